This design comes from an exercise in tuning for small area on the open sky130 flow, not from production work. At most, simulation tests tie the RTL to the original design; equivalence was not proved. Order is by start time. A run may have started before the one above it ended, and the first run may already hold edits. The series may have gaps, and a smaller design here may also do less where the tests do not look. The RTL of runs 5 and 6 was laid out without a check of its function.

**flow/design.v**
```verilog
module led_7_segment(
    input [3:0] bcd,     
    output reg [6:0] led  
);
    always @(*) begin
        case (bcd)
            4'b0000: led= 7'b1000000; 
            4'b0001: led= 7'b1111001; 
            4'b0010: led= 7'b0100100; 
            4'b0011: led= 7'b0110000; 
            4'b0100: led= 7'b0011001; 
            4'b0101: led= 7'b0010010; 
            4'b0110: led= 7'b0000010; 
            4'b0111: led= 7'b1111000; 
            4'b1000: led= 7'b0000000; 
            4'b1001: led= 7'b0010000; 
            default: led= 7'b1111111; 
        endcase
    end
endmodule
module frequency_1hz (
    input wire clk_in,        
    input wire reset,         
    output wire tick          
);
    reg [4:0] counter;  
    reg clk_out;        
    localparam [4:0] TC = 5'd24;
    assign tick = (counter == TC) && !clk_out;
    always @(posedge clk_in or posedge reset) begin
        if (reset) begin
            counter <= 5'd0;   
            clk_out <= 1'b0;    
        end else begin
            if (counter == TC) begin
                counter <= 5'd0;          
                clk_out <= ~clk_out;       
            end else begin
                counter <= counter + 1'b1;    
            end
        end
    end
endmodule
module led_blinker (
    input wire clk,           
    input wire reset,         
    input wire tick,          
    input wire enable,        
    output reg led_out        
);
    always @(posedge clk or posedge reset) begin
        if (reset) begin
            led_out <= 1'b0;
        end else if (tick) begin
            if (enable) begin
                led_out <= ~led_out;   
            end else begin
                led_out <= 1'b0;   
            end
        end
    end
endmodule
module timer10
#(parameter N = 4'b1001)  
(
    input wire set_time,       
    input wire set_time_nxt,   
    input wire Clk,            
    input wire en,             
    input wire start,
    input wire stop,
    input wire reset,
    input wire pause,
    input wire UpOrDown,   
    input wire [3:0] Init_value,
    output wire [3:0] Count,
    output wire carry,
    output wire carry_nxt      
);
localparam [3:0] Count0 = 4'b0000, 
                 Count1 = 4'b0001,
                 Count2 = 4'b0010,
                 Count3 = 4'b0011,
		 Count4 = 4'b0100,
		 Count5 = 4'b0101,
		 Count6 = 4'b0110,
		 Count7 = 4'b0111,
		 Count8 = 4'b1000,
		 Count9 = 4'b1001,
		 IDE    = 4'b1010,
		 Pause_state= 4'b1011,
		 Stop_state = 4'b1100;
reg [3:0] state_reg, state_next, state_hold;
reg [3:0] state_d, hold_d;
wire [3:0] Count_nxt_unused;
always @* begin
    state_d = state_reg;
    hold_d = state_hold;
    if (set_time_nxt)
        state_d = IDE;
    else if (en) begin
        if (set_time)
            state_d = IDE;
        else begin
            if (state_reg != Pause_state) hold_d = state_reg;
            state_d = state_next;
        end
    end
end
always @(posedge Clk or posedge reset) begin
    if (reset) 
        state_reg <= IDE;
    else
        state_reg <= state_d;
end
always @(posedge Clk) begin
    state_hold <= hold_d;
end
always @* begin
    state_next = state_reg;
    case (state_reg)
        IDE: begin
            if (start) begin
		if(UpOrDown)  begin 
			if( Init_value == N)  state_next= Count0;
			else 			 state_next = Init_value +1'b1; 
	    	end else begin 	
			if( Init_value == 1'b0)  state_next= N;
			else 			 state_next = Init_value - 1'b1; 
		end 
	    end 
        end
        Count0: begin
            if (pause || !start )
                state_next = Pause_state;
            else if (stop)
                state_next = Stop_state ;
	    else begin 
		if(UpOrDown) begin 
		state_next = Count1;
		end else begin 
		state_next = N;
                end 
	    end 
        end
        Count1: begin
            if (pause || !start )
                state_next = Pause_state;
            else if (stop)
                state_next = Stop_state ;
	    else begin 
		if(UpOrDown) begin
		   if(Count==N)      state_next=Count0;
		   else 	     state_next=Count2;
		end else begin
		   state_next = Count0;
		end 	
	    end 
        end
        Count2: begin
            if (pause || !start )
                state_next = Pause_state;
            else if (stop)
                state_next = Stop_state ;
	    else begin 
		if(UpOrDown) begin
		   if(Count==N)      state_next=Count0;
		   else 	     state_next=Count3;
		end else begin
		   state_next = Count1;
		end 	
	     end 
        end
        Count3: begin
            if (pause || !start )
                state_next = Pause_state;
            else if (stop)
                state_next = Stop_state ;
	    else begin 
		if(UpOrDown) begin
		   if(Count==N)      state_next=Count0;
		   else 	     state_next=Count4;
		end else begin
		   state_next = Count2;
		end 	
	    end 
        end
        Count4: begin
            if (pause || !start )
                state_next = Pause_state;
            else if (stop)
                state_next = Stop_state ;
	    else begin 
		if(UpOrDown) begin
		   if(Count==N)      state_next=Count0;
		   else 	     state_next=Count5;
		end else begin
		   state_next = Count3;
		end 	
	    end 
        end
        Count5: begin
            if (pause || !start )
                state_next = Pause_state;
            else if (stop)
                state_next = Stop_state ;
	    else begin 
		if(UpOrDown) begin
		   if(Count==N)      state_next=Count0;
		   else 	     state_next=Count6;
		end else begin
		   state_next = Count4;
		end 	
	    end 
        end
        Count6: begin
            if (pause || !start )
                state_next = Pause_state;
            else if (stop)
                state_next = Stop_state ;
	    else begin 
		if(UpOrDown) begin
		   if(Count==N)      state_next=Count0;
		   else 	     state_next=Count7;
		end else begin
		   state_next = Count5;
		end 	
	    end 
        end
        Count7: begin
            if (pause || !start )
                state_next = Pause_state;
            else if (stop)
                state_next = Stop_state ;
	    else begin 
		if(UpOrDown) begin
		   if(Count==N)      state_next=Count0;
		   else 	     state_next=Count8;
		end else begin
		   state_next = Count6;
		end 	
	    end 
        end
        Count8: begin
            if (pause || !start )
                state_next = Pause_state;
            else if (stop)
                state_next = Stop_state;
	    else begin 
		if(UpOrDown) begin
		   if(Count==N)      state_next=Count0;
		   else 	     state_next=Count9;
		end else begin
		   state_next = Count7;
		end 	
	    end 
        end
        Count9: begin
            if (pause || !start )
                state_next = Pause_state;
            else if (stop)
                state_next = Stop_state ;
	    else begin 
		if(UpOrDown) begin 
		state_next = Count0;
		end else begin 
		state_next = Count8;
		end 
	    end 
        end
        Pause_state: begin  
            if (!pause && start) begin 
		if(UpOrDown)  begin 
			if( Count == N)  state_next= Count0;
			else 			 state_next = Count + 1'b1; 
	    	end else begin 	
			if( Count == 1'b0)  state_next= N;
			else 			 state_next = Count - 1'b1; 
		end 
	   end 
        end
        Stop_state: begin
        end
        default: state_next = IDE;
    endcase
end
timer10_out #(.N(N)) Out_now (
    .state_reg(state_reg),
    .state_hold(state_hold),
    .UpOrDown(UpOrDown),
    .Init_value(Init_value),
    .Count(Count),
    .carry(carry)
);
timer10_out #(.N(N)) Out_nxt (
    .state_reg(state_d),
    .state_hold(hold_d),
    .UpOrDown(UpOrDown),
    .Init_value(Init_value),
    .Count(Count_nxt_unused),
    .carry(carry_nxt)
);
endmodule
module timer10_out
#(parameter N = 4'b1001)
(
    input wire [3:0] state_reg,
    input wire [3:0] state_hold,
    input wire UpOrDown,
    input wire [3:0] Init_value,
    output reg [3:0] Count,
    output reg carry
);
localparam [3:0] Count0 = 4'b0000, 
                 Count1 = 4'b0001,
                 Count2 = 4'b0010,
                 Count3 = 4'b0011,
		 Count4 = 4'b0100,
		 Count5 = 4'b0101,
		 Count6 = 4'b0110,
		 Count7 = 4'b0111,
		 Count8 = 4'b1000,
		 Count9 = 4'b1001,
		 IDE    = 4'b1010,
		 Pause_state= 4'b1011,
		 Stop_state = 4'b1100;
always @* begin 
case (state_reg) 
	IDE: begin 
		Count=Init_value;
		carry=1'b0; 
	     end 
	Count0: begin 
		Count=4'b0000;
		if(UpOrDown) carry=1'b1 ;
		else         carry=1'b0;
	        end 
	Count1: begin 
		Count=4'b0001;
		if(UpOrDown) carry=1'b0 ;
		else  begin     
			if( Count==N)  carry=1'b1;
			else           carry=1'b0;
               end 
	     end 
	Count2: begin 
		Count=4'b0010;
		if(UpOrDown) carry=1'b0 ;
		else  begin     
			if( Count==N)  carry=1'b1;
			else           carry=1'b0;
               end 
	     end 
	Count3: begin 
		Count=4'b011;
		if(UpOrDown) carry=1'b0 ;
		else  begin     
			if( Count==N)  carry=1'b1;
			else           carry=1'b0;
               end 
	     end 
	Count4: begin 
		Count=4'b0100;
		if(UpOrDown) carry=1'b0 ;
		else  begin     
			if( Count==N)  carry=1'b1;
			else           carry=1'b0;
               end 
	     end 
	Count5: begin 
		Count=4'b0101;
		if(UpOrDown) carry=1'b0 ;
		else  begin     
			if( Count==N)  carry=1'b1;
			else           carry=1'b0;
               end 
	     end 
	Count6: begin 
		Count=4'b0110;
		if(UpOrDown) carry=1'b0 ;
		else  begin     
			if( Count==N)  carry=1'b1;
			else           carry=1'b0;
               end 
	     end 
	Count7: begin 
		Count=4'b0111;
		if(UpOrDown) carry=1'b0 ;
		else  begin     
			if( Count==N)  carry=1'b1;
			else           carry=1'b0;
               end 
	     end 
	Count8: begin 
		Count=4'b1000;
		if(UpOrDown) carry = 1'b0 ;
		else  begin     
			if( Count==N)  carry = 1'b1;
			else           carry = 1'b0;
               end 
	     end 
	Count9: begin 
		Count=4'b1001;
		if(UpOrDown)	   carry=1'b0 ;
		else              carry=1'b1;
	     end 
	Pause_state: begin 
			Count=state_hold;
			if(UpOrDown)begin
				if(state_hold==4'b0000) carry=1'b1;
				else                    carry=1'b0;
			end else begin  
				if(state_hold==N)       carry=1'b1;
				else                    carry=1'b0;
			end 
	     end 
	Stop_state: begin
		Count=4'b0000;
		carry=1'b0;
		end 
	default  : begin 
		Count=4'b0000;
		carry=1'b0;
	end 
	endcase
end 
endmodule
module timer60 (
    input wire Clk,
    input wire en,
    input wire set_time,
    input wire set_time_nxt,
    input wire UpOrDown, 
    input wire start, 
    input wire stop,
    input wire reset,
    input wire pause,
    input wire [3:0] Init_unitvalue,
    input wire [3:0] Init_dozenvalue,
    output wire [7:0] Init_value60,
    output wire [7:0] Count60,
    output wire [1:0] carry60,
    output wire [1:0] carry60_nxt
);
    wire [3:0] count_lower, count_upper;
    wire carry_lower, carry_upper;
    wire carry_lower_nxt, carry_upper_nxt;
    assign Init_value60 = {Init_dozenvalue, Init_unitvalue};
    assign Count60 = {count_upper, count_lower};
    assign carry60 = {carry_upper, carry_lower};
    assign carry60_nxt = {carry_upper_nxt, carry_lower_nxt};
    timer10 #(.N(4'b1001)) Unit (
        .Clk(Clk),
        .en(en),
        .set_time(set_time),
        .set_time_nxt(set_time_nxt),
        .start(start),
        .stop(stop),
        .reset(reset),
        .pause(pause),
        .UpOrDown(UpOrDown),
        .Init_value(Init_unitvalue),
        .Count(count_lower),
        .carry(carry_lower),
        .carry_nxt(carry_lower_nxt)
    );
    timer10 #(.N(4'b0101)) Dozen (  
        .Clk(Clk),
        .en(carry_lower_nxt & ~carry_lower),
        .set_time(set_time),
        .set_time_nxt(set_time_nxt),
        .start(start),
        .stop(stop),
        .reset(reset),
        .pause(pause),
        .UpOrDown(UpOrDown),
        .Init_value(Init_dozenvalue),
        .Count(count_upper),
        .carry(carry_upper),
        .carry_nxt(carry_upper_nxt)
    );
endmodule
module timer_group3ok (
    input wire Clk,           
    input wire tick,          
    input wire set_time_increase,
    input wire set_time_decrease,
    input wire start,
    input wire pause,
    input wire reset,
    output wire [7:0] Init_minvalue,
    output wire [7:0] Init_secvalue,
    output wire [7:0] Countmin,
    output wire [7:0] Countsec,
    output wire [1:0] carrymin,
    output wire [1:0] carrysec,
    output wire blink_led
);
    reg [3:0] Int_min1value, Int_min0value;
    wire [3:0] Int_sec1value = 4'b0000;
    wire [3:0] Int_sec0value = 4'b0000;
    reg blink_signal;
    reg Set_clk;
    reg Set_clk_nxt;
    reg stop;
    wire trigger_start;
    wire UpOrDown = 1'b0;  
    wire [1:0] carrysec_nxt, carrymin_nxt;
    assign blink_led = blink_signal;
assign trigger_start = (start && (|Int_min1value || |Int_min0value)) ? 1 : 0;
    always @* begin
        Set_clk_nxt = Set_clk;
        if (tick && !start && !stop) begin
            if (set_time_increase==1'b0 || set_time_decrease==1'b0)
                Set_clk_nxt = 1'b1;
            else
                Set_clk_nxt = 1'b0;
        end
    end
      always @(posedge Clk or posedge reset) begin
        if (reset) begin
            Int_min1value <= 4'b0000;
            Int_min0value <= 4'b0000;
            Set_clk <= 1'b1;
        end else if (tick) begin
		if (!start && !stop) begin 
        if (set_time_increase==1'b0 ) begin
            if (Int_min0value < 4'b1001) begin
                Int_min0value <= Int_min0value + 1'b1;
            end else if (Int_min1value < 4'b0101) begin
                Int_min0value <= 4'b0000;
                Int_min1value <= Int_min1value + 1'b1;
            end else begin
                Int_min0value <= 4'b0000;
                Int_min1value <= 4'b0000;
            end
        end else if (set_time_decrease==1'b0 ) begin
            if (Int_min0value > 4'b0000) begin
                Int_min0value <= Int_min0value - 1'b1;
            end else if (Int_min1value > 4'b0000) begin
                Int_min1value <= Int_min1value - 1'b1;
                Int_min0value <= 4'b1001;
            end else begin
                Int_min1value <= 4'b0000;
                Int_min0value <= 4'b0000;
            end
        end
		  end 
            Set_clk <= Set_clk_nxt;
        end
    end
always @(posedge Clk or posedge reset) begin
    if (reset) begin
        blink_signal <= 1'b0;
        stop <= 1'b0;
    end else if (tick && trigger_start) begin
        if (Countmin==8'b00000000 && Countsec==8'b00000001 ) begin
            blink_signal <= 1'b1;
            stop <= 1'b1; 
        end 
    end
end
    timer60 seccount (
        .Clk(Clk),
        .en(tick),
        .set_time(Set_clk),
        .set_time_nxt(Set_clk_nxt),
        .UpOrDown(UpOrDown),
        .start(trigger_start),
        .stop(stop),
        .reset(reset),
        .pause(pause),
        .Init_unitvalue(Int_sec0value),
        .Init_dozenvalue(Int_sec1value),
        .Init_value60(Init_secvalue),
        .Count60(Countsec),
        .carry60(carrysec),
        .carry60_nxt(carrysec_nxt)
    );
    timer60 mincount (
        .Clk(Clk),
        .en(carrysec_nxt[1] & ~carrysec[1]),
        .set_time(Set_clk),
        .set_time_nxt(Set_clk_nxt),
        .UpOrDown(UpOrDown),
        .start(trigger_start),
        .stop(stop),
        .reset(reset),
        .pause(pause),
        .Init_unitvalue(Int_min0value),
        .Init_dozenvalue(Int_min1value),
        .Init_value60(Init_minvalue),
        .Count60(Countmin),
        .carry60(carrymin),
        .carry60_nxt(carrymin_nxt)
    );
endmodule
module timer_group3_final
(
input wire sys_clk,
input wire set_time_increase,
input wire set_time_decrease,
input wire start,
input wire pause,
input wire reset,
output wire [6:0] min1_led,
output wire [6:0] min0_led,
output wire [6:0] sec1_led,
output wire [6:0] sec0_led,
output wire blink_led
);
wire tick_1hz;
wire [7:0] Init_minvalue ;
wire [7:0] Init_secvalue ;
wire [7:0] Countmin ;
wire [7:0] Countsec ;
wire [1:0] carrymin ;
wire [1:0] carrysec ; 
wire enable_led ;
frequency_1hz Clk_block (.clk_in(sys_clk),.reset(reset),.tick(tick_1hz));
timer_group3ok FPGA_timer (
.Clk(sys_clk),
.tick(tick_1hz),
.set_time_increase(set_time_increase),
.set_time_decrease(set_time_decrease),
.start(start),
.pause(pause),
.reset(reset),
.Init_minvalue(Init_minvalue),
.Init_secvalue(Init_secvalue),
.Countmin(Countmin),
.Countsec(Countsec),
.carrymin(carrymin),
.carrysec(carrysec),
.blink_led(enable_led)
);
led_7_segment leg1_min (
.bcd(Countmin[7:4]),
.led(min1_led)
);
led_7_segment leg0_min (
.bcd(Countmin[3:0]),
.led(min0_led)
);
led_7_segment leg1_sec (
.bcd(Countsec[7:4]),
.led(sec1_led)
);
led_7_segment leg0_sec (
.bcd(Countsec[3:0]),
.led(sec0_led)
);
led_blinker toggle_led (
.clk(sys_clk),
.reset(reset),
.tick(tick_1hz),
.enable(enable_led),
.led_out(blink_led)
);
endmodule 
```
**flow/run.sh**
```bash
#!/bin/bash
# synth_recipe.tcl (not shown) runs the flow's synth.tcl, then flattens the netlist and writes it again
# the make line also repeats each setting of config.mk as NAME=value (left out here)
make -C /OpenROAD-flow-scripts/flow DESIGN_CONFIG=/design/flow/config.mk WORK_HOME=/design/flow/orfs CLKGATE_MAP_FILE= SYNTH_SCRIPT=/design/flow/synth_recipe.tcl finish
```
**flow/constraint.sdc**
```tcl
create_clock -name core_clock -period 10.0 [get_ports {sys_clk}]
set_input_delay 2.0000 -clock core_clock [delete_from_list [all_inputs] [get_ports {sys_clk}]]
set_output_delay 2.0000 -clock core_clock [all_outputs]
set_load 0.01 [all_outputs]
```
**flow/config.mk**
```make
export PLATFORM = sky130hd
export DESIGN_NAME = timer_group3_final
export DESIGN_NICKNAME = timer_group3_final
export VERILOG_FILES = /design/flow/design.v
export SDC_FILE = /design/flow/constraint.sdc
export NUM_CORES = 4
export LEC_CHECK = 0
export CAP_MARGIN = 20
export CORE_MARGIN = 2
export CORE_UTILIZATION = 40
export SLEW_MARGIN = 20
```
==> impl_metrics.toml, run 1 <==
[status]
status = "no timing/DRC/antenna violations"

[sta]
min_period_over_period_pct = 61.0
achievable-frequency_mhz = 164
maxSlewHeadroom_pct = 39.0
setup_violations = 0
hold_viol_final = 0
skew_ps = 8.85
grt_setup_unrepaired = "no"
timing_worst_slew_pin_value_ps = 903
fin_crit_ps = 6100
hold_ws_ps = 484
fin_tns_setup_ps = 0
slew_viol_final = 0

[critical_path]
ordered_list_of_cells_on_the_worst_path = "clkdlybuf4s50_1 -> a211o_1 -> and4_1 -> nand2_1 -> a221o_1 -> o211a_1 -> a211o_1 -> mux2_4 -> clkinv_2 -> nor3_2 -> o41a_1 -> nor3_1"
cpMostUsedCell = "sky130_fd_sc_hd__a211o_1"
worst_path_slowest_cell = "sky130_fd_sc_hd__clkdlybuf4s50_1"
critical_path.startpoint_type = "primary input"
critical_path.n_buffers_inverters = 2
critPathTopFamily = "compound AO/OA/AOI/OAI gates"
critPathCaptureType = "flop"
critical_path.max_stage_delay_ps = 970
type_of_the_setup_path_with_the_least_slack = "in -> reg"
cp.arrival_ps = 6040
crit_path_max_fanout = 20
cp.required_ps = 9940

[placed_design]
globalplace.congestion = 0.893
post_dp_cell_area_um2 = 5600
dp_hpwl_um = 11100
placement.io_buffers = 34

[cts]
clock-root-buffer = "sky130_fd_sc_hd__clkbuf_16"
cts_hold_buf = 0
clk-insertion-delay-late_ps = 310
postCtsSetupRepairBufs = 0
htreeDepth = 2
postCtsResizedCells = 0
tritoncts_num_sinks = 49
path_clk_slew_ps = 70
tritoncts.num_buffers = 5
cts.path.max_buffers = 2
tritoncts = "done"

[floorplan]
placementRows = 41
die_height_um = 118
die_area_um2 = 13900
floorplan.die.width_um = 118
std_cell_core_area_um2 = 12600
floorplan.initialDensity_pct = 41.1
design.portCount = 35

[routing]
drt-pass1-iter-count = 5
via_per_inst = 5.96
ant_nets = 0
routed-via-count = 5209
routed_wirelength_um = 14800
drt_iter0_markers = 452
post_drt_wl_per_cell_um = 17.0
drc_violations_left = 0

[logic_synthesis]
synth_top_cell_area_share_pct = 11.6
synth-async-reset-ratio_pct = 67.3
syn_inst = 694
dominantRegCellSynth = "sky130_fd_sc_hd__dfrtp_1"
synth.area.top_cells = "sky130_fd_sc_hd__dfrtp_1, sky130_fd_sc_hd__ha_1, sky130_fd_sc_hd__a21oi_1, sky130_fd_sc_hd__nand2_1, sky130_fd_sc_hd__o21ai_0"
synth.ff_latch_count = 49
synthesized_netlist_net_count = 731
synth-edff-count = 4
mappedNetlistArea_um2 = 5190
yosys.cell_types.count = 95
yosysWarningCount = 8
avgSynthCellArea_um2 = 7.48
yosysTopAreaCell = "sky130_fd_sc_hd__dfrtp_1"
synth-seq-area-share_pct = 23.1

[run]
max_cap_viol_count = 0

[grt]
number_of_global_route_vias_before_repair = 4866
grt_overflow = 0
grt_start_max_net_pins = 34
gr-usage-all-layers_pct = 21.1
global_route_wire_length_before_repair_um = 24500
antenna_found_initial = 0

[finish]
post-route-cell-area_um2 = 5750
proportion_of_layout_cells_with_a_drive_suffix_above_1_pct = 7.55
antennaDiodeCount = 0
final_util_pct = 45.6
fill_cells = 1308
area_delta_synth_final_pct = 10.9
registers.top_by_ff_count = "Clk_block.counter"
largest_reg_flops = 5
num-nets-final = 738

[worst_hold_path]
timing.hold.worst.class = "reg -> reg"
[routing by layer]
metal	GRT usage [%]	share of wire (%)
met5	0	0
met4	7.61	2.0
met3	3.25	4.3
met2	35.7	49
met1	27.3	45
[placed cells by master, fill, tap and decap left out, types with 5 or more instances in the layout]
cell / synthesis / final
sky130_fd_sc_hd__dfrtp_1: 24 / 24
sky130_fd_sc_hd__a31oi_1: 11 / 11
sky130_fd_sc_hd__o22ai_1: 9 / 9
sky130_fd_sc_hd__xnor2_1: 7 / 7
sky130_fd_sc_hd__a21oi_1: 66 / 66
sky130_fd_sc_hd__nand2_1: 81 / 81
sky130_fd_sc_hd__clkbuf_16: 0 / 5
sky130_fd_sc_hd__mux2i_1: 18 / 18
sky130_fd_sc_hd__o21a_1: 13 / 13
sky130_fd_sc_hd__dfstp_2: 9 / 9
sky130_fd_sc_hd__o21ai_0: 57 / 57
sky130_fd_sc_hd__a32oi_1: 7 / 7
sky130_fd_sc_hd__inv_1: 38 / 38
sky130_fd_sc_hd__a22oi_1: 7 / 7
sky130_fd_sc_hd__o2111ai_1: 5 / 5
sky130_fd_sc_hd__o31a_1: 5 / 5
sky130_fd_sc_hd__a21o_1: 5 / 5
sky130_fd_sc_hd__clkdlybuf4s50_1: 0 / 34
sky130_fd_sc_hd__nand2b_1: 14 / 14
sky130_fd_sc_hd__dfxtp_1: 12 / 12
sky130_fd_sc_hd__nor2b_1: 7 / 7
sky130_fd_sc_hd__nor3_1: 19 / 19
sky130_fd_sc_hd__and3_1: 5 / 5
sky130_fd_sc_hd__ha_1: 31 / 31
sky130_fd_sc_hd__a211oi_1: 10 / 10
sky130_fd_sc_hd__nor2_1: 66 / 66
sky130_fd_sc_hd__nand3_1: 14 / 14
[metrics by stage]
step / std cells / worst slack, ps
after global placement: 866 / 3780
final: 874 / 3910
after CTS: 874 / 3960
after detailed placement: 866 / 3650
after floorplan: 694 / 4980
after global routing: 874 / 3640
[Yosys cell counts (5+ instances only)]
cell / instances
sky130_fd_sc_hd__o31a_1: 5
sky130_fd_sc_hd__a211oi_1: 10
sky130_fd_sc_hd__clkbuf_1: 28
sky130_fd_sc_hd__ha_1: 31
sky130_fd_sc_hd__and3_1: 5
sky130_fd_sc_hd__nand3_1: 14
sky130_fd_sc_hd__a32oi_1: 7
sky130_fd_sc_hd__nand2_1: 81
sky130_fd_sc_hd__nor2b_1: 7
sky130_fd_sc_hd__o21ai_0: 57
sky130_fd_sc_hd__dfstp_2: 9
sky130_fd_sc_hd__a21o_1: 5
sky130_fd_sc_hd__dfxtp_1: 12
sky130_fd_sc_hd__a31oi_1: 11
sky130_fd_sc_hd__buf_2: 5
sky130_fd_sc_hd__nand2b_1: 14
sky130_fd_sc_hd__nor2_1: 66
sky130_fd_sc_hd__xnor2_1: 7
sky130_fd_sc_hd__o22ai_1: 9
sky130_fd_sc_hd__o21a_1: 13
sky130_fd_sc_hd__inv_1: 38
sky130_fd_sc_hd__a22oi_1: 7
sky130_fd_sc_hd__nor3_1: 19
sky130_fd_sc_hd__a21oi_1: 66
sky130_fd_sc_hd__o2111ai_1: 5
sky130_fd_sc_hd__mux2i_1: 18
sky130_fd_sc_hd__dfrtp_1: 24
[layout make-up]
cell class | count | area [um^2] | area share, %
inverter | 43 | 168 | 2.91
sequential | 49 | 1200 | 20.8
clock inverter | 1 | 7.51 | 0.130
clock buffer | 7 | 143 | 2.48
timing repair buffer | 38 | 370 | 6.44
tap | 172 | 215 | 3.74
multi-input combinational | 564 | 3650 | 63.5
[final timing paths]
check	from	end	slack, ps	depth (start not counted)
setup / recovery	set_time_increase	FPGA_timer.mincount.Dozen.state_hold[3]$_DFFE_PP_	3910	12
setup reg to reg	FPGA_timer.seccount.Dozen.state_reg[0]$_DFF_PP0_	FPGA_timer.mincount.Dozen.state_hold[1]$_DFFE_PP_	4840	16
min in group asynchronous	reset	toggle_led.led_out$_DFFE_PP0P_	2100	3
hold / removal	Clk_block.counter[0]$_DFF_PP0_	Clk_block.counter[0]$_DFF_PP0_	480	1
max in group asynchronous	reset	FPGA_timer.mincount.Dozen.state_reg[1]$_DFFE_PP1P_	7550	3
hold reg to reg	Clk_block.counter[0]$_DFF_PP0_	Clk_block.counter[0]$_DFF_PP0_	480	1
[kinds of logic after synthesis]
family | count (synthesis) | synth area share [%]
muxes | 21 | 4.20
adders and majority gates | 31 | 7.48
buffers and inverters | 81 | 6.53
and+or+nand+nor | 246 | 23.6
AOI/OAI and AO/OA | 257 | 33.6
DFF | 49 | 23.1
xor gates and xnor gates | 9 | 1.52
Power of run 1 is not shown: the default activity estimate is doubtful for this run.
==> run 2, diff against run 1 <==
==> flow/design.v (replaced) <==
module led_7_segment(
    input [3:0] bcd,     
    output reg [6:0] led  
);
    always @(*) begin
        case (bcd)
            4'b0000: led= 7'b1000000; 
            4'b0001: led= 7'b1111001; 
            4'b0010: led= 7'b0100100; 
            4'b0011: led= 7'b0110000; 
            4'b0100: led= 7'b0011001; 
            4'b0101: led= 7'b0010010; 
            4'b0110: led= 7'b0000010; 
            4'b0111: led= 7'b1111000; 
            4'b1000: led= 7'b0000000; 
            4'b1001: led= 7'b0010000; 
            default: led= 7'b1111111; 
        endcase
    end
endmodule
module timer_group3_final
(
input wire sys_clk,
input wire set_time_increase,
input wire set_time_decrease,
input wire start,
input wire pause,
input wire reset,
output wire [6:0] min1_led,
output wire [6:0] min0_led,
output wire [6:0] sec1_led,
output wire [6:0] sec0_led,
output wire blink_led
);
reg [4:0] div;
reg       half;
wire      wrap = div[4] & div[3];           
wire      tick = wrap & ~half;
always @(posedge sys_clk or posedge reset)
    if (reset) begin
        div  <= 5'd0;
        half <= 1'b0;
    end else if (wrap) begin
        div  <= 5'd0;
        half <= ~half;
    end else
        div <= div + 1'b1;
reg [2:0] m1;
reg [3:0] m0;
reg T, a, b, led;
reg [2:0] d3, d1;
reg [3:0] d2, d0;
wire btn  = ~set_time_increase | ~set_time_decrease;
wire go   = start & ~pause;
wire idle = ~T & ~b;
wire [2:0] s3 = idle ? m1 : d3;
wire [3:0] s2 = idle ? m0 : d2;
wire [2:0] s1 = idle ? 3'd0 : d1;
wire [3:0] s0 = idle ? 4'd0 : d0;
wire z0 = (s0 == 4'd0);
wire z1 = (s1 == 3'd0);
wire z2 = (s2 == 4'd0);
wire z3 = (s3 == 3'd0);
wire [3:0] n0 = z0 ? 4'd9 : s0 - 1'b1;
wire [2:0] n1 = z1 ? 3'd5 : s1 - 1'b1;
wire [3:0] n2 = z2 ? 4'd9 : s2 - 1'b1;
wire [2:0] n3 = s3 - 1'b1;
wire at_one = z3 & z2 & z1 & (s0 == 4'd1);
wire preset_nz = (m1 != 3'd0) | (m0 != 4'd0);
always @(posedge sys_clk or posedge reset)
    if (reset) begin
        m1 <= 3'd0;
        m0 <= 4'd0;
        T <= 1'b0;
        a <= 1'b1;
        b <= 1'b0;
        led <= 1'b0;
    end else if (tick) begin
        led <= T & ~led;
        if (!T) begin
            if (!start) begin
                a <= btn;
                b <= b & ~btn;
                if (!set_time_increase) begin
                    if (m0 != 4'd9) m0 <= m0 + 1'b1;
                    else begin
                        m0 <= 4'd0;
                        m1 <= (m1 == 3'd5) ? 3'd0 : m1 + 1'b1;
                    end
                end else if (!set_time_decrease) begin
                    if (m0 != 4'd0) m0 <= m0 - 1'b1;
                    else if (m1 != 3'd0) begin
                        m0 <= 4'd9;
                        m1 <= m1 - 1'b1;
                    end
                end
            end else if (b) begin
                if (at_one) begin
                    T <= 1'b1;
                    a <= pause;
                    b <= 1'b0;
                end
            end else if (!a && preset_nz)
                b <= 1'b1;
        end else begin
            a <= ~go & ~b;
            b <= b | (go & ~a);
        end
    end
always @(posedge sys_clk)
    if (tick) begin
        if (!T) begin
            if (idle || go) begin
                d0 <= n0;
                d1 <= z0 ? n1 : s1;
                d2 <= (z0 & z1) ? n2 : s2;
                d3 <= (z0 & z1 & z2) ? n3 : s3;
            end
        end else if (go)
            d0 <= a ? n0 : 4'd0;
    end
led_7_segment leg1_min (.bcd({1'b0, s3}), .led(min1_led));
led_7_segment leg0_min (.bcd(s2), .led(min0_led));
led_7_segment leg1_sec (.bcd({1'b0, s1}), .led(sec1_led));
led_7_segment leg0_sec (.bcd(s0), .led(sec0_led));
assign blink_led = led;
endmodule
==> run 2 against run 1 <==
  * First-iteration DRC count decreased by 63%
  * Via count decreased by 57%
  * Final area decreased by 47%
  * Wire length decreased by 63%
  * Maximum frequency increased by 14%
  * Synthesized cell count decreased by 56%
  * Non-clock buffer count decreased by 4
  * Die area decreased by 48%
  * Highest routed layer unchanged
  * Critical path type is now reg -> out
  * Sequential share of layout area increased by 6.8 points
  * Still clean on timing, DRC and antenna
==> impl_metrics.toml, run 2 <==
[status]
status = "no timing/DRC/antenna violations"

[cts]
tritoncts = "done"
path_clk_slew_ps = 70
cts.path.max_buffers = 2
tritoncts.num_buffers = 5
tritoncts_num_sinks = 31
htreeDepth = 2
cts_hold_buf = 0
clk-insertion-delay-late_ps = 280
clock-root-buffer = "sky130_fd_sc_hd__clkbuf_8"
postCtsSetupRepairBufs = 0
postCtsResizedCells = 0

[sta]
min_period_over_period_pct = 53.4
fin_tns_setup_ps = 0
fin_crit_ps = 5340
slew_viol_final = 0
hold_viol_final = 0
timing_worst_slew_pin_value_ps = 1020
grt_setup_unrepaired = "no"
hold_ws_ps = 461
setup_violations = 0
maxSlewHeadroom_pct = 31.7
achievable-frequency_mhz = 187
skew_ps = 8.75

[critical_path]
regToRegStartpoint = "T$_DFFE_PP0P_"
reg2reg_depth = 8
critical_path.n_buffers_inverters = 2
r2r_setup_slk_ps = 6730
crit_path_max_fanout = 22
type_of_the_setup_path_with_the_least_slack = "reg -> out"
ordered_list_of_cells_on_the_worst_path = "or2_1 -> mux2i_1 -> inv_1 -> ha_1 -> a21boi_0 -> a21oi_1 -> clkdlybuf4s50_1"
r2r_end = "a$_DFFE_PP1P_"
critPathCaptureType = "output port"
crit_start = "T$_DFFE_PP0P_"
critical_path.max_stage_delay_ps = 830
cp.required_ps = 8000
cp.arrival_ps = 3340
worst_path_slowest_cell = "sky130_fd_sc_hd__or2_1"
critPathTopFamily = "simple AND/OR/NAND/NOR gates"
critical_path.startpoint_type = "flop"

[grt]
grt_start_max_net_pins = 23
number_of_global_route_vias_before_repair = 2023
grt_overflow = 0
global_route_wire_length_before_repair_um = 9250
antenna_found_initial = 0
gr-usage-all-layers_pct = 15.6

[floorplan]
floorplan.initialDensity_pct = 41.2
design.portCount = 35
placementRows = 29
die_area_um2 = 7160
std_cell_core_area_um2 = 6310
floorplan.die.width_um = 84.6
die_height_um = 84.6

[routing]
via_per_inst = 5.48
routed-via-count = 2220
drt-pass1-iter-count = 4
drt_iter0_markers = 168
ant_nets = 0
drc_violations_left = 0
routed_wirelength_um = 5430
post_drt_wl_per_cell_um = 13.4

[logic_synthesis]
synth.ff_latch_count = 31
yosysWarningCount = 2
synth-edff-count = 14
yosys.cell_types.count = 53
synthesized_netlist_net_count = 335
synth-async-reset-ratio_pct = 54.8
yosysTopAreaCell = "sky130_fd_sc_hd__edfxtp_1"
synth-seq-area-share_pct = 32.6
syn_inst = 302
dominantRegCellSynth = "sky130_fd_sc_hd__dfrtp_1"
synth_top_cell_area_share_pct = 16.2
mappedNetlistArea_um2 = 2600
synth_common_cells = "sky130_fd_sc_hd__nand2_1, sky130_fd_sc_hd__nor2_1, sky130_fd_sc_hd__ha_1"
synth.area.top_cells = "sky130_fd_sc_hd__edfxtp_1, sky130_fd_sc_hd__dfrtp_1, sky130_fd_sc_hd__ha_1, sky130_fd_sc_hd__nand2_1, sky130_fd_sc_hd__o21ai_0"
yosysMostFrequentCell = "sky130_fd_sc_hd__nand2_1"
avgSynthCellArea_um2 = 8.61

[run]
max_cap_viol_count = 0

[finish]
post-route-cell-area_um2 = 3070
layout.cells.most_common_list = "sky130_fd_sc_hd__clkdlybuf4s50_1, sky130_fd_sc_hd__nand2_1, sky130_fd_sc_hd__nor2_1, sky130_fd_sc_hd__ha_1, sky130_fd_sc_hd__o21ai_0"
antennaDiodeCount = 0
num-nets-final = 360
largest_reg_flops = 5
registers.top_by_ff_count = "div"
proportion_of_layout_cells_with_a_drive_suffix_above_1_pct = 6.40
final_common_cell = "sky130_fd_sc_hd__clkdlybuf4s50_1"
area_delta_synth_final_pct = 17.9

[placed_design]
globalplace.congestion = 0.822
post_dp_cell_area_um2 = 2960
dp_hpwl_um = 3970
placement.io_buffers = 34

[worst_hold_path]
holdCritStartpoint = "div[0]$_DFF_PP0_"
timing.hold.worst.class = "reg -> reg"
holdPathStages = 1
min_to = "div[0]$_DFF_PP0_"
==> run 2: cell count changes in the layout (fill, tap and decap cells not counted), sizes merged, moves of 12 or more <==
cell	change
nand2	-48
inv	-21
nor2	-35
nor3	-14
o21ai	-35
a21oi	-45
dfxtp	-12
==> run 2: final cells by class <==
class                           count  area [um^2]
Clock inverter                      1         7.51
Sequential cell                    31          847
Clock buffer                        7         96.3
Tap cell                           77         96.3
Fill cell                         645         3250
Multi-Input combinational cell    236         1600
Timing Repair Buffer               34          340
Inverter                           19         76.3
==> run 2: layer usage <==
metal / GRT usage [%] / vias up / part of all wire (%)
met5: 0 / - / 0
met4: 4.47 / 0 / 1.1
met3: 3.34 / 6 / 3.0
met2: 25.1 / 39 / 48
met1: 21.1 / 1058 / 48
li1: - / 1117 / -
==> run 2: cells by family (layout without fill, tap and decap cells) <==
group	Yosys count	after routing	synth area share (%)
AOI/OAI and AO/OA	75	75	17.3
xor gates and xnor gates	8	8	2.69
adders and majority gates	27	27	13.0
buffers and inverters	35	61	6.06
DFF	31	31	32.6
muxes	15	15	7.12
and+or+nand+nor	111	111	21.3
==> run 2: worst max path at each step <==
stage / end / slack [ps] / cells after the start
global placement: min0_led[0] / 5120 / 7
floorplan: sec0_led[5] / 5930 / 10
CTS: min0_led[3] / 4660 / 7
global route: min0_led[0] / 4430 / 7
finish: min0_led[3] / 4660 / 7
detailed placement: min0_led[3] / 4980 / 7
==> run 2: per-stage QoR <==
| stage | std cells | utilization, % | worst slack [ps] |
|---|---|---|---|
| final | 405 | 48.6 | 4660 |
| after global routing | 405 | 48.6 | 4430 |
| after CTS | 405 | 48.5 | 4660 |
| after detailed placement | 397 | 46.8 | 4980 |
| after global placement | 397 | 46.8 | 5120 |
| after floorplan | 302 | - | 5930 |
Power of run 2 is not shown: the default activity estimate is doubtful for this run.
==> run 3, diff against run 2 <==
==> flow/design.v (replaced) <==
module led_7_segment(
    input [3:0] b,       
    output [6:0] led
);
    assign led[0] = ~(b[1] | b[3] | ~(b[2] ^ b[0]));
    assign led[1] = ~(~(b[1] ^ b[0]) | ~b[2]);
    assign led[2] = ~b[2] & b[1] & ~b[0];
    assign led[3] = (~b[3] & ~b[2] & ~b[1] & b[0]) | (b[2] & ~b[1] & ~b[0]) | (b[2] & b[1] & b[0]);
    assign led[4] = b[0] | (b[2] & ~b[1]);
    assign led[5] = (~b[3] & ~b[2] & b[0]) | (~b[2] & b[1]) | (b[1] & b[0]);
    assign led[6] = (b[2] & b[1] & b[0]) | (~b[3] & ~b[2] & ~b[1]);
endmodule
module led_7_segment6(
    input [2:0] b,       
    output [6:0] led
);
    assign led[0] = (~b[2] & ~b[1] & b[0]) | (b[2] & ~b[0]);
    assign led[1] = b[2] & b[0];
    assign led[2] = b[1] & ~b[0];
    assign led[3] = (~b[2] & ~b[1] & b[0]) | (b[2] & ~b[0]);
    assign led[4] = b[0] | b[2];
    assign led[5] = (~b[2] & b[0]) | b[1];
    assign led[6] = ~b[2] & ~b[1];
endmodule
module timer_group3_final
(
input wire sys_clk,
input wire set_time_increase,
input wire set_time_decrease,
input wire start,
input wire pause,
input wire reset,
output wire [6:0] min1_led,
output wire [6:0] min0_led,
output wire [6:0] sec1_led,
output wire [6:0] sec0_led,
output wire blink_led
);
function [3:0] dec9(input [3:0] x);
    dec9 = {(x[3] & x[0]) | (x == 4'd0),
            (x[2] & (x[1] | x[0])) | (x[3] & ~x[0]),
            ~(x[1] ^ x[0]) & (x[1] | x[2] | x[3]),
            ~x[0]};
endfunction
function [3:0] inc9(input [3:0] x);
    inc9 = {(x[2] & x[1] & x[0]) | (x[3] & ~x[0]),
            x[2] ^ (x[1] & x[0]),
            (x[1] ^ x[0]) & ~x[3],
            ~x[0]};
endfunction
function [2:0] dec5(input [2:0] x);
    dec5 = {(x == 3'd0) | (x[2] & x[0]),
            (x[1] & x[0]) | (x[2] & ~x[0]),
            ~x[0]};
endfunction
function [2:0] inc5(input [2:0] x);
    inc5 = {(x[1] & x[0]) | (x[2] & ~x[0]),
            ~x[2] & (x[1] ^ x[0]),
            ~x[0]};
endfunction
reg [4:0] div;
reg       half;
wire      wrap = div[4] & div[3];           
wire      tick = wrap & ~half;
wire [4:0] div_inc = {div[4] ^ (&div[3:0]), div[3] ^ (&div[2:0]), div[2] ^ (&div[1:0]), div[1] ^ div[0], ~div[0]};
always @(posedge sys_clk or posedge reset)
    if (reset) begin
        div  <= 5'd0;
        half <= 1'b0;
    end else if (wrap) begin
        div  <= 5'd0;
        half <= ~half;
    end else
        div <= div_inc;
reg [2:0] m1;
reg [3:0] m0;
reg T, a, b, led;
reg [2:0] d3, d1;
reg [3:0] d2, d0;
wire btn  = ~set_time_increase | ~set_time_decrease;
wire go   = start & ~pause;
wire idle = ~T & ~b;
wire [2:0] s3 = idle ? m1 : d3;
wire [3:0] s2 = idle ? m0 : d2;
wire [2:0] s1 = idle ? 3'd0 : d1;
wire [3:0] s0 = idle ? 4'd0 : d0;
wire z0 = (s0 == 4'd0);
wire z1 = (s1 == 3'd0);
wire z2 = (s2 == 4'd0);
wire z3 = (s3 == 3'd0);
wire at_one = z3 & z2 & z1 & (s0 == 4'd1);
wire preset_nz = (m1 != 3'd0) | (m0 != 4'd0);
always @(posedge sys_clk or posedge reset)
    if (reset) begin
        m1 <= 3'd0;
        m0 <= 4'd0;
        T <= 1'b0;
        a <= 1'b1;
        b <= 1'b0;
        led <= 1'b0;
    end else if (tick) begin
        led <= T & ~led;
        if (!T) begin
            if (!start) begin
                a <= btn;
                b <= b & ~btn;
                if (!set_time_increase) begin
                    m0 <= inc9(m0);
                    if (m0 == 4'd9) m1 <= inc5(m1);
                end else if (!set_time_decrease) begin
                    if (m0 != 4'd0) m0 <= dec9(m0);
                    else if (m1 != 3'd0) begin
                        m0 <= 4'd9;
                        m1 <= dec5(m1);
                    end
                end
            end else if (b) begin
                if (at_one) begin
                    T <= 1'b1;
                    a <= pause;
                    b <= 1'b0;
                end
            end else if (!a && preset_nz)
                b <= 1'b1;
        end else begin
            a <= ~go & ~b;
            b <= b | (go & ~a);
        end
    end
always @(posedge sys_clk)
    if (tick) begin
        if (!T) begin
            if (idle || go) begin
                d0 <= dec9(s0);
                d1 <= z0 ? dec5(s1) : s1;
                d2 <= (z0 & z1) ? dec9(s2) : s2;
                d3 <= (z0 & z1 & z2) ? dec5(s3) : s3;
            end
        end else if (go)
            d0 <= a ? dec9(d0) : 4'd0;
    end
led_7_segment6 leg1_min (.b(s3), .led(min1_led));
led_7_segment leg0_min (.b(s2), .led(min0_led));
led_7_segment6 leg1_sec (.b(s1), .led(sec1_led));
led_7_segment leg0_sec (.b(s0), .led(sec0_led));
assign blink_led = led;
endmodule
==> run 3 against run 2 <==
  * Clock-buffer cell count is 2 lower
  * Maximum frequency is 0.34% higher
  * Critical path depth is 2 lower
  * Via count is 17% lower
  * Still clean on timing, DRC and antenna
  * Die area is 13% lower
  * Register-to-register slack better by 140 ps
  * Cell count is 13% lower
  * Hold slack worse by 32 ps
  * Global-route usage is 1.5 points higher
==> impl_metrics.toml, run 3 <==
[logic_synthesis]
post_synth_and_or_nand_nor_area_fraction_pct = 20.5
synthesized_netlist_net_count = 267
synth.area.top_cells = "sky130_fd_sc_hd__edfxtp_1, sky130_fd_sc_hd__dfrtp_1, sky130_fd_sc_hd__ha_1, sky130_fd_sc_hd__nor2_1, sky130_fd_sc_hd__nand2_1"
yosysMostFrequentCell = "sky130_fd_sc_hd__nor2_1"
synth-seq-area-share_pct = 37.7
mappedNetlistArea_um2 = 2240
yosys.area_share.xor_xnor_pct = 2.73
yosys.cell_types.count = 60
avgSynthCellArea_um2 = 9.01
synth.ff_latch_count = 31
dominantRegCellSynth = "sky130_fd_sc_hd__dfrtp_1"
synth-async-reset-ratio_pct = 54.8
synth_compound_area_share_pct = 19.2
yosysTopAreaCell = "sky130_fd_sc_hd__edfxtp_1"
synth-edff-count = 14
synth_top_cell_area_share_pct = 18.7
synth_mux_area_share_pct = 6.63
yosysWarningCount = 1
synth_common_cells = "sky130_fd_sc_hd__nor2_1, sky130_fd_sc_hd__nand2_1, sky130_fd_sc_hd__inv_1"
synthAdderAreaFrac_pct = 6.69
synth_top_family_by_area = "simple AND/OR/NAND/NOR gates"
syn_inst = 249

[grt]
grtUsageMet2_pct = 27.8
gr-usage-all-layers_pct = 17.1
global_route_wire_length_before_repair_um = 8490
grt_start_max_net_pins = 25
number_of_global_route_vias_before_repair = 1804
antenna_found_initial = 0
global_route.peak_usage_layer = "met2"
grt_overflow = 0
grt.met3_usage_pct = 3.64
gr-usage-met1_pct = 22.6

[placed_design]
globalplace.congestion = 0.754
dp_hpwl_um = 3580
placement.io_buffers = 34

[finish]
fill_cells = 545
top_regs = "div x5, d0 x4, d2 x4"
largest_reg_flops = 5
area_delta_synth_final_pct = 21.3
num-nets-final = 296
final_common_cell = "sky130_fd_sc_hd__clkdlybuf4s50_1"
proportion_of_layout_cells_with_a_drive_suffix_above_1_pct = 7.89
antennaDiodeCount = 0
registers.top_by_ff_count = "div"
layout.cells.most_common_list = "sky130_fd_sc_hd__clkdlybuf4s50_1, sky130_fd_sc_hd__nor2_1, sky130_fd_sc_hd__nand2_1, sky130_fd_sc_hd__inv_1, sky130_fd_sc_hd__dfrtp_1"

[routing]
ant_nets = 0
routed_wirelength_um = 5050
drt_iter0_markers = 68
post_drt_wl_per_cell_um = 14.4
via_per_inst = 5.27
routed-via-count = 1851
drc_violations_left = 0
drt-pass1-iter-count = 4

[critical_path]
type_of_the_setup_path_with_the_least_slack = "reg -> out"
crit_path_max_fanout = 24
cp.required_ps = 8000
critPathCaptureType = "output port"
cp.arrival_ps = 3320
critical_path.startpoint_type = "flop"
r2r_setup_slk_ps = 6870

[sta]
min_period_over_period_pct = 53.2
hold_viol_final = 0
grt_setup_unrepaired = "no"
fin_crit_ps = 5320
timing_worst_slew_pin_value_ps = 697
setup_violations = 0
fin_tns_setup_ps = 0
achievable-frequency_mhz = 188
slew_viol_final = 0
maxSlewHeadroom_pct = 53.5
skew_ps = 8.18

[cts]
clk-insertion-delay-late_ps = 290
postCtsResizedCells = 0
postCtsSetupRepairBufs = 0
path_clk_slew_ps = 70
clock-root-buffer = "sky130_fd_sc_hd__clkbuf_8"
cts.path.max_buffers = 2
htreeDepth = 2
tritoncts.num_buffers = 5
tritoncts_num_sinks = 31
cts_hold_buf = 0
tritoncts = "done"

[status]
status = "no timing/DRC/antenna violations"

[floorplan]
die_area_um2 = 6230
floorplan.die.width_um = 78.9
die_height_um = 78.9
placementRows = 27
std_cell_core_area_um2 = 5470
floorplan.initialDensity_pct = 41.0
design.portCount = 35

[run]
max_cap_viol_count = 0

[worst_hold_path]
timing.hold.worst.class = "reg -> reg"
## run 3: worst max-delay path, stage by stage, from the launching register on
cell and delay [ps]:
sky130_fd_sc_hd__dfrtp_1 770, sky130_fd_sc_hd__or2_1 630, sky130_fd_sc_hd__mux2i_2 540, sky130_fd_sc_hd__mux2_2 380, sky130_fd_sc_hd__o21ai_0 140, sky130_fd_sc_hd__clkdlybuf4s50_1 560
## run 3: cells by family after synthesis
group,after synthesis
DFF,31
muxes,13
and+or+nand+nor,93
adders and majority gates,12
AOI/OAI and AO/OA,60
xor gates and xnor gates,7
buffers and inverters,33
## run 3: path summary, 6_finish.rpt
kind / cells past startpoint / end / startpoint
hold / removal: 1 / div[0]$_DFF_PP0_ / div[0]$_DFF_PP0_
setup reg to reg: 8 / a$_DFFE_PP1P_ / T$_DFFE_PP0P_
hold reg to reg: 1 / div[0]$_DFF_PP0_ / div[0]$_DFF_PP0_
max in group asynchronous: 2 / b$_DFFE_PP0P_ / reset
min in group asynchronous: 2 / async pin / reset
setup / recovery: 5 / min0_led[3] / T$_DFFE_PP0P_
## run 3: cell type report
class                   instances  area (um^2)  share of cell area, %
clock buffers                   5         68.8                   2.53
clock inverters                 3         38.8                   1.42
inverters                      19         71.3                   2.62
multi-input cells             185         1250                   46.0
flip-flops and latches         31          847                   31.1
well taps                      72         90.1                   3.31
repair buffers                 36          355                   13.1
## run 3: per-layer routing
| layer | vias to the layer above | share of wire, % |
|---|---|---|
| met5 | - | 0 |
| met4 | 0 | 1.4 |
| met3 | 6 | 3.2 |
| met2 | 36 | 47 |
| met1 | 866 | 49 |
| li1 | 943 | - |
## run 3: through the flow
stage	cell area (um^2)	util, %	hold slack (ps)	setup slack, ps	cells
6_report	2720	49.7	429	4680	351
5_1_grt	2720	49.7	477	4430	351
4_1_cts	2720	49.7	432	4660	351
3_5_place_dp	2620	47.8	425	5020	343
3_3_place_gp	2620	47.8	417	5080	343
2_1_floorplan	2240	-	406	6200	249
Power of run 3 is not shown: the default activity estimate is doubtful for this run.
==> run 4, diff against run 3 <==
==> flow/design.v (replaced) <==
module led_7_segment(
    input [3:0] b,
    output [6:0] led
);
    assign led[0] = ~((b[1]) | (b[2] & b[0]) | (~b[2] & ~b[0]) | (b[3]));
    assign led[1] = ~((~b[1] & ~b[0]) | (b[1] & b[0]) | (~b[2]));
    assign led[2] = (~b[2] & b[1] & ~b[0]);
    assign led[3] = (~b[3] & ~b[2] & ~b[1] & b[0]) | (b[2] & ~b[1] & ~b[0]) | (b[2] & b[1] & b[0]);
    assign led[4] = (b[0]) | (b[2] & ~b[1]);
    assign led[5] = (~b[3] & ~b[2] & b[0]) | (~b[2] & b[1]) | (b[1] & b[0]);
    assign led[6] = (b[2] & b[1] & b[0]) | (~b[3] & ~b[2] & ~b[1]);
endmodule
module led_7_segment_b(
    input [3:0] b,
    output [6:0] led
);
    assign led[0] = ~((b[1]) | (b[2] & b[0]) | (~b[2] & ~b[0]) | (b[3]));
    assign led[1] = ~((~b[1] & ~b[0]) | (b[1] & b[0]) | (~b[2]));
    assign led[2] = (~b[2] & b[1] & ~b[0]);
    assign led[3] = (~b[3] & ~b[2] & ~b[1] & b[0]) | (b[2] & ~b[1] & ~b[0]) | (b[2] & b[1] & b[0]);
    assign led[4] = (b[0]) | (b[2] & ~b[1]);
    assign led[5] = (~b[3] & ~b[2] & b[0]) | (~b[2] & b[1]) | (b[1] & b[0]);
    assign led[6] = (b[2] & b[1] & b[0]) | (~b[3] & ~b[2] & ~b[1]);
endmodule
module led_7_segment_c(
    input [2:0] b,
    output [6:0] led
);
    assign led[0] = (~b[2] & ~b[1] & b[0]) | (b[2] & ~b[0]);
    assign led[1] = (b[2] & b[0]);
    assign led[2] = (b[1] & ~b[0]);
    assign led[3] = (~b[2] & ~b[1] & b[0]) | (b[2] & ~b[0]);
    assign led[4] = (b[0]) | (b[2]);
    assign led[5] = (~b[2] & b[0]) | (b[1]);
    assign led[6] = (~b[2] & ~b[1]);
endmodule
module led_7_segment_d(
    input [2:0] b,
    output [6:0] led
);
    assign led[0] = (~b[2] & ~b[1] & b[0]) | (b[2] & ~b[0]);
    assign led[1] = (b[2] & b[0]);
    assign led[2] = (b[1] & ~b[0]);
    assign led[3] = (~b[2] & ~b[1] & b[0]) | (b[2] & ~b[0]);
    assign led[4] = (b[0]) | (b[2]);
    assign led[5] = (~b[2] & b[0]) | (b[1]);
    assign led[6] = (~b[2] & ~b[1]);
endmodule
module timer_group3_final
(
input wire sys_clk,
input wire set_time_increase,
input wire set_time_decrease,
input wire start,
input wire pause,
input wire reset,
output wire [6:0] min1_led,
output wire [6:0] min0_led,
output wire [6:0] sec1_led,
output wire [6:0] sec0_led,
output wire blink_led
);
function [3:0] decA(input [3:0] x);
    decA = {(x[3] & x[0]) | (~x[3] & ~x[2] & ~x[1] & ~x[0]),
        (x[2] & x[0]) | (x[2] & x[1]) | (x[3] & ~x[0]),
        (x[2] & ~x[1] & ~x[0]) | (x[3] & ~x[0]) | (x[1] & x[0]),
        (~x[0])};
endfunction
function [3:0] decB(input [3:0] x);
    decB = {(x[3] & x[0]) | (~x[3] & ~x[2] & ~x[1] & ~x[0]),
        (x[2] & x[0]) | (x[2] & x[1]) | (x[3] & ~x[0]),
        (x[2] & ~x[1] & ~x[0]) | (x[3] & ~x[0]) | (x[1] & x[0]),
        (~x[0])};
endfunction
function [3:0] incB(input [3:0] x);
    incB = {(x[2] & x[1] & x[0]) | (x[3] & ~x[0]),
        (~x[2] & x[1] & x[0]) | (x[2] & ~x[0]) | (x[2] & ~x[1]),
        (x[1] & ~x[0]) | (~x[3] & ~x[1] & x[0]),
        (~x[0])};
endfunction
function [2:0] decC(input [2:0] x);
    decC = {(x[2] & x[0]) | (~x[2] & ~x[1] & ~x[0]),
        (x[2] & ~x[0]) | (x[1] & x[0]),
        (~x[0])};
endfunction
function [2:0] decD(input [2:0] x);
    decD = {(x[2] & x[0]) | (~x[2] & ~x[1] & ~x[0]),
        (x[2] & ~x[0]) | (x[1] & x[0]),
        (~x[0])};
endfunction
function [2:0] incD(input [2:0] x);
    incD = {(x[2] & ~x[0]) | (x[1] & x[0]),
        (~x[2] & ~x[1] & x[0]) | (x[1] & ~x[0]),
        (~x[0])};
endfunction
function zA(input [3:0] x);
    zA = (~x[3] & ~x[2] & ~x[1] & ~x[0]);
endfunction
function oneA(input [3:0] x);
    oneA = (~x[3] & ~x[2] & ~x[1] & x[0]);
endfunction
function zB(input [3:0] x);
    zB = (~x[3] & ~x[2] & ~x[1] & ~x[0]);
endfunction
function nineB(input [3:0] x);
    nineB = (x[3] & x[0]);
endfunction
function zC(input [2:0] x);
    zC = (~x[2] & ~x[1] & ~x[0]);
endfunction
function zD(input [2:0] x);
    zD = (~x[2] & ~x[1] & ~x[0]);
endfunction
reg [5:0] dv;
wire dv_fb = (~dv[0] & ~dv[1] & ~dv[3] & ~dv[5]) | (~dv[0] & dv[1] & ~dv[3] & ~dv[5]) | (dv[0] & dv[1] & ~dv[3] & ~dv[5]) | (~dv[0] & dv[1] & dv[3] & ~dv[5]) | (dv[0] & dv[1] & dv[3] & ~dv[5]) | (dv[0] & ~dv[1] & ~dv[3] & dv[5]) | (~dv[0] & ~dv[1] & dv[3] & dv[5]) | (dv[0] & ~dv[1] & dv[3] & dv[5]);
wire tick = ~dv[0] & ~dv[1] & dv[2] & dv[4] & ~dv[5];
always @(posedge sys_clk or posedge reset)
    if (reset) dv <= 6'd8;
    else dv <= {dv[4:0], dv_fb};
reg [2:0] m1;
reg [3:0] m0;
reg T, a, b, led;
reg [2:0] d3, d1;
reg [3:0] d2, d0;
wire btn  = ~set_time_increase | ~set_time_decrease;
wire go   = start & ~pause;
wire idle = ~T & ~b;
wire [2:0] s3 = idle ? m1 : d3;
wire [3:0] s2 = idle ? m0 : d2;
wire [2:0] s1 = idle ? 3'd0 : d1;
wire [3:0] s0 = idle ? 4'd0 : d0;
wire z0 = zA(s0);
wire z1 = zC(s1);
wire z2 = zB(s2);
wire at_one = zD(s3) & z2 & z1 & oneA(s0);
wire preset_nz = ~zD(m1) | ~zB(m0);
always @(posedge sys_clk or posedge reset)
    if (reset) begin
        m1 <= 3'd0;
        m0 <= 4'd0;
        T <= 1'b0;
        a <= 1'b1;
        b <= 1'b0;
        led <= 1'b0;
    end else if (tick) begin
        led <= T & ~led;
        if (!T) begin
            if (!start) begin
                a <= btn;
                b <= b & ~btn;
                if (!set_time_increase) begin
                    m0 <= incB(m0);
                    if (nineB(m0)) m1 <= incD(m1);
                end else if (!set_time_decrease) begin
                    if (!zB(m0)) m0 <= decB(m0);
                    else if (!zD(m1)) begin
                        m0 <= 4'd9;
                        m1 <= decD(m1);
                    end
                end
            end else if (b) begin
                if (at_one) begin
                    T <= 1'b1;
                    a <= pause;
                    b <= 1'b0;
                end
            end else if (!a && preset_nz)
                b <= 1'b1;
        end else begin
            a <= ~go & ~b;
            b <= b | (go & ~a);
        end
    end
always @(posedge sys_clk)
    if (tick) begin
        if (!T) begin
            if (idle || go) begin
                d0 <= decA(s0);
                d1 <= z0 ? decC(s1) : s1;
                d2 <= (z0 & z1) ? decB(s2) : s2;
                d3 <= (z0 & z1 & z2) ? decD(s3) : s3;
            end
        end else if (go)
            d0 <= a ? decA(d0) : 4'd0;
    end
led_7_segment_d leg1_min (.b(s3), .led(min1_led));
led_7_segment_b leg0_min (.b(s2), .led(min0_led));
led_7_segment_c leg1_sec (.b(s1), .led(sec1_led));
led_7_segment   leg0_sec (.b(s0), .led(sec0_led));
assign blink_led = led;
endmodule
--- a/flow/config.mk
+++ b/flow/config.mk
@@ -7,2 +7,3 @@
 export LEC_CHECK = 0
+export ABC_AREA = 1
 export CAP_MARGIN = 20
==> run 4 against run 3 <==
  * Sequential cell count unchanged
  * Cell count up 10%
  * First-iteration DRC count up 16%
  * Synthesized cell count up 12%
  * Global-route usage down 0.11 points
  * Largest cell class unchanged
==> impl_metrics.toml, run 4 <==
[status]
status = "no timing/DRC/antenna violations"

[run]
max_cap_viol_count = 0

[critical_path]
crit_start = "T$_DFFE_PP0P_"
cp.arrival_ps = 2480
cpMostUsedCell = "sky130_fd_sc_hd__inv_1"
cp.required_ps = 8000
critical_path.n_buffers_inverters = 3
critical_path.max_stage_delay_ps = 540
critPathCaptureType = "output port"
critPathTopFamily = "simple AND/OR/NAND/NOR gates"
ordered_list_of_cells_on_the_worst_path = "nor2_4 -> nand2_1 -> nand2_4 -> inv_1 -> ha_1 -> inv_1 -> nor2_1 -> clkdlybuf4s50_1"
regToRegStartpoint = "T$_DFFE_PP0P_"
worst_path_slowest_cell = "sky130_fd_sc_hd__clkdlybuf4s50_1"
crit_path_max_fanout = 16
critical_path.startpoint_type = "flop"
type_of_the_setup_path_with_the_least_slack = "reg -> out"

[routing]
drt_iter0_markers = 79
top_signal_layer_used = "met4"
ant_nets = 0
routed_wirelength_um = 4710
routed-via-count = 1920
route.met3.wl_um = 184
via_per_inst = 4.97
m1WireLength_um = 2240
drt-pass1-iter-count = 4
post_drt_wl_per_cell_um = 12.2
drc_violations_left = 0
met2RoutedLength_um = 2170

[logic_synthesis]
yosysTopAreaCell = "sky130_fd_sc_hd__edfxtp_1"
synth.ff_latch_count = 31
mappedNetlistArea_um2 = 2140
yosysMostFrequentCell = "sky130_fd_sc_hd__nand2_1"
synthesized_netlist_net_count = 286
dominantRegCellSynth = "sky130_fd_sc_hd__dfrtp_1"
synth.area.top_cells = "sky130_fd_sc_hd__edfxtp_1, sky130_fd_sc_hd__dfrtp_1, sky130_fd_sc_hd__nand2_1, sky130_fd_sc_hd__inv_1, sky130_fd_sc_hd__o21ai_0"
synth-seq-area-share_pct = 39.6
synth_top_cell_area_share_pct = 19.6
synth_common_cells = "sky130_fd_sc_hd__nand2_1, sky130_fd_sc_hd__inv_1, sky130_fd_sc_hd__nor2_1"
syn_inst = 278
avgSynthCellArea_um2 = 7.71
synth-async-reset-ratio_pct = 54.8
synth-edff-count = 14
yosysWarningCount = 1
yosys.cell_types.count = 37

[finish]
antennaDiodeCount = 0
num-nets-final = 323
post-route-cell-area_um2 = 2640
area_delta_synth_final_pct = 23.0
final_common_cell = "sky130_fd_sc_hd__nand2_1"
proportion_of_layout_cells_with_a_drive_suffix_above_1_pct = 12.7
layout.cells.most_common_list = "sky130_fd_sc_hd__nand2_1, sky130_fd_sc_hd__inv_1, sky130_fd_sc_hd__clkdlybuf4s50_1, sky130_fd_sc_hd__nor2_1, sky130_fd_sc_hd__o21ai_0"

[sta]
fin_crit_ps = 4480
timing_worst_slew_pin_value_ps = 618
setup_violations = 0
achievable-frequency_mhz = 223
skew_ps = 6.38
grt_setup_unrepaired = "no"
maxSlewHeadroom_pct = 58.7
min_period_over_period_pct = 44.8
hold_viol_final = 0
slew_viol_final = 0
fin_tns_setup_ps = 0

[grt]
antenna_found_initial = 0
gr-usage-all-layers_pct = 17.0
number_of_global_route_vias_before_repair = 1820
global_route_wire_length_before_repair_um = 8210
grt_overflow = 0
grt_start_max_net_pins = 18

[placed_design]
dp_hpwl_um = 3610
globalplace.congestion = 0.855
placement.io_buffers = 34
post_dp_cell_area_um2 = 2530

[cts]
tritoncts = "done"
tritoncts.num_buffers = 5
tritoncts_num_sinks = 31
clk-insertion-delay-late_ps = 290
cts_hold_buf = 0
path_clk_slew_ps = 70
htreeDepth = 2
postCtsResizedCells = 0
cts.path.max_buffers = 2
postCtsSetupRepairBufs = 0
clock-root-buffer = "sky130_fd_sc_hd__clkbuf_8"

[floorplan]
design.portCount = 35
placementRows = 26
die_area_um2 = 5960
floorplan.die.width_um = 77.2
std_cell_core_area_um2 = 5140
floorplan.initialDensity_pct = 41.7
die_height_um = 77.2

[worst_hold_path]
timing.hold.worst.class = "reg -> reg"
holdCritStartpoint = "dv[2]$_DFF_PP0_"
## run 4: through the flow
stage	util, %	worst slack [ps]	hold slack [ps]	cells
2_1_floorplan	-	6420	354	278
3_3_place_gp	49.2	5850	371	378
3_5_place_dp	49.2	5840	375	378
4_1_cts	51.3	5510	393	386
5_1_grt	51.3	5330	404	386
6_report	51.3	5520	393	386
## run 4: final timing paths
kind,endpoint,slack (ps),cells after the start
setup / recovery,min0_led[1],5520,8
hold / removal,dv[3]$_DFF_PP1_,390,0
setup reg to reg,d2[3]$_DFFE_PP_,7970,8
hold reg to reg,dv[3]$_DFF_PP1_,390,0
max in group asynchronous,T$_DFFE_PP0P_,7520,2
min in group asynchronous,dv[1]$_DFF_PP0_,2080,2
## run 4: cells by family (layout without fill, tap and decap cells)
| group | after synthesis | after routing | share of synthesized area [%] |
|---|---|---|---|
| and+or+nand+nor | 131 | 131 | 31.1 |
| AOI/OAI and AO/OA | 57 | 57 | 15.3 |
| buffers and inverters | 51 | 89 | 10.4 |
| DFF | 31 | 31 | 39.6 |
| xor gates and xnor gates | 6 | 6 | 2.45 |
| adders and majority gates | 2 | 2 | 1.17 |
## run 4: metal layers
layer	vias up	global-route usage, %
met5	-	0
met4	0	8.21
met3	9	2.24
met2	52	27.5
met1	874	22.4
li1	985	-
## run 4: cell type report
type,count,area [um^2]
Clock buffer,6,93.8
Clock inverter,2,13.8
Fill cell,529,2500
Inverter,46,175
Multi-Input combinational cell,196,1070
Sequential cell,31,848
Tap cell,70,87.6
Timing Repair Buffer,35,348
## run 4: worst register-to-register path, stage by stage, from the launching register on
cell                      delay [ps]
sky130_fd_sc_hd__dfrtp_1         490
sky130_fd_sc_hd__nor2_4          360
sky130_fd_sc_hd__nor2_1          190
sky130_fd_sc_hd__nor2_4          160
sky130_fd_sc_hd__nand2_4         100
sky130_fd_sc_hd__nor2_8          150
sky130_fd_sc_hd__inv_1            70
sky130_fd_sc_hd__o21ai_0         180
sky130_fd_sc_hd__nand2_1          70
Power of run 4 is not shown: the default activity estimate is doubtful for this run.
==> run 5, diff against run 4 <==
==> flow/design.v (replaced) <==
module led_7_segment(
    input [3:0] b,
    output [6:0] led
);
    assign led[0] = ~((~b[1] & ~b[0]) | (~b[3]));
    assign led[1] = (~b[3] & b[2]);
    assign led[2] = (~b[3] & ~b[1] & b[0]);
    assign led[3] = (b[3] & ~b[2]);
    assign led[4] = ~((~b[3] & ~b[2] & b[0]) | (b[2] & ~b[0]));
    assign led[5] = (~b[2] & ~b[1]);
    assign led[6] = (b[3] & ~b[1]);
endmodule
module led_7_segment_b(
    input [3:0] b,
    output [6:0] led
);
    assign led[0] = (~b[3] & ~b[1] & b[0]);
    assign led[1] = ~((~b[2] & b[0]) | (~b[1]));
    assign led[2] = (b[2] & ~b[0]);
    assign led[3] = (~b[3] & ~b[1]);
    assign led[4] = (~b[3]) | (b[1] & b[0]);
    assign led[5] = (~b[3] & ~b[2]) | (b[2] & ~b[0]);
    assign led[6] = (~b[2] & ~b[1]);
endmodule
module led_7_segment_c(
    input [2:0] b,
    output [6:0] led
);
    assign led[0] = (~b[1] & b[0]) | (b[1] & ~b[0]);
    assign led[1] = (b[2] & ~b[1]);
    assign led[2] = (~b[2] & b[1]);
    assign led[3] = (~b[1] & b[0]) | (b[1] & ~b[0]);
    assign led[4] = (~b[1] & b[0]) | (b[2]);
    assign led[5] = (b[0]);
    assign led[6] = (~b[2] & ~b[1]);
endmodule
module led_7_segment_d(
    input [2:0] b,
    output [6:0] led
);
    assign led[0] = (~b[1] & b[0]) | (b[1] & ~b[0]);
    assign led[1] = (b[2] & ~b[1]);
    assign led[2] = (~b[2] & b[1]);
    assign led[3] = (~b[1] & b[0]) | (b[1] & ~b[0]);
    assign led[4] = (~b[1] & b[0]) | (b[2]);
    assign led[5] = (b[0]);
    assign led[6] = (~b[2] & ~b[1]);
endmodule
module timer_group3_final
(
input wire sys_clk,
input wire set_time_increase,
input wire set_time_decrease,
input wire start,
input wire pause,
input wire reset,
output wire [6:0] min1_led,
output wire [6:0] min0_led,
output wire [6:0] sec1_led,
output wire [6:0] sec0_led,
output wire blink_led
);
function [3:0] decA(input [3:0] x);
    decA = {(x[0]),
        ~((x[1]) | (x[3] & x[2]) | (~x[3] & ~x[2])),
        (x[2]) | (~x[3] & x[1] & ~x[0]),
        ~((x[3]) | (x[1] & x[0]))};
endfunction
function [3:0] decB(input [3:0] x);
    decB = {(~x[2]),
        (x[1]),
        (~x[2] & ~x[0]) | (~x[3] & x[2]),
        ~((x[3] & ~x[1] & x[0]) | (~x[3] & ~x[2]))};
endfunction
function [3:0] incB(input [3:0] x);
    incB = {(~x[3] & ~x[1]) | (x[3] & x[0]),
        (~x[3]),
        (x[2]),
        ~((x[3] & x[1]) | (~x[2] & ~x[1] & x[0]))};
endfunction
function [2:0] decC(input [2:0] x);
    decC = {(~x[0]),
        (x[2]),
        (x[1])};
endfunction
function [2:0] decD(input [2:0] x);
    decD = {(~x[0]),
        (x[2]),
        (x[1])};
endfunction
function [2:0] incD(input [2:0] x);
    incD = {(x[1]),
        (x[0]),
        (~x[2])};
endfunction
function zA(input [3:0] x);
    zA = (x[3] & x[2]);
endfunction
function oneA(input [3:0] x);
    oneA = (x[3] & x[0]);
endfunction
function zB(input [3:0] x);
    zB = (x[3] & ~x[2] & ~x[1]);
endfunction
function nineB(input [3:0] x);
    nineB = (x[3] & ~x[2] & x[0]);
endfunction
function zC(input [2:0] x);
    zC = (~x[2] & ~x[0]);
endfunction
function zD(input [2:0] x);
    zD = (~x[2] & ~x[0]);
endfunction
reg [5:0] dv;
wire dv_fb = (~dv[0] & ~dv[1] & ~dv[3] & ~dv[5]) | (~dv[0] & dv[1] & ~dv[3] & ~dv[5]) | (dv[0] & dv[1] & ~dv[3] & ~dv[5]) | (~dv[0] & dv[1] & dv[3] & ~dv[5]) | (dv[0] & dv[1] & dv[3] & ~dv[5]) | (dv[0] & ~dv[1] & ~dv[3] & dv[5]) | (~dv[0] & ~dv[1] & dv[3] & dv[5]) | (dv[0] & ~dv[1] & dv[3] & dv[5]);
wire tick = ~dv[0] & ~dv[1] & dv[2] & dv[4] & ~dv[5];
always @(posedge sys_clk or posedge reset)
    if (reset) dv <= 6'd8;
    else dv <= {dv[4:0], dv_fb};
reg [2:0] m1;
reg [3:0] m0;
reg T, a, b, led;
reg [2:0] d3, d1;
reg [3:0] d2, d0;
wire btn  = ~set_time_increase | ~set_time_decrease;
wire go   = start & ~pause;
wire idle = ~T & ~b;
wire [2:0] s3 = idle ? m1 : d3;
wire [3:0] s2 = idle ? m0 : d2;
wire [2:0] s1 = idle ? 3'd0 : d1;
wire [3:0] s0 = idle ? 4'd12 : d0;
wire z0 = zA(s0);
wire z1 = zC(s1);
wire z2 = zB(s2);
wire at_one = zD(s3) & z2 & z1 & oneA(s0);
wire preset_nz = ~zD(m1) | ~zB(m0);
always @(posedge sys_clk or posedge reset)
    if (reset) begin
        m1 <= 3'd0;
        m0 <= 4'd8;
        T <= 1'b0;
        a <= 1'b1;
        b <= 1'b0;
        led <= 1'b0;
    end else if (tick) begin
        led <= T & ~led;
        if (!T) begin
            if (!start) begin
                a <= btn;
                b <= b & ~btn;
                if (!set_time_increase) begin
                    m0 <= incB(m0);
                    if (nineB(m0)) m1 <= incD(m1);
                end else if (!set_time_decrease) begin
                    if (!zB(m0)) m0 <= decB(m0);
                    else if (!zD(m1)) begin
                        m0 <= 4'd11;
                        m1 <= decD(m1);
                    end
                end
            end else if (b) begin
                if (at_one) begin
                    T <= 1'b1;
                    a <= pause;
                    b <= 1'b0;
                end
            end else if (!a && preset_nz)
                b <= 1'b1;
        end else begin
            a <= ~go & ~b;
            b <= b | (go & ~a);
        end
    end
always @(posedge sys_clk)
    if (tick) begin
        if (!T) begin
            if (idle || go) begin
                d0 <= decA(s0);
                d1 <= z0 ? decC(s1) : s1;
                d2 <= (z0 & z1) ? decB(s2) : s2;
                d3 <= (z0 & z1 & z2) ? decD(s3) : s3;
            end
        end else if (go)
            d0 <= a ? decA(d0) : 4'd12;
    end
led_7_segment_d leg1_min (.b(s3), .led(min1_led));
led_7_segment_b leg0_min (.b(s2), .led(min0_led));
led_7_segment_c leg1_sec (.b(s1), .led(sec1_led));
led_7_segment   leg0_sec (.b(s0), .led(sec0_led));
assign blink_led = led;
endmodule
==> run 5 against run 4 <==
  * Still clean on timing, DRC and antenna
  * Hold slack got worse by 13 ps
  * Critical path depth decreased by 3
  * Utilization decreased by 0.70 points
  * Maximum frequency decreased by 0.80%
  * Sequential cell count unchanged
  * Setup slack got worse by 36 ps
  * Critical endpoint is now min1_led[4]
==> impl_metrics.toml, run 5 <==
[status]
status = "no timing/DRC/antenna violations"

[cts]
tritoncts.num_buffers = 5
clock-root-buffer = "sky130_fd_sc_hd__clkbuf_8"
htreeDepth = 2
cts_hold_buf = 0
tritoncts = "done"
tritoncts_num_sinks = 31
postCtsSetupRepairBufs = 0
cts.path.max_buffers = 2
path_clk_slew_ps = 70
clk-insertion-delay-late_ps = 280
postCtsResizedCells = 0

[grt]
grt_overflow = 0
global_route_wire_length_before_repair_um = 6770
gr-usage-all-layers_pct = 16.6
number_of_global_route_vias_before_repair = 1543
antenna_found_initial = 0
grt_start_max_net_pins = 18

[placed_design]
dp_hpwl_um = 3020
detailedPlace.worstSlack_ps = 5770
globalplace.congestion = 0.847
cell_count_after_placement = 330
placement.io_buffers = 34

[logic_synthesis]
dominantRegCellSynth = "sky130_fd_sc_hd__edfxtp_1"
yosysTopAreaCell = "sky130_fd_sc_hd__edfxtp_1"
yosys.cell_types.count = 33
synth-async-reset-ratio_pct = 54.8
synth_common_cells = "sky130_fd_sc_hd__nand2_1, sky130_fd_sc_hd__inv_1, sky130_fd_sc_hd__o21ai_0"
synth.area.top_cells = "sky130_fd_sc_hd__edfxtp_1, sky130_fd_sc_hd__dfrtp_1, sky130_fd_sc_hd__nand2_1, sky130_fd_sc_hd__o21ai_0, sky130_fd_sc_hd__inv_1"
yosysWarningCount = 1
synth_top_cell_area_share_pct = 21.8
yosysMostFrequentCell = "sky130_fd_sc_hd__nand2_1"
synth-edff-count = 14
avgSynthCellArea_um2 = 7.82
synth.ff_latch_count = 31
syn_inst = 246
mappedNetlistArea_um2 = 1920
synthesized_netlist_net_count = 254
synth-seq-area-share_pct = 44.1

[floorplan]
floorplan.die.width_um = 73.4
floorplan.initialDensity_pct = 41.0
design.portCount = 35
std_cell_core_area_um2 = 4690
placementRows = 25
die_height_um = 73.4
die_area_um2 = 5380

[critical_path]
type_of_the_setup_path_with_the_least_slack = "reg -> out"
cp.arrival_ps = 2520
r2r_setup_slk_ps = 7900
crit_path_max_fanout = 11
critPathCaptureType = "output port"
ordered_list_of_cells_on_the_worst_path = "nor2_1 -> o21ai_1 -> ha_1 -> or2_2 -> clkdlybuf4s50_1"
critical_path.startpoint_type = "flop"
cp.required_ps = 8000
critical_path.max_stage_delay_ps = 550
worst_path_slowest_cell = "sky130_fd_sc_hd__nor2_1"

[routing]
via_per_inst = 4.92
routed_wirelength_um = 4070
drc_violations_left = 0
ant_nets = 0
post_drt_wl_per_cell_um = 12.0
routed-via-count = 1662
drt_iter0_markers = 66
drt-pass1-iter-count = 6

[sta]
maxSlewHeadroom_pct = 55.7
final_setup_slack_of_the_worst_path_ps = 5480
min_period_over_period_pct = 45.2
hold_viol_final = 0
timing_worst_slew_pin_value_ps = 662
achievable-frequency_mhz = 221
skew_ps = 2.08
setup_violations = 0
fin_crit_ps = 4520
grt_setup_unrepaired = "no"
slew_viol_final = 0
fin_tns_setup_ps = 0

[finish]
fill_cells = 466
proportion_of_layout_cells_with_a_drive_suffix_above_1_pct = 12.0
registers.top_by_ff_count = "dv"
layout.cells.non_filler = 338
num-nets-final = 291
layout.cells.most_common_list = "sky130_fd_sc_hd__nand2_1, sky130_fd_sc_hd__inv_1, sky130_fd_sc_hd__clkdlybuf4s50_1, sky130_fd_sc_hd__o21ai_0, sky130_fd_sc_hd__nor2_1"
largest_reg_flops = 6
final_common_cell = "sky130_fd_sc_hd__nand2_1"
area_delta_synth_final_pct = 23.5
multi_input_comb_area_um2 = 871
antennaDiodeCount = 0
ff_latch_area_um2 = 850

[worst_hold_path]
timing.hold.worst.class = "reg -> reg"

[run]
max_cap_viol_count = 0
-- run 5: cells by family (layout without fill, tap and decap cells) --
| group | count (synthesis) | count (layout) | share of synthesized area (%) |
|---|---|---|---|
| XOR/XNOR | 1 | 1 | 0.455 |
| AND/OR/NAND/NOR | 113 | 113 | 28.5 |
| AO/OA/AOI/OAI | 53 | 53 | 15.0 |
| buffers and inverters | 46 | 84 | 10.6 |
| adder cells (fa/ha/maj) | 2 | 2 | 1.30 |
| flip-flops | 31 | 31 | 44.1 |
-- run 5: per-layer routing --
metal | wire length (um) | global-route usage (%) | vias up
li1 | - | - | 868
met1 | 2000 | 21.3 | 751
met2 | 1850 | 26.2 | 41
met3 | 178 | 4.39 | 2
met4 | 41 | 7.27 | 0
met5 | 0 | 0 | -
-- run 5: layout make-up --
type / count / area share [%]
Clock inverter: 3 / 0.737
Timing Repair Buffer: 35 / 14.6
Tap cell: 54 / 2.84
Multi-Input combinational cell: 169 / 36.7
Inverter: 41 / 6.48
Sequential cell: 31 / 35.8
Clock buffer: 5 / 2.90
-- run 5: path summary, 6_finish.rpt --
check / cells after the start / startpoint / endpoint
max: 5 / b$_DFFE_PP0P_ / min1_led[4]
min: 0 / dv[4]$_DFF_PP0_ / dv[5]$_DFF_PP0_
max reg2reg: 8 / b$_DFFE_PP0P_ / d3[2]$_DFFE_PP_
min reg2reg: 0 / dv[4]$_DFF_PP0_ / dv[5]$_DFF_PP0_
max in group asynchronous: 2 / reset / T$_DFFE_PP0P_
min in group asynchronous: 2 / reset / dv[2]$_DFF_PP0_
-- run 5: worst max-delay path: cells and delay by family (launching register included) --
| kind | cells | cell delay [ps] |
|---|---|---|
| AND/OR/NAND/NOR | 2 | 830 |
| flip-flops | 1 | 450 |
| AO/OA/AOI/OAI | 1 | 240 |
| adder cells (fa/ha/maj) | 1 | 230 |
| buffers and inverters | 1 | 480 |
-- run 5: metrics by stage --
stage	area, um^2	utilization [%]	hold slack [ps]
after floorplan	1920	-	354
after global placement	2290	48.8	357
after detailed placement	2290	48.8	365
after CTS	2380	50.6	384
after global routing	2380	50.6	387
final	2380	50.6	381
Power of run 5 is not shown: the default activity estimate is doubtful for this run.
==> run 6, diff against run 5 <==
--- a/flow/config.mk
+++ b/flow/config.mk
@@ -11,2 +11,4 @@
 export CORE_UTILIZATION = 40
+export CTS_BUF_LIST = sky130_fd_sc_hd__clkbuf_4
+export CTS_CLUSTER_SIZE = 40
 export SLEW_MARGIN = 20
==> run 6 against run 5 <==
  * Still clean
  * Setup slack worse by 73 ps
  * Maximum frequency decreased by 1.6%
  * First-iteration DRC count up 18%
  * Sequential share of layout area up 0.48 points
  * Non-clock buffer count unchanged
  * Global-route usage fell by 0.086 points
  * Clock-buffer cell count is the same
  * Clock skew grew 3.2 ps
  * Area after synthesis is the same
  * Wire length is 0.15% lower
  * Critical path type unchanged
  * Critical endpoint unchanged
==> impl_metrics.toml, run 6 <==
[floorplan]
placementRows = 25
floorplan.initialDensity_pct = 41.0
die_height_um = 73.4
floorplan.die.width_um = 73.4
die_area_um2 = 5380
std_cell_core_area_um2 = 4690
design.portCount = 35

[grt]
gr-usage-all-layers_pct = 16.5
grt_start_max_net_pins = 18
antenna_found_initial = 0
global_route_wire_length_before_repair_um = 6780
number_of_global_route_vias_before_repair = 1543
grt_overflow = 0

[finish]
area_delta_synth_final_pct = 21.8
final_common_cell = "sky130_fd_sc_hd__nand2_1"
layout.cells.most_common_list = "sky130_fd_sc_hd__nand2_1, sky130_fd_sc_hd__inv_1, sky130_fd_sc_hd__clkdlybuf4s50_1, sky130_fd_sc_hd__o21ai_0, sky130_fd_sc_hd__nor2_1"
antennaDiodeCount = 0
ff_latch_area_um2 = 850
fill_cells = 468
multi_input_comb_area_um2 = 871
final_util_pct = 50.0
num-nets-final = 291
proportion_of_layout_cells_with_a_drive_suffix_above_1_pct = 12.0
registers.top_by_ff_count = "dv"
largest_reg_flops = 6

[logic_synthesis]
yosysWarningCount = 1
synth.area.top_cells = "sky130_fd_sc_hd__edfxtp_1, sky130_fd_sc_hd__dfrtp_1, sky130_fd_sc_hd__nand2_1, sky130_fd_sc_hd__o21ai_0, sky130_fd_sc_hd__inv_1"
synth_common_cells = "sky130_fd_sc_hd__nand2_1, sky130_fd_sc_hd__inv_1, sky130_fd_sc_hd__o21ai_0"
synth.ff_latch_count = 31
syn_inst = 246
mappedNetlistArea_um2 = 1920
synth-edff-count = 14
synth-async-reset-ratio_pct = 54.8
synthesized_netlist_net_count = 254
yosysMostFrequentCell = "sky130_fd_sc_hd__nand2_1"
yosysTopAreaCell = "sky130_fd_sc_hd__edfxtp_1"
avgSynthCellArea_um2 = 7.82
dominantRegCellSynth = "sky130_fd_sc_hd__edfxtp_1"
synth_top_cell_area_share_pct = 21.8
yosys.cell_types.count = 33
synth-seq-area-share_pct = 44.1

[sta]
fin_tns_setup_ps = 0
timing_worst_slew_pin_value_ps = 668
grt_setup_unrepaired = "no"
slew_viol_final = 0
maxSlewHeadroom_pct = 55.3
skew_ps = 5.24
min_period_over_period_pct = 45.9
fin_crit_ps = 4590
hold_viol_final = 0
setup_violations = 0
achievable-frequency_mhz = 218

[cts]
clk-insertion-delay-late_ps = 340
tritoncts = "done"
tritoncts.num_buffers = 5
path_clk_slew_ps = 100
postCtsResizedCells = 0
postCtsSetupRepairBufs = 0
cts_hold_buf = 0
cts.path.max_buffers = 2
htreeDepth = 2
tritoncts_num_sinks = 31
clock-root-buffer = "sky130_fd_sc_hd__clkbuf_4"

[critical_path]
crit_path_max_fanout = 11
critical_path.startpoint_type = "flop"
critPathCaptureType = "output port"
cp.arrival_ps = 2590
cp.required_ps = 8000
type_of_the_setup_path_with_the_least_slack = "reg -> out"

[routing]
post_drt_wl_per_cell_um = 12.0
routed-via-count = 1649
drt_iter0_markers = 78
drc_violations_left = 0
routed_wirelength_um = 4060
via_per_inst = 4.88
drt-pass1-iter-count = 4
ant_nets = 0

[placed_design]
placement.io_buffers = 34
dp_hpwl_um = 3020
globalplace.congestion = 0.847

[status]
status = "no timing/DRC/antenna violations"

[run]
max_cap_viol_count = 0

[worst_hold_path]
timing.hold.worst.class = "reg -> reg"
-- run 6: cell types whose count changed in the layout (fill, tap and decap cells not counted) --
cell	before	now
sky130_fd_sc_hd__clkbuf_8	5	0
sky130_fd_sc_hd__clkbuf_4	0	5
-- run 6: critical path, stage by stage (launching register included) --
cell and delay [ps]:
sky130_fd_sc_hd__dfrtp_1 460, sky130_fd_sc_hd__nor2_1 560, sky130_fd_sc_hd__o21ai_1 240, sky130_fd_sc_hd__ha_1 230
sky130_fd_sc_hd__or2_2 280, sky130_fd_sc_hd__clkdlybuf4s50_1 480
-- run 6: per-layer routing --
layer / wire length [um] / track usage [%]
met5: 0 / 0
met4: 72 / 7.27
met1: 2020 / 21.2
met2: 1810 / 26.3
met3: 167 / 3.98
-- run 6: kinds of logic (layout without fill, tap and decap cells) --
logic type,count (synthesis),after routing,synth area share (%)
AOI/OAI and AO/OA,53,53,15.0
xor gates and xnor gates,1,1,0.455
adders and majority gates,2,2,1.30
buffers and inverters,46,84,10.6
DFF,31,31,44.1
and+or+nand+nor,113,113,28.5
-- run 6: path summary, 6_finish.rpt --
kind / start / endpoint / slack (ps) / cells past startpoint
worst max register to register: b$_DFFE_PP0P_ / d3[2]$_DFFE_PP_ / 7900 / 8
min in group asynchronous: reset / dv[2]$_DFF_PP0_ / 2030 / 2
worst min register to register: dv[4]$_DFF_PP0_ / dv[5]$_DFF_PP0_ / 390 / 0
worst min-delay path: dv[4]$_DFF_PP0_ / dv[5]$_DFF_PP0_ / 390 / 0
max in group asynchronous: reset / T$_DFFE_PP0P_ / 7570 / 2
worst max-delay path: b$_DFFE_PP0P_ / min1_led[4] / 5410 / 5
-- run 6: through the flow --
stage	setup WS, ps	instances	hold WS, ps	area, um^2
final	5410	338	389	2340
after global routing	5240	338	398	2340
after CTS	5380	338	394	2340
after detailed placement	5770	330	365	2290
after global placement	5850	330	357	2290
after floorplan	6450	246	354	1920
-- run 6: layout make-up --
cell class              count  area share [%]
multi-input cells         169            37.1
flip-flops and latches     31            36.2
repair buffers             35            14.8
inverters                  41            6.56
well taps                  54            2.88
clock buffers               5            1.60
clock inverters             3           0.747
Power of run 6 is not shown: the default activity estimate is doubtful for this run.
==> run 7, diff against run 6 <==
--- a/flow/design.v
+++ b/flow/design.v
@@ -4,9 +4,9 @@
 );
-    assign led[0] = ~((~b[1] & ~b[0]) | (~b[3]));
-    assign led[1] = (~b[3] & b[2]);
-    assign led[2] = (~b[3] & ~b[1] & b[0]);
-    assign led[3] = (b[3] & ~b[2]);
-    assign led[4] = ~((~b[3] & ~b[2] & b[0]) | (b[2] & ~b[0]));
-    assign led[5] = (~b[2] & ~b[1]);
-    assign led[6] = (b[3] & ~b[1]);
+    assign led[0] = ~((b[0]) | (~b[3]) | (~b[2] & b[1]));
+    assign led[1] = (~b[3] & b[0]);
+    assign led[2] = (b[2] & b[1] & b[0]);
+    assign led[3] = (b[3] & ~b[0]);
+    assign led[4] = ~((b[3] & b[2] & b[0]) | (~b[3] & b[1]));
+    assign led[5] = (b[3] & b[1]);
+    assign led[6] = (b[1] & ~b[0]);
 endmodule
@@ -16,9 +16,9 @@
 );
-    assign led[0] = (~b[3] & ~b[1] & b[0]);
-    assign led[1] = ~((~b[2] & b[0]) | (~b[1]));
-    assign led[2] = (b[2] & ~b[0]);
-    assign led[3] = (~b[3] & ~b[1]);
-    assign led[4] = (~b[3]) | (b[1] & b[0]);
-    assign led[5] = (~b[3] & ~b[2]) | (b[2] & ~b[0]);
-    assign led[6] = (~b[2] & ~b[1]);
+    assign led[0] = (~b[2] & ~b[1] & b[0]);
+    assign led[1] = ~((b[0]) | (b[2] & ~b[1]));
+    assign led[2] = (~b[3] & ~b[1] & ~b[0]);
+    assign led[3] = (~b[2] & b[0]);
+    assign led[4] = (b[3]) | (~b[2]);
+    assign led[5] = (~b[3] & ~b[1] & ~b[0]) | (b[3] & b[0]);
+    assign led[6] = ~((~b[3] & ~b[1]) | (~b[0]) | (b[3] & b[2]));
 endmodule
@@ -28,9 +28,9 @@
 );
-    assign led[0] = (~b[1] & b[0]) | (b[1] & ~b[0]);
-    assign led[1] = (b[2] & ~b[1]);
-    assign led[2] = (~b[2] & b[1]);
-    assign led[3] = (~b[1] & b[0]) | (b[1] & ~b[0]);
-    assign led[4] = (~b[1] & b[0]) | (b[2]);
-    assign led[5] = (b[0]);
-    assign led[6] = (~b[2] & ~b[1]);
+    assign led[0] = (~b[1] & ~b[0]) | (b[1] & b[0]);
+    assign led[1] = (b[2] & b[0]);
+    assign led[2] = (~b[2] & ~b[0]);
+    assign led[3] = (~b[1] & ~b[0]) | (b[1] & b[0]);
+    assign led[4] = (b[2]) | (b[1] & b[0]);
+    assign led[5] = (b[1]);
+    assign led[6] = (~b[2] & b[0]);
 endmodule
@@ -40,9 +40,9 @@
 );
-    assign led[0] = (~b[1] & b[0]) | (b[1] & ~b[0]);
-    assign led[1] = (b[2] & ~b[1]);
-    assign led[2] = (~b[2] & b[1]);
-    assign led[3] = (~b[1] & b[0]) | (b[1] & ~b[0]);
-    assign led[4] = (~b[1] & b[0]) | (b[2]);
-    assign led[5] = (b[0]);
-    assign led[6] = (~b[2] & ~b[1]);
+    assign led[0] = (b[2]);
+    assign led[1] = (~b[2] & ~b[1] & ~b[0]);
+    assign led[2] = (~b[2] & ~b[1] & b[0]);
+    assign led[3] = (b[2]);
+    assign led[4] = (b[2]) | (~b[0]);
+    assign led[5] = (~b[2] & ~b[1] & b[0]) | (b[2] & ~b[0]) | (b[1] & ~b[0]);
+    assign led[6] = (b[2] & ~b[0]) | (b[1] & b[0]);
 endmodule
@@ -63,28 +63,28 @@
 function [3:0] decA(input [3:0] x);
-    decA = {(x[0]),
-        ~((x[1]) | (x[3] & x[2]) | (~x[3] & ~x[2])),
-        (x[2]) | (~x[3] & x[1] & ~x[0]),
-        ~((x[3]) | (x[1] & x[0]))};
+    decA = {(~x[1]) | (x[3] & x[0]),
+        (x[3] & x[2] & ~x[0]) | (x[1] & x[0]) | (~x[3] & ~x[2]),
+        (x[3]),
+        (~x[2])};
 endfunction
 function [3:0] decB(input [3:0] x);
-    decB = {(~x[2]),
-        (x[1]),
-        (~x[2] & ~x[0]) | (~x[3] & x[2]),
-        ~((x[3] & ~x[1] & x[0]) | (~x[3] & ~x[2]))};
+    decB = {(~x[3]),
+        (x[3] & x[2]) | (~x[2] & x[0]) | (x[1] & x[0]),
+        ~((x[2] & x[1]) | (~x[0])),
+        (~x[1])};
 endfunction
 function [3:0] incB(input [3:0] x);
-    incB = {(~x[3] & ~x[1]) | (x[3] & x[0]),
-        (~x[3]),
-        (x[2]),
-        ~((x[3] & x[1]) | (~x[2] & ~x[1] & x[0]))};
+    incB = {(~x[3]),
+        (x[3] & ~x[2]) | (x[2] & ~x[1]),
+        (~x[0]),
+        (x[2] & ~x[0]) | (x[1])};
 endfunction
 function [2:0] decC(input [2:0] x);
-    decC = {(~x[0]),
-        (x[2]),
-        (x[1])};
+    decC = {(~x[1]),
+        (~x[0]),
+        (~x[2])};
 endfunction
 function [2:0] decD(input [2:0] x);
-    decD = {(~x[0]),
+    decD = {(~x[2] & ~x[1]),
         (x[2]),
-        (x[1])};
+        (~x[0])};
 endfunction
@@ -92,22 +92,22 @@
     incD = {(x[1]),
-        (x[0]),
-        (~x[2])};
+        (~x[2] & ~x[1]),
+        (~x[0])};
 endfunction
 function zA(input [3:0] x);
-    zA = (x[3] & x[2]);
+    zA = (~x[3] & x[2] & ~x[0]);
 endfunction
 function oneA(input [3:0] x);
-    oneA = (x[3] & x[0]);
+    oneA = (x[3] & x[2] & ~x[0]);
 endfunction
 function zB(input [3:0] x);
-    zB = (x[3] & ~x[2] & ~x[1]);
+    zB = (~x[3] & x[1] & x[0]);
 endfunction
 function nineB(input [3:0] x);
-    nineB = (x[3] & ~x[2] & x[0]);
+    nineB = (x[3] & x[2] & ~x[1]);
 endfunction
 function zC(input [2:0] x);
-    zC = (~x[2] & ~x[0]);
+    zC = (~x[2] & ~x[1]);
 endfunction
 function zD(input [2:0] x);
-    zD = (~x[2] & ~x[0]);
+    zD = (x[1] & x[0]);
 endfunction
@@ -129,4 +129,4 @@
 wire [3:0] s2 = idle ? m0 : d2;
-wire [2:0] s1 = idle ? 3'd0 : d1;
-wire [3:0] s0 = idle ? 4'd12 : d0;
+wire [2:0] s1 = idle ? 3'd1 : d1;
+wire [3:0] s0 = idle ? 4'd6 : d0;
 wire z0 = zA(s0);
@@ -138,4 +138,4 @@
     if (reset) begin
-        m1 <= 3'd0;
-        m0 <= 4'd8;
+        m1 <= 3'd3;
+        m0 <= 4'd7;
         T <= 1'b0;
@@ -156,3 +156,3 @@
                     else if (!zD(m1)) begin
-                        m0 <= 4'd11;
+                        m0 <= 4'd12;
                         m1 <= decD(m1);
@@ -183,3 +183,3 @@
         end else if (go)
-            d0 <= a ? decA(d0) : 4'd12;
+            d0 <= a ? decA(d0) : 4'd6;
     end
==> flow/flow/run.sh (new file) <==
#!/bin/bash
set -o pipefail
export PRE_FLOORPLAN_TCL="$PWD/flow/downsize.tcl"
export BUFFER_PORTS_ARGS="-buffer_cell sky130_fd_sc_hd__buf_1"
export CTS_ARGS="-sink_clustering_enable -repair_clock_nets -dont_use_dummy_load -sink_clustering_size 40 -buf_list sky130_fd_sc_hd__clkbuf_4"
bash standard.sh > standard.log 2>&1
==> flow/flow/downsize.tcl (new file) <==
# Swap every combinational cell that synthesis gave more than the smallest
# drive strength for the smallest variant of the same cell; slack is large,
# and the later repair steps upsize again wherever slew or capacitance need it.
set db [ord::get_db]
set block [ord::get_db_block]
set n 0
foreach inst [$block getInsts] {
  set name [[$inst getMaster] getName]
  if {![regexp {^sky130_fd_sc_hd__([a-z0-9]+)_([0-9]+)$} $name -> base drv]} { continue }
  if {[regexp {^(df|edf|sdf|sed|dl|clk|conb|tap|fill|decap|lpflow)} $base]} { continue }
  foreach d {0 1 2 4} {
    if {$d >= $drv} { break }
    set nm [$db findMaster "sky130_fd_sc_hd__${base}_$d"]
    if {$nm != "NULL"} {
      $inst swapMaster $nm
      incr n
      break
    }
  }
}
puts "downsize.tcl: swapped $n cells to a smaller drive strength"
==> flow/standard.sh (new file) <==
#!/bin/bash
# synth_recipe.tcl (not shown) runs the flow's synth.tcl, then flattens the netlist and writes it again
# the make line also repeats each setting of config.mk as NAME=value (left out here)
make -C /OpenROAD-flow-scripts/flow DESIGN_CONFIG=/design/flow/config.mk WORK_HOME=/design/flow/orfs CLKGATE_MAP_FILE= SYNTH_SCRIPT=/design/flow/synth_recipe.tcl "${@:-finish}"
removed: flow/run.sh
==> run 7 against run 6 <==
  * Clock skew rose by 10 ps
  * Wire length fell by 5.7%
  * Sequential share of layout area rose by 7.1 points
  * Synthesized cell count fell by 6.5%
  * Utilization fell by 4.0 points
  * Setup slack improved by 210 ps
  * Register-to-register slack got worse by 610 ps
  * Critical endpoint is now min0_led[6]
  * Largest cell class is now flip-flops and latches
  * Final area fell by 16%
==> impl_metrics.toml, run 7 <==
[grt]
grt_start_max_net_pins = 18
global_route_wire_length_before_repair_um = 6810
number_of_global_route_vias_before_repair = 1538
antenna_found_initial = 0
gr-usage-all-layers_pct = 17.3
grt_overflow = 0

[routing]
drt_iter0_markers = 102
drc_violations_left = 0
routed_wirelength_um = 3830
routed-via-count = 1581
drt-pass1-iter-count = 4
via_per_inst = 4.99
ant_nets = 0
post_drt_wl_per_cell_um = 12.1

[floorplan]
die_height_um = 70.2
floorplan.die.width_um = 70.2
std_cell_core_area_um2 = 4290
floorplan.initialDensity_pct = 40.9
design.portCount = 35
placementRows = 24
die_area_um2 = 4930

[logic_synthesis]
yosysWarningCount = 1
synthesized_netlist_net_count = 237
syn_inst = 230

[worst_hold_path]
timing.hold.worst.class = "reg -> reg"

[cts]
cts_hold_buf = 0
path_clk_slew_ps = 100
postCtsSetupRepairBufs = 0
tritoncts = "done"
tritoncts.num_buffers = 5
htreeDepth = 2
clock-root-buffer = "sky130_fd_sc_hd__clkbuf_4"
cts.path.max_buffers = 2
postCtsResizedCells = 0
tritoncts_num_sinks = 31
clk-insertion-delay-late_ps = 330

[status]
status = "no timing/DRC/antenna violations"

[finish]
registers.top_by_ff_count = "dv"
layout.cells.most_common_list = "sky130_fd_sc_hd__nand2_1, sky130_fd_sc_hd__buf_1, sky130_fd_sc_hd__nor2_1, sky130_fd_sc_hd__o21ai_0, sky130_fd_sc_hd__inv_1"
antennaDiodeCount = 0
num-nets-final = 274
largest_reg_flops = 6
proportion_of_layout_cells_with_a_drive_suffix_above_1_pct = 4.91
final_common_cell = "sky130_fd_sc_hd__nand2_1"

[critical_path]
crit_path_max_fanout = 13
cp.required_ps = 8000
critPathCaptureType = "output port"
type_of_the_setup_path_with_the_least_slack = "reg -> out"
cp.arrival_ps = 2380
r2r_setup_slk_ps = 7290
critical_path.startpoint_type = "flop"

[run]
max_cap_viol_count = 0

[sta]
fin_crit_ps = 4380
grt_setup_unrepaired = "no"
slew_viol_final = 0
maxSlewHeadroom_pct = 42.5
skew_ps = 15.2
fin_tns_setup_ps = 0
achievable-frequency_mhz = 228
min_period_over_period_pct = 43.8
hold_viol_final = 0
timing_worst_slew_pin_value_ps = 860
setup_violations = 0

[placed_design]
placement.io_buffers = 34
globalplace.congestion = 0.841
dp_hpwl_um = 2880
==> run 7: layout make-up <==
type	instances	area (um^2)
Tap cell	52	65.1
Timing Repair Buffer	35	135
Inverter	26	97.6
Sequential cell	31	855
Fill cell	456	2320
Multi-Input combinational cell	168	785
Clock buffer	5	37.5
==> run 7: worst paths after layout <==
kind / start / end / cells past startpoint
max: T$_DFFE_PP0P_ / min0_led[6] / 6
min: dv[2]$_DFF_PP0_ / dv[3]$_DFF_PP1_ / 0
max reg2reg: T$_DFFE_PP0P_ / d3[1]$_DFFE_PP_ / 6
min reg2reg: dv[2]$_DFF_PP0_ / dv[3]$_DFF_PP1_ / 0
max in group asynchronous: reset / m0[3]$_DFFE_PP0P_ / 2
min in group asynchronous: reset / dv[2]$_DFF_PP0_ / 2
==> run 7: layer usage <==
metal	routed length, um	share of wire [%]	global-route usage [%]	up-vias
met3	118	3.1	4.04	5
met1	1800	47	21.7	723
li1	-	-	-	827
met5	0	0	0	-
met4	50	1.3	6.84	0
met2	1870	49	28.6	26
==> run 7: stage by stage <==
stage                     utilization, %  instance area, um^2  hold slack, ps  instances  worst slack (ps)
after floorplan                        -                 1760             354        230              6290
after global placement              45.1                 1940             358        312              6050
after detailed placement            45.1                 1940             363        312              5980
after CTS                           46.0                 1970             393        317              5600
after global routing                46.0                 1970             413        317              5300
final                               46.0                 1970             390        317              5620
==> run 7: critical path, stage by stage, from the launching register on <==
cell and delay (ps):
sky130_fd_sc_hd__dfrtp_1 450, sky130_fd_sc_hd__inv_1 170, sky130_fd_sc_hd__nand2_1 280, sky130_fd_sc_hd__o21ai_0 700, sky130_fd_sc_hd__o21ai_0 160, sky130_fd_sc_hd__a21oi_1 140
sky130_fd_sc_hd__buf_1 160
Power of run 7 is not shown: the default activity estimate is doubtful for this run.
==> run 8, diff against run 7 <==
==> flow/flow/run.sh (replaced) <==
#!/bin/bash
set -o pipefail
export PRE_FLOORPLAN_TCL="$PWD/flow/downsize.tcl"
export BUFFER_PORTS_ARGS="-buffer_cell sky130_fd_sc_hd__buf_1"
export CTS_ARGS="-repair_clock_nets -dont_use_dummy_load -buf_list sky130_fd_sc_hd__clkbuf_4"
bash standard.sh > standard.log 2>&1
==> run 8 against run 7 <==
  * Still clean on timing, DRC and antenna
  * Setup slack is the same
  * Register-to-register slack about the same
  * Utilization did not move
  * Die area unchanged
  * Highest routed layer unchanged
==> impl_metrics.toml, run 8 <==
[finish]
final_common_cell = "sky130_fd_sc_hd__nand2_1"
ff_latch_area_um2 = 855
fill_cells = 456
post-route-cell-area_um2 = 1970
registers.top_by_ff_count = "dv"
layout.cells.most_common_list = "sky130_fd_sc_hd__nand2_1, sky130_fd_sc_hd__buf_1, sky130_fd_sc_hd__nor2_1, sky130_fd_sc_hd__o21ai_0, sky130_fd_sc_hd__inv_1"
num-nets-final = 274
largest_reg_flops = 6
antennaDiodeCount = 0
proportion_of_layout_cells_with_a_drive_suffix_above_1_pct = 4.91
multi_input_comb_area_um2 = 785

[cts]
postCtsResizedCells = 0
path_clk_slew_ps = 100
tritoncts = "done"
tritoncts.num_buffers = 5
clk-insertion-delay-late_ps = 330
postCtsSetupRepairBufs = 0
cts.path.max_buffers = 2
cts_hold_buf = 0
clock-root-buffer = "sky130_fd_sc_hd__clkbuf_4"
tritoncts_num_sinks = 31
htreeDepth = 2

[sta]
fin_tns_setup_ps = 0
timing_worst_slew_pin_value_ps = 860
setup_violations = 0
skew_ps = 15.2
hold_viol_final = 0
grt_setup_unrepaired = "no"
maxSlewHeadroom_pct = 42.5
min_period_over_period_pct = 43.8
fin_crit_ps = 4380
achievable-frequency_mhz = 228
slew_viol_final = 0

[critical_path]
critPathCaptureType = "output port"
type_of_the_setup_path_with_the_least_slack = "reg -> out"
crit_path_max_fanout = 13
critical_path.startpoint_type = "flop"
cp.arrival_ps = 2380
cp.required_ps = 8000

[routing]
post_drt_wl_per_cell_um = 12.1
drt-pass1-iter-count = 4
routed-via-count = 1581
ant_nets = 0
via_per_inst = 4.99
routed_wirelength_um = 3830
drc_violations_left = 0
drt_iter0_markers = 102

[grt]
global_route_wire_length_before_repair_um = 6810
antenna_found_initial = 0
number_of_global_route_vias_before_repair = 1538
grt_start_max_net_pins = 18
grt_overflow = 0
gr-usage-all-layers_pct = 17.3

[placed_design]
placement.io_buffers = 34
dp_hpwl_um = 2880
globalplace.congestion = 0.841
post_dp_cell_area_um2 = 1940

[floorplan]
die_area_um2 = 4930
floorplan.initialDensity_pct = 40.9
die_height_um = 70.2
floorplan.die.width_um = 70.2
placementRows = 24
std_cell_core_area_um2 = 4290
design.portCount = 35

[status]
status = "no timing/DRC/antenna violations"

[logic_synthesis]
synthesized_netlist_net_count = 237
yosysWarningCount = 1
syn_inst = 230

[run]
max_cap_viol_count = 0

[worst_hold_path]
timing.hold.worst.class = "reg -> reg"
==> run 8: cell counts in the layout (fill, tap and decap cells not counted) <==
No cell type changed its count.
==> run 8: path summary, 6_finish.rpt <==
check / start / endpoint / slack [ps] / cells past startpoint
setup / recovery: T$_DFFE_PP0P_ / min0_led[6] / 5620 / 6
hold / removal: dv[2]$_DFF_PP0_ / dv[3]$_DFF_PP1_ / 390 / 0
setup reg to reg: T$_DFFE_PP0P_ / d3[1]$_DFFE_PP_ / 7290 / 6
hold reg to reg: dv[2]$_DFF_PP0_ / dv[3]$_DFF_PP1_ / 390 / 0
max in group asynchronous: reset / m0[3]$_DFFE_PP0P_ / 7860 / 2
min in group asynchronous: reset / dv[2]$_DFF_PP0_ / 1720 / 2
==> run 8: area by class of cell <==
cell class / count / share of cell area [%]
Inverter: 26 / 4.94
Clock buffer: 5 / 1.90
Sequential cell: 31 / 43.3
Multi-Input combinational cell: 168 / 39.7
Tap cell: 52 / 3.30
Timing Repair Buffer: 35 / 6.84
==> run 8: per-stage QoR <==
stage,util (%),hold WS [ps],std cells,setup slack [ps]
finish,46.0,390,317,5620
global route,46.0,413,317,5300
CTS,46.0,393,317,5600
detailed placement,45.1,363,312,5980
global placement,45.1,358,312,6050
floorplan,-,354,230,6290
==> run 8: metal layers <==
metal | vias up | share of wire [%] | track usage (%)
met5 | - | 0 | 0
met4 | 0 | 1.3 | 6.84
met3 | 5 | 3.1 | 4.04
met2 | 26 | 49 | 28.6
met1 | 723 | 47 | 21.7
li1 | 827 | - | -
==> run 8: critical path, cell delays in order, from the launching register on <==
cell                      delay (ps)
sky130_fd_sc_hd__dfrtp_1         450
sky130_fd_sc_hd__inv_1           170
sky130_fd_sc_hd__nand2_1         280
sky130_fd_sc_hd__o21ai_0         700
sky130_fd_sc_hd__o21ai_0         160
sky130_fd_sc_hd__a21oi_1         140
sky130_fd_sc_hd__buf_1           160
Power of run 8 is not shown: the default activity estimate is doubtful for this run.
==> run 9, diff against run 8 <==
==> flow/flow/run.sh (replaced) <==
#!/bin/bash
set -o pipefail
export PRE_FLOORPLAN_TCL="$PWD/flow/downsize.tcl"
export BUFFER_PORTS_ARGS="-buffer_cell sky130_fd_sc_hd__buf_1"
export CTS_ARGS="-sink_clustering_enable -repair_clock_nets -dont_use_dummy_load -sink_clustering_size 40 -sink_clustering_max_diameter 2000 -buf_list sky130_fd_sc_hd__clkbuf_8 -root_buf sky130_fd_sc_hd__clkbuf_8"
bash standard.sh > standard.log 2>&1
==> run 9 against run 8 <==
  * Via count rose by 0.38%
  * Wire length fell by 0.10%
  * First-iteration DRC count fell by 13%
  * Highest routed layer unchanged
==> impl_metrics.toml, run 9 <==
[status]
status = "no timing/DRC/antenna violations"

[cts]
clk-insertion-delay-late_ps = 280
postCtsResizedCells = 0
path_clk_slew_ps = 60
tritoncts_num_sinks = 31
tritoncts.num_buffers = 5
tritoncts = "done"
htreeDepth = 2
clock-root-buffer = "sky130_fd_sc_hd__clkbuf_8"
cts_hold_buf = 0
cts.path.max_buffers = 2
postCtsSetupRepairBufs = 0

[floorplan]
floorplan.die.width_um = 70.2
floorplan.initialDensity_pct = 40.9
placementRows = 24
design.portCount = 35
std_cell_core_area_um2 = 4290
die_height_um = 70.2
die_area_um2 = 4930

[critical_path]
r2r_end = "d3[1]$_DFFE_PP_"
critical_path.startpoint_type = "flop"
crit_path_max_fanout = 13
type_of_the_setup_path_with_the_least_slack = "reg -> out"
regToRegStartpoint = "T$_DFFE_PP0P_"
crit_start = "T$_DFFE_PP0P_"
cp.arrival_ps = 2340
reg2reg_depth = 6
timing.critical_path.to = "min0_led[6]"
r2r_setup_slk_ps = 7330
cp.required_ps = 8000
critPathCaptureType = "output port"

[sta]
min_period_over_period_pct = 43.4
fin_crit_ps = 4340
hold_ws_ps = 382
grt_setup_unrepaired = "no"
hold_viol_final = 0
maxSlewHeadroom_pct = 43.4
timing_worst_slew_pin_value_ps = 846
slew_viol_final = 0
fin_tns_setup_ps = 0
skew_ps = 10.0
achievable-frequency_mhz = 230
setup_violations = 0

[finish]
antennaDiodeCount = 0
post-route-cell-area_um2 = 2010
layout.cells.most_common_list = "sky130_fd_sc_hd__nand2_1, sky130_fd_sc_hd__buf_1, sky130_fd_sc_hd__nor2_1, sky130_fd_sc_hd__o21ai_0, sky130_fd_sc_hd__inv_1"
num-nets-final = 274
registers.top_by_ff_count = "dv"
fill_cells = 452
proportion_of_layout_cells_with_a_drive_suffix_above_1_pct = 4.91
largest_reg_flops = 6
final_common_cell = "sky130_fd_sc_hd__nand2_1"

[routing]
drt_iter0_markers = 89
routed_wirelength_um = 3830
post_drt_wl_per_cell_um = 12.1
drt-pass1-iter-count = 5
via_per_inst = 5.01
ant_nets = 0
drc_violations_left = 0
routed-via-count = 1587

[placed_design]
globalplace.congestion = 0.841
placement.io_buffers = 34
post_dp_cell_area_um2 = 1940
dp_hpwl_um = 2880

[logic_synthesis]
synthesized_netlist_net_count = 237
yosysWarningCount = 1
syn_inst = 230

[grt]
gr-usage-all-layers_pct = 17.3
grt_start_max_net_pins = 18
grt_overflow = 0
number_of_global_route_vias_before_repair = 1547
antenna_found_initial = 0
global_route_wire_length_before_repair_um = 6810

[worst_hold_path]
timing.hold.worst.class = "reg -> reg"

[run]
max_cap_viol_count = 0
## run 9: worst max-delay path, stage by stage (launching register included)
cell	delay (ps)
sky130_fd_sc_hd__dfrtp_1	440
sky130_fd_sc_hd__inv_1	170
sky130_fd_sc_hd__nand2_1	290
sky130_fd_sc_hd__o21ai_0	710
sky130_fd_sc_hd__o21ai_0	160
sky130_fd_sc_hd__a21oi_1	140
sky130_fd_sc_hd__buf_1	160
## run 9: worst min-delay path by stage
stage	from	endpoint	slack, ps	depth (start not counted)
after floorplan	dv[4]$_DFF_PP0_	dv[5]$_DFF_PP0_	350	0
after global placement	dv[4]$_DFF_PP0_	dv[5]$_DFF_PP0_	360	0
after detailed placement	dv[4]$_DFF_PP0_	dv[5]$_DFF_PP0_	360	0
after CTS	dv[2]$_DFF_PP0_	dv[3]$_DFF_PP1_	380	0
after global routing	dv[4]$_DFF_PP0_	dv[5]$_DFF_PP0_	410	0
final	dv[2]$_DFF_PP0_	dv[3]$_DFF_PP1_	380	0
## run 9: cell type report
cell class / count / area (um^2) / area share [%]
Sequential cell: 31 / 855 / 42.6
Inverter: 26 / 97.6 / 4.87
Multi-Input combinational cell: 168 / 785 / 39.1
Tap cell: 52 / 65.1 / 3.24
Clock buffer: 5 / 68.8 / 3.43
Timing Repair Buffer: 35 / 135 / 6.74
## run 9: metal layers
layer / vias up / global-route usage (%) / share of wire [%]
met3: 4 / 4.18 / 3.6
met2: 36 / 28.3 / 47
met4: 0 / 7.05 / 1.4
met5: - / 0 / 0
li1: 826 / - / -
met1: 721 / 21.8 / 48
## run 9: per-stage QoR
stage,instances,setup slack [ps],util (%)
floorplan,230,6290,-
global placement,312,6050,45.1
detailed placement,312,5980,45.1
CTS,317,5660,46.7
global route,317,5370,46.7
finish,317,5660,46.7
Power of run 9 is not shown: the default activity estimate is doubtful for this run.
==> run 10, diff against run 9 <==
--- a/flow/design.v
+++ b/flow/design.v
@@ -4,9 +4,9 @@
 );
-    assign led[0] = ~((b[0]) | (~b[3]) | (~b[2] & b[1]));
-    assign led[1] = (~b[3] & b[0]);
-    assign led[2] = (b[2] & b[1] & b[0]);
-    assign led[3] = (b[3] & ~b[0]);
-    assign led[4] = ~((b[3] & b[2] & b[0]) | (~b[3] & b[1]));
-    assign led[5] = (b[3] & b[1]);
-    assign led[6] = (b[1] & ~b[0]);
+    assign led[0] = (b[3] & ~b[0]);
+    assign led[1] = (b[3] & b[1] & b[0]);
+    assign led[2] = (~b[2] & ~b[0]);
+    assign led[3] = ~((~b[3]) | (b[1] & b[0]));
+    assign led[4] = (b[2]);
+    assign led[5] = ~((b[1]) | (~b[3] & b[0]));
+    assign led[6] = (b[3] & ~b[1]) | (~b[2] & ~b[1] & b[0]);
 endmodule
@@ -28,9 +28,9 @@
 );
-    assign led[0] = (~b[1] & ~b[0]) | (b[1] & b[0]);
-    assign led[1] = (b[2] & b[0]);
-    assign led[2] = (~b[2] & ~b[0]);
-    assign led[3] = (~b[1] & ~b[0]) | (b[1] & b[0]);
-    assign led[4] = (b[2]) | (b[1] & b[0]);
-    assign led[5] = (b[1]);
-    assign led[6] = (~b[2] & b[0]);
+    assign led[0] = (~b[2] & b[1]) | (b[2] & ~b[1]);
+    assign led[1] = (b[1] & ~b[0]);
+    assign led[2] = (~b[1] & b[0]);
+    assign led[3] = (~b[2] & b[1]) | (b[2] & ~b[1]);
+    assign led[4] = (~b[2] & b[1]) | (~b[0]);
+    assign led[5] = (~b[2]);
+    assign led[6] = (b[1] & b[0]);
 endmodule
@@ -63,6 +63,6 @@
 function [3:0] decA(input [3:0] x);
-    decA = {(~x[1]) | (x[3] & x[0]),
-        (x[3] & x[2] & ~x[0]) | (x[1] & x[0]) | (~x[3] & ~x[2]),
-        (x[3]),
-        (~x[2])};
+    decA = {~((x[2] & ~x[0]) | (~x[3] & ~x[1] & x[0])),
+        (x[1]) | (~x[2]),
+        ~((~x[0]) | (~x[3] & ~x[2])),
+        ~((~x[3] & ~x[0]) | (x[2] & x[1]))};
 endfunction
@@ -81,4 +81,4 @@
 function [2:0] decC(input [2:0] x);
-    decC = {(~x[1]),
-        (~x[0]),
+    decC = {(x[1]),
+        (x[0]),
         (~x[2])};
@@ -96,6 +96,6 @@
 function zA(input [3:0] x);
-    zA = (~x[3] & x[2] & ~x[0]);
+    zA = (~x[2] & ~x[1] & x[0]);
 endfunction
 function oneA(input [3:0] x);
-    oneA = (x[3] & x[2] & ~x[0]);
+    oneA = (x[3] & ~x[1] & ~x[0]);
 endfunction
@@ -108,3 +108,3 @@
 function zC(input [2:0] x);
-    zC = (~x[2] & ~x[1]);
+    zC = (x[2] & x[0]);
 endfunction
@@ -114,6 +114,6 @@
 reg [5:0] dv;
-wire dv_fb = (~dv[0] & ~dv[1] & ~dv[3] & ~dv[5]) | (~dv[0] & dv[1] & ~dv[3] & ~dv[5]) | (dv[0] & dv[1] & ~dv[3] & ~dv[5]) | (~dv[0] & dv[1] & dv[3] & ~dv[5]) | (dv[0] & dv[1] & dv[3] & ~dv[5]) | (dv[0] & ~dv[1] & ~dv[3] & dv[5]) | (~dv[0] & ~dv[1] & dv[3] & dv[5]) | (dv[0] & ~dv[1] & dv[3] & dv[5]);
-wire tick = ~dv[0] & ~dv[1] & dv[2] & dv[4] & ~dv[5];
+wire dv_fb = (dv[0] & ~dv[3] & ~dv[4] & ~dv[5]) | (~dv[0] & dv[3] & ~dv[4] & ~dv[5]) | (dv[0] & dv[3] & ~dv[4] & ~dv[5]) | (~dv[0] & ~dv[3] & ~dv[4] & dv[5]) | (~dv[0] & ~dv[3] & dv[4] & dv[5]) | (dv[0] & ~dv[3] & dv[4] & dv[5]) | (~dv[0] & dv[3] & dv[4] & dv[5]) | (dv[0] & dv[3] & dv[4] & dv[5]);
+wire tick = ~dv[0] & dv[1] & dv[2] & ~dv[3] & dv[4];
 always @(posedge sys_clk or posedge reset)
-    if (reset) dv <= 6'd8;
+    if (reset) dv <= 6'd20;
     else dv <= {dv[4:0], dv_fb};
@@ -121,3 +121,4 @@
 reg [3:0] m0;
-reg T, a, b, led;
+reg a, b, led;
+reg T;
 reg [2:0] d3, d1;
@@ -129,4 +130,4 @@
 wire [3:0] s2 = idle ? m0 : d2;
-wire [2:0] s1 = idle ? 3'd1 : d1;
-wire [3:0] s0 = idle ? 4'd6 : d0;
+wire [2:0] s1 = idle ? 3'd7 : d1;
+wire [3:0] s0 = idle ? 4'd1 : d0;
 wire z0 = zA(s0);
@@ -183,3 +184,3 @@
         end else if (go)
-            d0 <= a ? decA(d0) : 4'd6;
+            d0 <= a ? decA(d0) : 4'd1;
     end
==> flow/flow/run.sh (replaced) <==
#!/bin/bash
set -o pipefail
export PRE_FLOORPLAN_TCL="$PWD/flow/downsize.tcl"
export BUFFER_PORTS_ARGS="-buffer_cell sky130_fd_sc_hd__buf_1"
export CTS_ARGS="-sink_clustering_enable -repair_clock_nets -dont_use_dummy_load -sink_clustering_size 40 -buf_list sky130_fd_sc_hd__clkbuf_4"
bash standard.sh > standard.log 2>&1
==> run 10 against run 9 <==
  * Still clean on timing, DRC and antenna
  * Critical path depth up 1
  * Die area down 1.9%
  * Setup slack better by 170 ps
  * Clock-buffer cell count unchanged
  * Final area down 2.9%
  * Non-clock buffer count up 1
  * Utilization up 1.3 points
  * Sequential share of layout area up 1.4 points
  * Sequential cell count unchanged
  * Global-route usage down 0.22 points
  * Wire length down 1.7%
  * Critical path type unchanged
==> impl_metrics.toml, run 10 <==
[grt]
gr-usage-all-layers_pct = 17.1
grt_overflow = 0
number_of_global_route_vias_before_repair = 1386
grt_start_max_net_pins = 18
global_route_wire_length_before_repair_um = 6460
antenna_found_initial = 0

[sta]
maxSlewHeadroom_pct = 54.4
min_period_over_period_pct = 41.8
slew_viol_final = 0
setup_violations = 0
skew_ps = 19.9
achievable-frequency_mhz = 240
fin_tns_setup_ps = 0
fin_crit_ps = 4180
grt_setup_unrepaired = "no"
hold_viol_final = 0
timing_worst_slew_pin_value_ps = 679

[routing]
m1WireLength_um = 1840
drt-pass1-iter-count = 5
via_per_inst = 5.08
met2RoutedLength_um = 1700
routed_wirelength_um = 3770
drc_violations_left = 0
post_drt_wl_per_cell_um = 12.2
routed-via-count = 1564
ant_nets = 0
top_signal_layer_used = "met4"
route.met3.wl_um = 175
drt_iter0_markers = 135

[floorplan]
floorplan.die.width_um = 69.6
design.portCount = 35
placementRows = 23
die_area_um2 = 4840
floorplan.initialDensity_pct = 42.4
die_height_um = 69.6
std_cell_core_area_um2 = 4060

[placed_design]
globalplace.congestion = 0.794
placement.io_buffers = 34
post_dp_cell_area_um2 = 1910
dp_hpwl_um = 2830

[status]
status = "no timing/DRC/antenna violations"

[cts]
cts.path.max_buffers = 2
path_clk_slew_ps = 100
tritoncts = "done"
tritoncts.num_buffers = 5
cts_hold_buf = 0
tritoncts_num_sinks = 31
clk-insertion-delay-late_ps = 330
clock-root-buffer = "sky130_fd_sc_hd__clkbuf_4"
postCtsResizedCells = 0
htreeDepth = 2
postCtsSetupRepairBufs = 0

[worst_hold_path]
holdPathStages = 0
min_to = "dv[2]$_DFF_PP1_"
holdCritStartpoint = "dv[1]$_DFF_PP0_"
timing.hold.worst.class = "reg -> reg"

[critical_path]
r2r_end = "d3[0]$_DFFE_PP_"
ordered_list_of_cells_on_the_worst_path = "nor2_1 -> nand2_1 -> o21ai_0 -> inv_1 -> nor3_1 -> o21bai_1 -> buf_1"
r2r_setup_slk_ps = 7310
critPathTopFamily = "simple AND/OR/NAND/NOR gates"
crit_path_max_fanout = 10
cp.arrival_ps = 2180
worst_path_slowest_cell = "sky130_fd_sc_hd__dfrtp_1"
critical_path.max_stage_delay_ps = 460
critical_path.startpoint_type = "flop"
reg2reg_depth = 6
crit_start = "T$_DFFE_PP0P_"
cp.required_ps = 8000
regToRegStartpoint = "T$_DFFE_PP0P_"
type_of_the_setup_path_with_the_least_slack = "reg -> out"
critPathCaptureType = "output port"
critical_path.n_buffers_inverters = 2

[run]
max_cap_viol_count = 0

[finish]
final_common_cell = "sky130_fd_sc_hd__nand2_1"
layout.cells.most_common_list = "sky130_fd_sc_hd__nand2_1, sky130_fd_sc_hd__o21ai_0, sky130_fd_sc_hd__buf_1, sky130_fd_sc_hd__nor2_1, sky130_fd_sc_hd__inv_1"
registers.top_by_ff_count = "dv"
num-nets-final = 267
fill_cells = 428
proportion_of_layout_cells_with_a_drive_suffix_above_1_pct = 5.81
antennaDiodeCount = 0
largest_reg_flops = 6
post-route-cell-area_um2 = 1950

[logic_synthesis]
synthesized_netlist_net_count = 228
yosysWarningCount = 1
syn_inst = 221
[run 10: worst max path at each step]
stage / to / slack (ps) / depth (start not counted)
3_5_place_dp: min0_led[5] / 6160 / 7
5_1_grt: min0_led[5] / 5460 / 7
3_3_place_gp: min0_led[5] / 6210 / 7
6_report: min0_led[5] / 5820 / 7
4_1_cts: min0_led[5] / 5770 / 7
2_1_floorplan: sec1_led[3] / 6190 / 8
[run 10: per-layer routing]
| metal | vias to the layer above | global-route usage [%] |
|---|---|---|
| met5 | - | 0 |
| met4 | 0 | 5.23 |
| met3 | 7 | 6.25 |
| met2 | 48 | 25.6 |
| met1 | 699 | 22.9 |
| li1 | 810 | - |
[run 10: area by class of cell]
| type | count | area, um^2 | share of cell area, % |
|---|---|---|---|
| sequential | 31 | 856 | 44.0 |
| multi-input combinational | 159 | 747 | 38.4 |
| timing repair buffer | 36 | 143 | 7.33 |
| inverter | 27 | 101 | 5.21 |
| tap | 50 | 62.6 | 3.21 |
| clock buffer | 5 | 37.5 | 1.93 |
[run 10: stage by stage]
step	hold slack (ps)	util (%)	setup WS (ps)	instances
after floorplan	354	-	6190	221
after global placement	358	47.1	6210	303
after detailed placement	364	47.1	6160	303
after CTS	389	48.0	5770	308
after global routing	413	48.0	5460	308
final	390	48.0	5820	308
Power of run 10 is not shown: the default activity estimate is doubtful for this run.
==> run 11, diff against run 10 <==
--- a/flow/design.v
+++ b/flow/design.v
@@ -154,8 +154,5 @@
                     if (nineB(m0)) m1 <= incD(m1);
-                end else if (!set_time_decrease) begin
-                    if (!zB(m0)) m0 <= decB(m0);
-                    else if (!zD(m1)) begin
-                        m0 <= 4'd12;
-                        m1 <= decD(m1);
-                    end
+                end else if (!set_time_decrease && preset_nz) begin
+                    m0 <= decB(m0);    
+                    if (zB(m0)) m1 <= decD(m1);
                 end
@@ -179,4 +176,4 @@
                 d0 <= decA(s0);
-                d1 <= z0 ? decC(s1) : s1;
-                d2 <= (z0 & z1) ? decB(s2) : s2;
+                if (z0) d1 <= decC(s1);
+                if (z0 & z1) d2 <= decB(s2);
                 d3 <= (z0 & z1 & z2) ? decD(s3) : s3;
==> run 11 against run 10 <==
  * Cell count shrank 3.6%
  * Hold slack better by 0.64 ps
  * Wire length is 7.3% lower
  * Maximum frequency rose by 0.74%
  * Critical path depth grew 1
  * Highest routed layer unchanged
==> impl_metrics.toml, run 11 <==
[status]
status = "no timing/DRC/antenna violations"

[routing]
drt-pass1-iter-count = 4
drt_iter0_markers = 91
post_drt_wl_per_cell_um = 11.8
ant_nets = 0
routed-via-count = 1486
routed_wirelength_um = 3490
via_per_inst = 5.00
drc_violations_left = 0

[critical_path]
critical_path.max_stage_delay_ps = 440
cp.arrival_ps = 2140
worst_path_slowest_cell = "sky130_fd_sc_hd__dfrtp_1"
critPathCaptureType = "output port"
r2r_end = "d2[2]$_DFFE_PP_"
crit_path_max_fanout = 8
ordered_list_of_cells_on_the_worst_path = "inv_1 -> nand2_1 -> or2_0 -> o21ai_0 -> nand2_1 -> nor2_1 -> nor2_1 -> buf_1"
critPathTopFamily = "simple AND/OR/NAND/NOR gates"
type_of_the_setup_path_with_the_least_slack = "reg -> out"
critical_path.n_buffers_inverters = 2
r2r_setup_slk_ps = 7590
critical_path.startpoint_type = "flop"
reg2reg_depth = 4
regToRegStartpoint = "T$_DFFE_PP0P_"
cp.required_ps = 8000

[finish]
largest_reg_flops = 6
proportion_of_layout_cells_with_a_drive_suffix_above_1_pct = 5.67
num-nets-final = 256
antennaDiodeCount = 0
final_common_cell = "sky130_fd_sc_hd__nand2_1"
fill_cells = 425
multi_input_comb_area_um2 = 698
registers.top_by_ff_count = "dv"
ff_latch_area_um2 = 856
layout.cells.most_common_list = "sky130_fd_sc_hd__nand2_1, sky130_fd_sc_hd__nor2_1, sky130_fd_sc_hd__buf_1, sky130_fd_sc_hd__inv_1, sky130_fd_sc_hd__o21ai_0"

[floorplan]
die_height_um = 68.8
die_area_um2 = 4740
design.portCount = 35
floorplan.initialDensity_pct = 41.7
placementRows = 23
std_cell_core_area_um2 = 4030
floorplan.die.width_um = 68.8

[cts]
postCtsSetupRepairBufs = 0
cts_hold_buf = 0
htreeDepth = 2
clock-root-buffer = "sky130_fd_sc_hd__clkbuf_4"
path_clk_slew_ps = 90
tritoncts = "done"
clk-insertion-delay-late_ps = 330
postCtsResizedCells = 0
tritoncts_num_sinks = 31
tritoncts.num_buffers = 5
cts.path.max_buffers = 2

[worst_hold_path]
min_to = "dv[4]$_DFF_PP1_"
timing.hold.worst.class = "reg -> reg"
holdPathStages = 0
holdCritStartpoint = "dv[3]$_DFF_PP0_"

[sta]
fin_tns_setup_ps = 0
timing_worst_slew_pin_value_ps = 906
grt_setup_unrepaired = "no"
skew_ps = 15.4
slew_viol_final = 0
min_period_over_period_pct = 41.4
hold_viol_final = 0
setup_violations = 0
maxSlewHeadroom_pct = 39.0
fin_crit_ps = 4140
final_setup_slack_of_the_worst_path_ps = 5860
achievable-frequency_mhz = 241

[grt]
grt_overflow = 0
grt_start_max_net_pins = 20
gr-usage-all-layers_pct = 16.5
number_of_global_route_vias_before_repair = 1246
antenna_found_initial = 0
global_route_wire_length_before_repair_um = 5590

[logic_synthesis]
synthesized_netlist_net_count = 218
syn_inst = 211
yosysWarningCount = 1

[placed_design]
dp_hpwl_um = 2660
detailedPlace.worstSlack_ps = 5850
placement.io_buffers = 34
globalplace.congestion = 0.765

[run]
max_cap_viol_count = 0
-- run 11: how the worst max path moves through the flow --
stage,startpoint,end,slack [ps],cells after the start
final,T$_DFFE_PP0P_,min1_led[5],5860,8
after global routing,T$_DFFE_PP0P_,min1_led[5],5560,8
after CTS,T$_DFFE_PP0P_,min1_led[6],5490,5
after detailed placement,T$_DFFE_PP0P_,min1_led[6],5850,5
after global placement,T$_DFFE_PP0P_,min1_led[6],5930,5
after floorplan,T$_DFFE_PP0P_,min0_led[0],6230,8
-- run 11: cell type report --
type / instances / area share [%]
Timing Repair Buffer: 35 / 7.11
Multi-Input combinational cell: 146 / 36.7
Inverter: 30 / 5.92
Tap cell: 50 / 3.29
Clock buffer: 5 / 1.97
Sequential cell: 31 / 45.0
-- run 11: metal layers --
layer	vias to the layer above	GRT usage, %	part of all wire [%]
li1	775	-	-
met1	666	21.7	48
met2	38	25.6	45
met3	7	4.87	5.5
met4	0	6.62	1.6
met5	-	0	0
-- run 11: metrics by stage --
stage                     cell area [um^2]  std cells  hold WS [ps]  utilization (%)
after floorplan                       1680        211           355                -
after global placement                1860        291           362             46.1
after detailed placement              1860        291           367             46.1
after CTS                             1890        296           392             47.0
after global routing                  1900        297           402             47.2
final                                 1900        297           391             47.2
Power of run 11 is not shown: the default activity estimate is doubtful for this run.
==> run 12, diff against run 11 <==
--- a/flow/config.mk
+++ b/flow/config.mk
@@ -8,3 +8,3 @@
 export ABC_AREA = 1
-export CAP_MARGIN = 20
+export CAP_MARGIN = 0
 export CORE_MARGIN = 2
@@ -13,2 +13,3 @@
 export CTS_CLUSTER_SIZE = 40
-export SLEW_MARGIN = 20
+export GPL_TIMING_DRIVEN = 0
+export SLEW_MARGIN = 0
==> run 12 against run 11 <==
  * Still clean
  * Final area grew 0.39%
  * Non-clock buffer count up 3
  * Die area did not move
  * Register-to-register slack got worse by 210 ps
  * Global-route usage is 0.80 points higher
  * Setup slack got worse by 320 ps
  * Sequential share of layout area fell by 0.18 points
  * Hold slack about the same
  * First-iteration DRC count grew 22%
==> impl_metrics.toml, run 12 <==
[grt]
grt_overflow = 0
grt_start_max_net_pins = 18
gr-usage-all-layers_pct = 17.3
global_route_wire_length_before_repair_um = 5940
number_of_global_route_vias_before_repair = 1278
antenna_found_initial = 0

[routing]
drt-pass1-iter-count = 4
ant_nets = 0
post_drt_wl_per_cell_um = 12.1
routed_wirelength_um = 3640
routed-via-count = 1482
drt_iter0_markers = 111
via_per_inst = 4.94
drc_violations_left = 0

[critical_path]
type_of_the_setup_path_with_the_least_slack = "reg -> out"
crit_start = "T$_DFFE_PP0P_"
crit_path_max_fanout = 10
critical_path.startpoint_type = "flop"
reg2reg_depth = 4
cp.required_ps = 8000
regToRegStartpoint = "T$_DFFE_PP0P_"
critPathCaptureType = "output port"
cp.arrival_ps = 2460

[cts]
cts_hold_buf = 0
clock-root-buffer = "sky130_fd_sc_hd__clkbuf_4"
cts.path.max_buffers = 2
tritoncts.num_buffers = 5
postCtsResizedCells = 0
path_clk_slew_ps = 90
tritoncts = "done"
clk-insertion-delay-late_ps = 320
tritoncts_num_sinks = 31
htreeDepth = 2
postCtsSetupRepairBufs = 0

[finish]
antennaDiodeCount = 0
num-nets-final = 259
final_common_cell = "sky130_fd_sc_hd__nand2_1"
fill_cells = 425
layout.cells.most_common_list = "sky130_fd_sc_hd__nand2_1, sky130_fd_sc_hd__nor2_1, sky130_fd_sc_hd__buf_1, sky130_fd_sc_hd__inv_1, sky130_fd_sc_hd__o21ai_0"
registers.top_by_ff_count = "dv"
largest_reg_flops = 6
proportion_of_layout_cells_with_a_drive_suffix_above_1_pct = 5.20

[floorplan]
die_area_um2 = 4740
die_height_um = 68.8
floorplan.die.width_um = 68.8
std_cell_core_area_um2 = 4030
placementRows = 23
design.portCount = 35
floorplan.initialDensity_pct = 41.7

[placed_design]
placement.io_buffers = 34
globalplace.congestion = 0.713
dp_hpwl_um = 2730

[logic_synthesis]
syn_inst = 211
yosysWarningCount = 1
synthesized_netlist_net_count = 218

[worst_hold_path]
holdCritStartpoint = "dv[3]$_DFF_PP0_"
holdPathStages = 0
timing.hold.worst.class = "reg -> reg"

[sta]
achievable-frequency_mhz = 224
setup_violations = 0
slew_viol_final = 0
min_period_over_period_pct = 44.6
fin_crit_ps = 4460
timing_worst_slew_pin_value_ps = 845
maxSlewHeadroom_pct = 43.2
fin_tns_setup_ps = 0
hold_viol_final = 0
skew_ps = 16.7
grt_setup_unrepaired = "no"

[run]
max_cap_viol_count = 0

[status]
status = "no timing/DRC/antenna violations"
[run 12: cell count changes in the layout (fill, tap and decap cells not counted), sizes merged]
cell	before	now
clkbuf	5	6
buf	35	37
[run 12: stage by stage]
stage / setup WS [ps] / hold WS (ps) / instances / utilization [%] / cell area (um^2)
floorplan: 6230 / 355 / 211 / - / 1680
global placement: 5880 / 361 / 295 / 46.5 / 1870
detailed placement: 5910 / 363 / 295 / 46.5 / 1870
CTS: 5530 / 394 / 300 / 47.4 / 1910
global route: 5170 / 406 / 300 / 47.4 / 1910
finish: 5540 / 391 / 300 / 47.4 / 1910
[run 12: cell type report]
class,instances,area [um^2],share of cell area [%]
well taps,50,62.6,3.28
plain buffers,4,15.0,0.786
clock buffers,5,37.5,1.97
inverters,30,113,5.90
multi-input cells,146,698,36.6
flip-flops and latches,31,856,44.8
repair buffers,34,128,6.68
[run 12: path summary, 6_finish.rpt]
kind,endpoint,slack [ps]
min in group asynchronous,m1[2]$_DFFE_PP0P_,1710
hold / removal,dv[4]$_DFF_PP1_,390
setup / recovery,min0_led[0],5540
max in group asynchronous,b$_DFFE_PP0P_,7870
setup reg to reg,d2[0]$_DFFE_PP_,7380
hold reg to reg,dv[4]$_DFF_PP1_,390
[run 12: routing by layer]
metal | up-vias | GRT usage [%] | share of wire [%]
li1 | 779 | - | -
met1 | 663 | 23.2 | 50
met2 | 36 | 26.2 | 44
met3 | 4 | 5.36 | 4.5
met4 | 0 | 6.86 | 1.3
met5 | - | 0 | 0
[run 12: worst max-delay path, stage by stage (launching register included)]
cell and delay (ps):
sky130_fd_sc_hd__dfrtp_1 460, sky130_fd_sc_hd__nor2_1 500, sky130_fd_sc_hd__buf_1 390, sky130_fd_sc_hd__nand2_1 80, sky130_fd_sc_hd__o21ai_0 130, sky130_fd_sc_hd__inv_1 140
sky130_fd_sc_hd__nor2_1 130, sky130_fd_sc_hd__inv_1 70, sky130_fd_sc_hd__nor2_1 90, sky130_fd_sc_hd__buf_1 160
Power of run 12 is not shown: the default activity estimate is doubtful for this run.
==> run 13, diff against run 12 <==
--- a/flow/design.v
+++ b/flow/design.v
@@ -5,7 +5,7 @@
     assign led[0] = (b[3] & ~b[0]);
-    assign led[1] = (b[3] & b[1] & b[0]);
-    assign led[2] = (~b[2] & ~b[0]);
+    assign led[1] = (~b[2] & ~b[0]) | (b[2] & b[1] & b[0]);
+    assign led[2] = (b[3] & ~b[2]);
     assign led[3] = ~((~b[3]) | (b[1] & b[0]));
     assign led[4] = (b[2]);
-    assign led[5] = ~((b[1]) | (~b[3] & b[0]));
+    assign led[5] = ~((~b[2] & ~b[1]) | (~b[3] & b[0]) | (b[2] & b[1]));
     assign led[6] = (b[3] & ~b[1]) | (~b[2] & ~b[1] & b[0]);
@@ -63,6 +63,6 @@
 function [3:0] decA(input [3:0] x);
-    decA = {~((x[2] & ~x[0]) | (~x[3] & ~x[1] & x[0])),
+    decA = {(~x[3] & ~x[0]) | (x[1] & x[0]),
         (x[1]) | (~x[2]),
-        ~((~x[0]) | (~x[3] & ~x[2])),
-        ~((~x[3] & ~x[0]) | (x[2] & x[1]))};
+        ~((x[1] & ~x[0]) | (x[3] & ~x[1]) | (~x[2] & x[0])),
+        (~x[1] & ~x[0]) | (~x[3])};
 endfunction
--- a/flow/config.mk
+++ b/flow/config.mk
@@ -8,3 +8,3 @@
 export ABC_AREA = 1
-export CAP_MARGIN = 0
+export CAP_MARGIN = 20
 export CORE_MARGIN = 2
@@ -13,3 +13,2 @@
 export CTS_CLUSTER_SIZE = 40
-export GPL_TIMING_DRIVEN = 0
-export SLEW_MARGIN = 0
+export SLEW_MARGIN = 20
==> run 13 against run 12 <==
  * Die area fell by 0.36%
  * Final area fell by 1.1%
  * Utilization fell by 0.53 points
  * Setup slack improved by 150 ps
  * Critical path depth fell by 3
  * Clock-buffer cell count did not move
  * Critical path type unchanged
  * Critical endpoint is now sec0_led[6]
==> impl_metrics.toml, run 13 <==
[cts]
tritoncts.num_buffers = 5
cts.path.max_buffers = 2
tritoncts_num_sinks = 31
clock-root-buffer = "sky130_fd_sc_hd__clkbuf_4"
postCtsResizedCells = 0
cts_hold_buf = 0
postCtsSetupRepairBufs = 0
clk-insertion-delay-late_ps = 320
tritoncts = "done"
path_clk_slew_ps = 90
htreeDepth = 2

[floorplan]
floorplan.die.width_um = 68.7
floorplan.initialDensity_pct = 41.6
placementRows = 23
die_area_um2 = 4720
die_height_um = 68.7
std_cell_core_area_um2 = 4030
design.portCount = 35

[placed_design]
globalplace.congestion = 0.843
cell_count_after_placement = 293
dp_hpwl_um = 2660
placement.io_buffers = 34

[grt]
grt_start_max_net_pins = 18
number_of_global_route_vias_before_repair = 1279
global_route_wire_length_before_repair_um = 5620
gr-usage-all-layers_pct = 16.3
grt_overflow = 0
antenna_found_initial = 0

[finish]
fill_cells = 424
layout.cells.non_filler = 298
num-nets-final = 257
layout.cells.most_common_list = "sky130_fd_sc_hd__nand2_1, sky130_fd_sc_hd__nor2_1, sky130_fd_sc_hd__buf_1, sky130_fd_sc_hd__inv_1, sky130_fd_sc_hd__o21ai_0"
antennaDiodeCount = 0
final_util_pct = 46.9
largest_reg_flops = 6
final_common_cell = "sky130_fd_sc_hd__nand2_1"
registers.top_by_ff_count = "dv"
proportion_of_layout_cells_with_a_drive_suffix_above_1_pct = 5.24

[critical_path]
crit_start = "T$_DFFE_PP0P_"
reg2reg_depth = 6
type_of_the_setup_path_with_the_least_slack = "reg -> out"
cpMostUsedCell = "sky130_fd_sc_hd__nor2_1"
critPathCaptureType = "output port"
cp.arrival_ps = 2320
critical_path.max_stage_delay_ps = 680
worst_path_slowest_cell = "sky130_fd_sc_hd__nor2_1"
regToRegStartpoint = "T$_DFFE_PP0P_"
critical_path.startpoint_type = "flop"
r2r_end = "d2[2]$_DFFE_PP_"
ordered_list_of_cells_on_the_worst_path = "nor2_1 -> nor2_1 -> nor2_1 -> nand2_1 -> o21ai_0 -> buf_1"
cp.required_ps = 8000
crit_path_max_fanout = 14
r2r_setup_slk_ps = 7160

[sta]
grt_setup_unrepaired = "no"
achievable-frequency_mhz = 232
timing_worst_slew_pin_value_ps = 845
slew_viol_final = 0
maxSlewHeadroom_pct = 43.4
fin_crit_ps = 4320
setup_violations = 0
hold_viol_final = 0
fin_tns_setup_ps = 0
min_period_over_period_pct = 43.2
skew_ps = 20.3

[routing]
ant_nets = 0
post_drt_wl_per_cell_um = 11.7
drt-pass1-iter-count = 4
routed_wirelength_um = 3470
drt_iter0_markers = 167
routed-via-count = 1494
drc_violations_left = 0
via_per_inst = 5.01

[run]
max_cap_viol_count = 0

[logic_synthesis]
syn_inst = 213
yosysWarningCount = 1
synthesized_netlist_net_count = 220

[worst_hold_path]
min_to = "dv[1]$_DFF_PP0_"
timing.hold.worst.class = "reg -> reg"
holdCritStartpoint = "dv[0]$_DFF_PP0_"
holdPathStages = 0

[status]
status = "no timing/DRC/antenna violations"
-- run 13: per-stage QoR --
step           hold slack [ps]  area (um^2)  setup WS [ps]
5_1_grt                    394         1890           5430
4_1_cts                    389         1890           5680
3_3_place_gp               365         1850           6120
6_report                   384         1890           5680
2_1_floorplan              355         1680           6370
3_5_place_dp               366         1850           6060
-- run 13: cell type report --
cell class / instances / area [um^2] / share of cell area [%]
Inverter: 30 / 113 / 5.96
Clock buffer: 5 / 37.5 / 1.99
Sequential cell: 31 / 856 / 45.3
Multi-Input combinational cell: 148 / 692 / 36.6
Timing Repair Buffer: 34 / 128 / 6.76
Tap cell: 50 / 62.6 / 3.31
-- run 13: critical path, delay by kind of cell, from the launching register on --
kind,cells,cell delay [ps]
AND/OR/NAND/NOR,4,1280
AO/OA/AOI/OAI,1,80
flip-flops,1,440
buffers and inverters,1,180
-- run 13: metal layers --
| metal | wire [um] | vias to the layer above | GRT usage, % |
|---|---|---|---|
| li1 | - | 770 | - |
| met1 | 1760 | 670 | 23.2 |
| met2 | 1420 | 50 | 23.9 |
| met3 | 246 | 4 | 5.03 |
| met4 | 38 | 0 | 4.66 |
| met5 | 0 | - | 0 |
-- run 13: worst max-delay path by stage --
stage	end	slack [ps]	cells past startpoint
floorplan	min0_led[0]	6370	8
global placement	sec0_led[6]	6120	6
detailed placement	sec0_led[6]	6060	6
CTS	sec0_led[6]	5680	6
global route	sec0_led[6]	5430	6
finish	sec0_led[6]	5680	6
Power of run 13 is not shown: the default activity estimate is doubtful for this run.

what the ideal ports hide:
Ports are ideal in the flow. The routed layouts listed here were re-timed in OpenROAD.
Step 1, drivers: a clkbuf_16 drives sys_clk and a buf_2 each remaining input, both assumed.
Step 2 adds t to the input delays and takes it off the output delays; t is the mean of the earliest and latest rising clock arrival at the registers after step 1. Input paths then give back, and output paths get back, about the clock's delay inside the block.
Slacks: ideal / step 1 / step 2; pairs: ideal / step 1.
run	t, ns	setup WS [ns]	clock arrival spread, ns
run 1	0.341	3.905 / 3.914 / 3.573	0.009 / 0.008
run 2	0.301	4.662 / 4.636 / 4.937	0.009 / 0.009
run 3	0.318	4.680 / 4.652 / 4.969	0.008 / 0.009
run 4	0.313	5.520 / 5.493 / 5.806	0.007 / 0.006
run 5	0.308	5.484 / 5.457 / 5.765	0.002 / 0.002
run 6	0.360	5.412 / 5.386 / 5.746	0.005 / 0.005
run 7	0.343	5.620 / 5.595 / 5.938	0.015 / 0.015
run 8	0.343	5.620 / 5.595 / 5.938	0.015 / 0.015
run 9	0.299	5.659 / 5.632 / 5.931	0.010 / 0.010
run 10	0.344	5.825 / 5.800 / 6.144	0.020 / 0.020
run 11	0.341	5.855 / 5.833 / 6.166	0.015 / 0.015
run 12	0.339	5.539 / 5.514 / 5.853	0.017 / 0.017
run 13	0.337	5.684 / 5.661 / 5.998	0.021 / 0.021
After both steps every run listed still meets setup and hold. The setup slack of run 1, which loses most, moves by +0.009 ns with the drivers and by -0.332 ns with both steps.
